What follows belongs to an exercise in optimizing a design on an open flow for small area and a short achievable clock period; a production flow would make more cautious choices. RTL that was checked went through simulation tests only; none was proved equivalent to the original. Runs are listed by start time; runs that overlapped did not see each other's results, and the first one shown may already differ from the original design. The series may have gaps, and a smaller design here may also do less where the tests do not look. No functional check of the RTL was part of run 1. Power figures rest on the tool's default switching activity, not on a simulated workload.

==> design/flow/design.v <==
`timescale 1ns / 1ps
module MUX(
    input [1:0]i,
    input sel,
    output o
    );
    assign o = (sel & i[1]) | (~sel & i[0]);
endmodule
`timescale 1ns / 1ps
module MUXarray #(parameter SIZE=4)(
    input [SIZE-1:0] a,
    input [SIZE-1:0] b,
    input sel,
    output [SIZE-1:0] o
    );
    genvar i;
    generate 
        for(i=0; i<SIZE; i=i+1) begin
            MUX m(
                .i({a[i],b[i]}),
                .sel(sel),
                .o(o[i])
                );
        end
    endgenerate 
endmodule
`timescale 1ns / 1ps
module decoder3_8(
    input [2:0] d,
    input en,
    output reg [7:0] o
    );
always @(*) begin
    if (en) begin
        case (d)
            3'd7: o=8'd1;
            3'd6: o=8'd2;
            3'd5: o=8'd4;
            3'd4: o=8'd8;
            3'd3: o=8'd16;
            3'd2: o=8'd32;
            3'd1: o=8'd64;
            3'd0: o=8'd128;
        endcase
    end
    else
        o=8'd0;
end
endmodule
`timescale 1ns / 1ps
module decoder4_16(
    input [3:0]d,
    output [15:0]o
    );
    wire en1, en2;
    assign en1 = d[3];
    assign en2 = ~d[3];
    decoder3_8 low ( 
        .en(en1),
        .d(d),
        .o(o[7:0])
        );
    decoder3_8 high(
        .en(en2),
        .d(d),
        .o(o[15:8])
        );
endmodule
`timescale 1ns / 1ps
module NewSevenSegment(
    input [3:0] d,
    output [6:0] seg
    );
    wire [15:0] o;
    decoder4_16 D(.d(d), .o(o));
    assign seg [0] = ~| (16'hB7EB& o);
    assign seg [1] = ~| (16'hF9E4& o);
    assign seg [2] = ~| (16'hDFF4& o);
    assign seg [3] = ~| (16'hB6DE& o);
    assign seg [4] = ~| (16'hA2BF& o);
    assign seg [5] = ~| (16'h8EFB& o);
    assign seg [6] = ~| (16'h3EF7& o);
endmodule
`timescale 1ns / 1ns
module ClockDivider #(parameter PRESCALER = 25_000_000)(
    input clkin,
    input rst,
    output reg clkout
    );
    reg [24:0] count;
    always @(posedge clkin) begin
        if(rst) begin
            count <= 0;
            clkout <= 0;
        end
        else if(count == PRESCALER) begin
            count <=0;
            clkout <= ~clkout;
        end
        else begin
            count <= count + 1;
        end
    end
endmodule
`timescale 1ns / 1ps
module DoubleSevenSegment(
    input clk,
    input rst,
    input [3:0] a,
    input [3:0] b,
    input [3:0] c,
    input [3:0] d,
    output [6:0] out,
    output [0:3] an
    );
    wire sel, sel2;
    wire [3:0] d1, d2, d3;
    ClockDivider #(.PRESCALER(25000)) CDK(
                    .clkin(clk),
                    .rst(rst),
                    .clkout(sel)
                    );
    ClockDivider #(.PRESCALER (50001)) CDK1(
                     .clkin(clk),
                    .rst(rst),
                    .clkout(sel2)
    );
    MUXarray run1 (.a(a), .b(c), .sel(sel), .o(d1));
    MUXarray run2 (.a(b), .b(d), .sel(sel), .o(d2));
    MUXarray run3 (.a(d1), .b(d2), .sel(sel2), .o(d3));
    NewSevenSegment run4 (.d(d3), .seg(out));
   assign an[0] = ~sel & ~sel2;
   assign an[1] = sel & ~sel2;
   assign an[2] = ~sel & sel2;
   assign an[3] = sel & sel2;
endmodule
`timescale 1ns / 1ps
module FSM(
    input bu, br, bl, bd, reset,
    input [7:0]a,b,
    input clk,
    input rst,
    output reg [15:0]led
    );
    reg[3:0]state;
    always @(posedge clk) begin
        if (rst) begin
            state <= 0;
            led <= 0;
        end
        else
        case(state)
        4'b0000:begin
            if(bu ==1)begin
                state <=1;
                led <= a+b;
            end
            else if(br ==1)begin
                state <=2;
                led <= a-b;
            end
             else if(bd ==1)begin
                state <=3;
                led <=a*b;
            end
             else if(bl ==1 && b != 0)begin
                state <=4;
                led <=a/b;
            end
            else if(bl ==1 && b == 0)begin
                state <=4;
                led <=0;
            end
            else if(reset == 1)begin
                state <= 0;
                led <= 0;
            end
        end
        4'b0001:begin
            if (bl ==1) begin
                led <= led << 1;
                state <= 5;
            end
            else if(br ==1)begin
                led <= led >> 1;
                state <= 6;
            end
            else if(bd ==1)begin
                led <= a|b;
                state <= 7;
            end
            if(reset ==1)begin
                state <=0;
                led <=0;
                end
        end
        4'b0010:begin
            if(reset ==1)begin
                state <=0;
                led <=0;
            end
            if(reset ==1)begin
                state <=0;
                led <=0;
                end
        end
        4'b0011:begin
            if(bu ==1) begin
                led <=a&b;
                state <= 8;
            end
            if(reset ==1)begin
                state <=0;
                led <=0;
                end
        end
        4'b0100:begin
            if(reset ==1)begin
                state <=0;
                led <=0;
            end
        end
         4'b0101:begin
            if(reset ==1)begin
                state <=0;
                led <=0;
            end
        end
         4'b0110:begin
            if(reset ==1)begin
                state <=0;
                led <=0;
            end
        end
         4'b0111:begin
            if(reset ==1)begin
                state <=0;
                led <=0;
            end
        end
         4'b1000:begin
            if(reset ==1)begin
                state <=0;
                led <=0;
            end
        end
        default:begin
            state <= 0;
            led <=0;
        end
   endcase
   end     
endmodule
`timescale 1ns / 1ps
module top(
output[15:0]led,
    input [15:0]sw,
    output[6:0]seg,
    input btnC, btnU, btnL, btnR, btnD,
    output [3:0] an,
    input clk,
    input rst
    );
    wire [3:0] bicks;
    assign an = ~bicks;
    FSM tig (.bu(btnU),.br(btnR),.bl(btnL),.bd(btnD),
             .reset(btnC),.a(sw[15:8]),.b(sw[7:0]),.clk(clk),.rst(rst),.led(led));
    DoubleSevenSegment biddies (.clk(clk),.rst(rst),.a(led[15:12]),.b(led[11:8]),.c(led[7:4]),.d(led[3:0]), .an(bicks), .out(seg));
endmodule
==> design/flow/run.sh <==
#!/bin/bash
# synth_recipe.tcl (not shown) runs the flow's synth.tcl, then flattens the netlist and writes it again
# the make line also repeats each setting of config.mk as NAME=value (left out here)
make -C /OpenROAD-flow-scripts/flow DESIGN_CONFIG=/design/flow/config.mk WORK_HOME=/design/flow/orfs CLKGATE_MAP_FILE= SYNTH_SCRIPT=/design/flow/synth_recipe.tcl finish
==> design/flow/config.mk <==
export PLATFORM = sky130hd
export DESIGN_NAME = top
export DESIGN_NICKNAME = top
export VERILOG_FILES = /design/flow/design.v
export SDC_FILE = /design/flow/constraint.sdc
export NUM_CORES = 4
export LEC_CHECK = 0
export CAP_MARGIN = 20
export CORE_MARGIN = 2
export CORE_UTILIZATION = 40
export SLEW_MARGIN = 20
==> design/flow/constraint.sdc <==
create_clock -name core_clock -period 32.0 [get_ports {clk}]
set_input_delay 6.4000 -clock core_clock [delete_from_list [all_inputs] [get_ports {clk}]]
set_output_delay 6.4000 -clock core_clock [all_outputs]
set_load 0.01 [all_outputs]
==> notes.md, run 1 <==
The flow ran to the end and the layout has no timing, DRC or antenna violations. The I/O pin count is 50. For the worst-skew pair, the clock arrives at the later sink with an insertion delay of 340 ps.

For this run, the leading register cell type out of synthesis is dfxtp_1. Largest stage delay on the critical path: 480 ps. The logs give 0 for the post-route DRC violation count and 9 for the clock buffer count from CTS.

For the placer's final routability congestion estimate, the log shows 0.921. In the detailed route, the total length drawn on met3 is 1.82 mm. The hold violation count in the final report is 0. The data required time at the worst endpoint is 32210 ps, and the relative max-transition margin is 36.2%. For this design the ratio of total power to cell area is 91.2 nW/um2. After legalization and detailed placement, the total HPWL measured 26.1 mm. The run gives 31040 ps as the data arrival at the endpoint of the critical path. The starting density of the core is 40.5%, and the area overhead of the layout relative to synthesis is 16.1%. The via count of the first global-routing pass is 10.9k.

The repair_antennas step left the layout with diodes totalling 0. The ratio of routed vias to standard cells came out at 5.61. In this run the tool buffered the top-level ports with 49 buffer cells.

In this run the worst hold path is classified as reg -> reg. The logs give 11.7k for the via total after detailed routing and 10.5 ps for the clock tree skew after final layout. Among the stages of the critical path, the cell type that occurs most often is o21a_1. Of all flip-flops after synthesis, the portion carrying an async set or reset was 0%. The number of search-and-repair iterations in the first detailed-routing pass was 5; the net count of the finished layout was 1917.

The run gives 2 as the largest buffer count on any clock path. After filler insertion, the fill cell instance count of the layout stands at 2953. The initial antenna violation count was 1; the number of enable-type register cells in the synthesized netlist was 0. The post-route netlist has 13.0% of its cells at a drive strength greater than 1. For this run, the number of Yosys warnings is 6.

The final critical delay including setup and external delays was 30820 ps. In the post-route analysis, the smallest setup slack over all paths is 1180 ps. The clock tree synthesis step divided the H-tree into 3 levels.

The average instance in the mapped netlist occupies 7.49 um2. The die footprint is 31300 um2. The run gives 56.2 mm as the first-pass GRT wire length. The wire length reported by the detailed router was 34.7 mm; the maximum clock frequency was 32.4 MHz. Highest signal layer in the routed design: met4. The number of placed instances, taps included, is 2039.

The tree is rooted in a clkbuf_16. Height of the die: 177 um. Endpoint type of the worst setup path: a register.

Counting every sink on the clock net gives 72. Prior to clock tree synthesis, the placed netlist has a worst setup slack of -738 ps. In this run, the number of DRC markers left after iteration 0 of detailed routing was 780. Of all nets on the critical path, the largest fanout is 8. Total count of max-transition violations in the final report: 0.

The detailed-route wire length on metal 1 was 17.0 mm. Counting flops and latches in the post-synthesis netlist gives 72. Synthesis instantiated 93 different standard cells from the library. The nature of the critical path startpoint is an input port. The area of the placeable core was 29600 um2; the met2 wire length was 15.3 mm. The tools report the number of core rows as 63. The tools report the final global-route overflow total as 0. In this run the remaining antenna-violating nets after routing total 0.

Combined area of all synthesized cells: 12000 um2. The ratio of final minimum period to clock period was 96.3%; the number of standard cells in the final layout excluding fillers was 2085. Of the synthesized area, sequential elements account for 12.0%. At the pin with the least slew margin, the transition time is 949 ps. The logs give 1599 for the number of instances in the synthesized netlist and 52 for the maximum number of pins on one net before global-route repair. The tools report the peak supply drop as 0.105 mV.

TritonCTS built the clock tree. The die width is 177 um. The global-route usage over all layers is 21.9%.

The slowest stage of the critical path is the clkdlybuf4s50_1 cell. The run gives 6.08 nW as the reported leakage power. The mean routed wirelength per cell is 16.7 um.

Clock-pin slew was measured on the worst setup and hold paths at 70 ps. The class of the most critical setup path was in -> reg. The count of maximum capacitance violations was 0.

The count of final setup violators was 0.
where the power goes:
group	internal, W	total [W]	switching, W
clock	0.0000543	0.0000980	0.0000438
sequential	0.0000938	0.000102	0.00000865
combinational	0.000495	0.00107	0.000572
registers in the layout (all words and copies together), names as in the netlist:
name / count
biddies.CDK.clkout: 1
tig.led: 16
biddies.CDK1.count: 25
biddies.CDK.count: 25
tig.state: 4
biddies.CDK1.clkout: 1
layout make-up:
class / instances / area, um2 / area share, %
well taps: 390 / 488 / 3.51
inverters: 111 / 417 / 3.00
multi-input cells: 1368 / 10200 / 73.1
clock inverters: 7 / 63.8 / 0.459
flip-flops and latches: 72 / 1440 / 10.4
clock buffers: 9 / 225 / 1.62
repair buffers: 128 / 1100 / 7.90
layout by cell type (no fill, tap or decap), types with 23 or more instances in the layout:
cell and count:
inv_1 110, fa_1 38, nand2_1 129, dfxtp_1 72
a21o_1 23, buf_4 76, nor3_1 60, nor2_1 227
xor2_1 46, clkdlybuf4s50_1 48, ha_1 160, a21oi_1 90
nand3_1 45, o21ai_0 65, o21a_1 49, xnor2_1 56
per-layer routing:
| layer | global-route usage, % | vias up |
|---|---|---|
| met2 | 35.0 | 307 |
| met4 | 5.37 | 0 |
| met3 | 2.81 | 49 |
| met5 | 0 | - |
| met1 | 31.2 | 5468 |
| li1 | - | 5873 |
what timing repair did:
item	in CTS	in global routing
resized for setup	6	63
setup endpoints to repair	1	2
setup buffers	5	25
pin swaps	5	29
hold buffers	0	0
per-stage QoR:
stage / util (%) / hold WS [ps] / area, um2 / power, W / TNS, ps
global route: 47.0 / 483 / 13900 / 0.00139 / -162
CTS: 45.5 / 468 / 13400 / 0.00119 / 0
floorplan: - / 430 / 12000 / 0.000895 / 0
global placement: 44.3 / 444 / 13100 / 0.00107 / 0
detailed placement: 44.3 / 453 / 13100 / 0.00107 / -738
finish: 47.0 / 461 / 13900 / 0.00127 / 0
worst max-delay path: cells and delay by family:
| kind | cells | cell delay [ps] |
|---|---|---|
| AND/OR/NAND/NOR | 29 | 4290 |
| AO/OA/AOI/OAI | 71 | 12860 |
| buffers and inverters | 6 | 990 |
| multiplexers | 9 | 2450 |
| adder cells (fa/ha/maj) | 14 | 4050 |
synth_stat cells (7+ instances only):
cell type | n | share of area (%)
nor2_1 | 234 | 7.3
ha_1 | 166 | 17
nand2_1 | 130 | 4.1
inv_1 | 110 | 3.4
a21oi_1 | 97 | 4.1
o21ai_0 | 73 | 3.1
dfxtp_1 | 72 | 12
nor3_1 | 62 | 2.6
xnor2_1 | 56 | 4.1
o21a_1 | 50 | 3.1
xor2_1 | 46 | 3.4
nand3_1 | 45 | 1.9
clkbuf_1 | 44 | 1.4
fa_1 | 38 | 6.4
a21o_1 | 24 | 1.5
o31ai_1 | 23 | 1.4
a221oi_1 | 19 | 1.4
mux2_2 | 18 | 1.7
nor2b_1 | 18 | 0.94
nand4_1 | 17 | 0.89
a211oi_1 | 16 | 1.0
nand2b_1 | 16 | 0.84
and2_1 | 15 | 0.78
and3_1 | 13 | 0.68
o21bai_1 | 13 | 0.82
mux2i_1 | 11 | 0.92
or3_1 | 11 | 0.57
or2_2 | 10 | 0.52
nor4_1 | 9 | 0.47
a31oi_1 | 8 | 0.42
o21ai_2 | 7 | 0.51
logic make-up (layout without fill, tap and decap cells):
logic type,after synthesis,in the layout,share of synthesized area (%)
adders and majority gates,204,204,23.7
other,1,8,0.0313
buffers and inverters,166,255,5.59
AOI/OAI and AO/OA,402,402,22.9
muxes,39,39,4.06
DFF,72,72,12.0
xor gates and xnor gates,102,102,7.46
and+or+nand+nor,613,613,24.2
final timing paths:
path                            depth (start not counted)  slack [ps]                              end                            start
worst min-delay path                                    1         460  biddies.CDK.count[0]$_SDFF_PP0_  biddies.CDK.count[0]$_SDFF_PP0_
worst max register to register                         15       29220          tig.led[0]$_SDFFE_PP0P_        tig.state[3]$_SDFFE_PP0P_
worst max-delay path                                  129        1180          tig.led[0]$_SDFFE_PP0P_                            sw[0]
worst min register to register                          1         460  biddies.CDK.count[0]$_SDFF_PP0_  biddies.CDK.count[0]$_SDFF_PP0_
==> inputs of run 2 (changes only) <==
--- a/design/flow/design.v
+++ b/design/flow/design.v
@@ -254,16 +254,104 @@
 `timescale 1ns / 1ps
 module top(
-output[15:0]led,
-    input [15:0]sw,
-    output[6:0]seg,
-    input btnC, btnU, btnL, btnR, btnD,
-    output [3:0] an,
-    input clk,
-    input rst
+    output [15:0] led,
+    input  [15:0] sw,
+    output [6:0]  seg,
+    input  btnC, btnU, btnL, btnR, btnD,
+    output [3:0]  an,
+    input  clk,
+    input  rst
     );
-    wire [3:0] bicks;
-    assign an = ~bicks;
-    FSM tig (.bu(btnU),.br(btnR),.bl(btnL),.bd(btnD),
-             .reset(btnC),.a(sw[15:8]),.b(sw[7:0]),.clk(clk),.rst(rst),.led(led));
-    DoubleSevenSegment biddies (.clk(clk),.rst(rst),.a(led[15:12]),.b(led[11:8]),.c(led[7:4]),.d(led[3:0]), .an(bicks), .out(seg));
+    wire [7:0] a = sw[15:8];
+    wire [7:0] b = sw[7:0];
+    localparam IDLE = 2'd0, SUM = 2'd1, PROD = 2'd2, DONE = 2'd3;
+    reg [1:0]  state;
+    reg [15:0] led_r;
+    assign led = led_r;
+    wire [8:0] addr = {1'b0, a} + {1'b0, b};
+    wire [8:0] subr = {1'b0, a} - {1'b0, b};
+    wire [15:0] mulr = a * b;
+    reg [7:0] q;
+    reg [8:0] rem;
+    reg [8:0] p;
+    reg [8:0] dif;
+    integer j;
+    always @(*) begin
+        rem = 9'd0;
+        for (j = 7; j >= 0; j = j - 1) begin
+            p = {rem[7:0], a[j]};
+            dif = p - {1'b0, b};
+            q[j] = ~dif[8];
+            if (~dif[8]) rem = dif & ((9'd1 << (8 - j)) - 9'd1);
+            else rem = p & ((9'd1 << (8 - j)) - 9'd1);
+        end
+    end
+    wire bz = (b == 8'd0);
+    wire [7:0] divr = bz ? 8'd0 : q;
+    reg [15:0] led_n;
+    reg [1:0]  state_n;
+    always @(*) begin
+        led_n = led_r;
+        state_n = state;
+        case (state)
+            IDLE: begin
+                if (btnU)      begin led_n = {7'd0, addr};        state_n = SUM;  end
+                else if (btnR) begin led_n = {{7{subr[8]}}, subr}; state_n = DONE; end
+                else if (btnD) begin led_n = mulr;                state_n = PROD; end
+                else if (btnL) begin led_n = {8'd0, divr};        state_n = DONE; end
+                else if (btnC) begin led_n = 16'd0; end
+            end
+            SUM: begin
+                if (btnC)      begin led_n = 16'd0;              state_n = IDLE; end
+                else if (btnL) begin led_n = {led_r[14:0], 1'b0}; state_n = DONE; end
+                else if (btnR) begin led_n = {1'b0, led_r[15:1]}; state_n = DONE; end
+                else if (btnD) begin led_n = {8'd0, a | b};       state_n = DONE; end
+            end
+            PROD: begin
+                if (btnC)      begin led_n = 16'd0;              state_n = IDLE; end
+                else if (btnU) begin led_n = {8'd0, a & b};       state_n = DONE; end
+            end
+            default: begin
+                if (btnC)      begin led_n = 16'd0;              state_n = IDLE; end
+            end
+        endcase
+    end
+    always @(posedge clk) begin
+        if (rst) begin
+            state <= IDLE;
+            led_r <= 16'd0;
+        end else begin
+            state <= state_n;
+            led_r <= led_n;
+        end
+    end
+    reg [14:0] lfsr;
+    reg [1:0]  dsel;    
+    wire wrap = (lfsr == 15'h6F73);
+    always @(posedge clk) begin
+        if (rst | wrap) lfsr <= 15'd0;
+        else            lfsr <= {lfsr[13:0], ~(lfsr[14] ^ lfsr[13])};
+        if (rst)        dsel <= 2'd0;
+        else if (wrap)  dsel <= dsel + 2'd1;
+    end
+    reg [3:0] v;
+    reg [3:0] an_r;
+    always @(*) begin
+        case (dsel)
+            2'b00: begin v = led_r[3:0];   an_r = 4'b0111; end
+            2'b01: begin v = led_r[11:8];  an_r = 4'b1011; end
+            2'b10: begin v = led_r[7:4];   an_r = 4'b1101; end
+            default: begin v = led_r[15:12]; an_r = 4'b1110; end
+        endcase
+    end
+    assign an = an_r;
+    localparam [15:0] M0 = 16'hB7EB, M1 = 16'hF9E4, M2 = 16'hDFF4, M3 = 16'hB6DE,
+                      M4 = 16'hA2BF, M5 = 16'h8EFB, M6 = 16'h3EF7;
+    wire [3:0] vi = 4'd15 - v;
+    assign seg[0] = ~M0[vi];
+    assign seg[1] = ~M1[vi];
+    assign seg[2] = ~M2[vi];
+    assign seg[3] = ~M3[vi];
+    assign seg[4] = ~M4[vi];
+    assign seg[5] = ~M5[vi];
+    assign seg[6] = ~M6[vi];
 endmodule
==> run 2 against run 1 <==
Global-route usage up 1.5 points. Critical path depth decreased by 84. Utilization decreased by 1.4 points. Critical path type unchanged. Final area fell by 44%. Largest power group unchanged.
==> notes.md, run 2 <==
The worst hold margin is 457 ps (-4.43 ps). The largest registers in the layout are led_r x16, lfsr x15. The final total negative setup slack is 0 ps (unchanged).

The run gives 1113 (-42%) as the net count of the finished layout. The logs give 5 (-4) for the clock buffer count from CTS and 701 um2 (-51%) for the area occupied by registers. Area fraction of the dominant cell type after synthesis: 20.3% (+3.0 points).

The register with the most flip-flops in the layout has 16 of them. Quantity of hold-fixing buffers added after cts: 0 (unchanged). Final global-route overflow total: 0 (unchanged).

The family with the most delay on the worst path is compound AO/OA/AOI/OAI gates. Placed instance count: 1151 (-44%). The number of storage elements in the synthesis netlist was 35 (-51%). Post-CTS setup buffer count: 0 (-5). The maximum clock frequency is 53.7 MHz (+65%), and the ratio of final minimum period to clock period is 58.2% (-38 points). For the number of standard cells in the final layout excluding fillers, the log shows 1159 (-44%).

Endpoint type of the worst setup path: a register. In the post-synthesis netlist, the cell with the most instances is ha_1. Among all flip-flop cells after synthesis, the most frequent one is dfxtp_1. In this design, the critical path's most frequently occurring cell is ha_1. Ranked by total cell area, the synthesized netlist is headed by ha_1 (20%), fa_1 (13%), dfxtp_1 (10%).

Combined area of all synthesized cells: 6950 um2 (-42%). The detailed placement HPWL came out at 16.6 mm (-36%). The number of search-and-repair iterations in the first detailed-routing pass is 5 (unchanged), and the wire length reported by the detailed router is 21.1 mm (-39%).

The ratio of cells with drive above 1 in the final layout is 4.28% (-8.7 points). The tools report the first-pass GRT wire length as 34.2 mm (-39%). The die width is 136 um (-23%), and the initial antenna violation count is 0 (-1). The hold violation count in the final report is 0 (unchanged), and the count of input and output buffers is 49 (unchanged).

The number of core rows came out at 48 (-24%). From synthesis to final layout, the design area changed by 12.5%. The class of the most critical setup path is in -> reg. ha_1 takes more of the synthesized area than any other cell.

The post-synthesis cell type count was 70 (-25%); the power per standard cell area was 52.5 nW/um2 (-42%). More flip-flops sit in one register than any other, and that register is led_r. The min-delay analysis places its worst path in the category reg -> reg. The post-route antenna net violation count is 0 (unchanged), and the number of instances in the synthesized netlist is 899 (-44%).

By count the netlist is led by ha_1 (113), inv_1 (105), nand2_1 (80), nor2_1 (78), a21oi_1 (69). For the die footprint, the log shows 18400 um2 (-41%). The height of the die works out to 136 um (-23%). The post-cts gate resize count came out at 0 (-6). The peak fanout along the critical path came out at 10 (+2). The tools report the nature of the critical path startpoint as an input port.

The final critical delay including setup and external delays is 18640 ps (-12190 ps). TritonCTS built the clock tree. Area of the placeable core: 17100 um2 (-42%).

The library cell used most frequently in the layout, excluding fill and tap cells, is ha_1. The clock tree skew after final layout is 4.40 ps (-6.13 ps), and the clock sink count is 35 (-51%). Setup repair after global routing left no endpoint under its margin. Async set-or-reset flop fraction in the synthesized netlist: 0% (unchanged).

The peak supply drop is 0.0357 mV (-66%). The run finished with no timing, DRC or antenna violations. The via count of the first global-routing pass is 6418 (-41%).

The largest stage delay on the critical path works out to 680 ps (+200 ps). The data arrival at the endpoint of the critical path was 18810 ps (-12230 ps). The tree is rooted in a clkbuf_16. The tools report the maximum number of pins on one net before global-route repair as 39 (-25%). The core utilization of the finished layout is 45.7% (-1.4 points). The starting density of the core was 40.6% (+0.10 points).

The tools report the data required time at the worst endpoint as 32170 ps (-40 ps). The area taken by multi-input logic gates is 5720 um2 (-44%). The critical path buffer and inverter count was 3 (-3); the total count of max-transition violations in the final report was 0 (unchanged).

The tools report the I/O pin count as 50 (unchanged). The clock edge transition at the registers on the reported setup and hold paths is 60 ps (about the same), and the count of yosys warnings during synthesis is 1 (-5). The post-route DRC violation count was 0 (unchanged); the worst-skew pair later-pin latency was 280 ps (-60 ps). The library cells used most frequently in the layout, excluding fill and tap cells, are ha_1 (113), inv_1 (105), nand2_1 (80), nor2_1 (78), a21oi_1 (69).

The mean post-synth cell area was 7.73 um2 (+3.2%); the largest buffer count on any clock path was 2 (unchanged). Worst-path cell with the longest stage delay: o31ai_2. The number of enable-type register cells in the synthesized netlist came out at 0 (unchanged). The actual transition at the worst max-transition pin is 1180 ps (+235 ps), and the relative max-transition margin is 20.9% (-15 points). The tools report the count of maximum capacitance violations as 0 (unchanged).

The mean routed wirelength per cell was 18.2 um (+9.1%); the number of inserted diodes was 0 (unchanged). The ratio of routed vias to standard cells was 5.74 (+2.3%). For the final-layout fill cell count, the log shows 1766 (-40%).

The reported leakage power came out at 3.53 nW (-42%). The tools report the number of levels the H-tree was split into as 2 (-1). The count of final setup violators is 0 (unchanged), and the register area share after synthesis is 10.1% (-2.0 points). For the violation count after the first detailed-route iteration, the log shows 568 (-27%).

The via total after detailed routing came out at 6650 (-43%). Global-route usage over all layers: 23.4% (+1.5 points). The placer's final routability congestion estimate is 0.941 (+2.2%).
-- run 2: cell count changes after synthesis, moves of 15 or more --
| cell | delta |
|---|---|
| a21oi_1 | -28 |
| clkbuf_1 | -20 |
| dfxtp_1 | -37 |
| ha_1 | -53 |
| nand2_1 | -50 |
| nand3_1 | -29 |
| nor2_1 | -156 |
| nor3_1 | -50 |
| o21a_1 | -44 |
| o21ai_0 | -15 |
| o31ai_1 | -18 |
| xnor2_1 | -38 |
| xor2_1 | -36 |
-- run 2: report_power, final --
part | switching (W) | total [W] | internal, W | leakage, nW
sequential | 0.0000179 | 0.0000703 | 0.0000525 | 0.286
combinational | 0.000161 | 0.000285 | 0.000124 | 3.16
clock | 0.0000188 | 0.0000555 | 0.0000367 | 0.0838
total | 0.000197 | 0.000410 | 0.000213 | 3.53
-- run 2: metal layers --
layer	track usage [%]	wire length, um	share of wire (%)
met3	2.24	1460	6.9
met2	38.8	9520	45
met1	32.5	9570	45
met5	0	0	0
met4	6.37	497	2.4
-- run 2: path summary, 6_finish.rpt --
kind         slack [ps]                    end  cells after the start                   from
max reg2reg       29380  led_r[2]$_SDFFE_PP0P_                      9  state[0]$_SDFFE_PP0P_
min reg2reg         460    lfsr[11]$_SDFF_PP0_                      1    lfsr[10]$_SDFF_PP0_
max               13360  led_r[0]$_SDFFE_PP0P_                     45                 sw[15]
min                 460    lfsr[11]$_SDFF_PP0_                      1    lfsr[10]$_SDFF_PP0_
-- run 2: per-stage QoR --
step           instance area (um2)  power [W]  worst slack (ps)
2_1_floorplan                 6950   0.000255             15290
3_3_place_gp                  7650   0.000353             13600
3_5_place_dp                  7650   0.000352             13160
4_1_cts                       7820   0.000410             13440
5_1_grt                       7820   0.000449             12050
6_report                      7820   0.000410             13360
-- run 2: layout make-up --
type	count	share of cell area (%)
sequential	35	8.96
tap	225	3.60
clock buffer	5	1.60
timing repair buffer	56	6.95
multi-input combinational	727	73.1
inverter	108	5.19
clock inverter	3	0.560
-- run 2: logic make-up (layout without fill, tap and decap cells) --
family	Yosys count	in the layout	share of synthesized area [%]
AND/OR/NAND/NOR	269	269	18.7
AO/OA/AOI/OAI	252	252	23.7
adder cells (fa/ha/maj)	157	157	33.0
buffers and inverters	137	172	7.64
flip-flops	35	35	10.1
XOR/XNOR	28	28	3.53
multiplexers	21	21	3.35
==> inputs of run 3 (changes only) <==
--- a/design/flow/design.v
+++ b/design/flow/design.v
@@ -264,65 +264,95 @@
     wire [7:0] a = sw[15:8];
     wire [7:0] b = sw[7:0];
+    function [15:0] mul8(input [7:0] x, input [7:0] y);
+        reg [7:0] sm, cy, ns, nc, pp;
+        reg       t;
+        integer r, c;
+        begin
+            sm = x & {8{y[0]}};
+            cy = 8'd0;
+            mul8 = 16'd0;
+            mul8[0] = sm[0];
+            for (r = 1; r < 8; r = r + 1) begin
+                pp = x & {8{y[r]}};
+                for (c = 0; c < 8; c = c + 1) begin
+                    t = (c < 7) ? sm[(c + 1) % 8] : 1'b0;
+                    ns[c] = pp[c] ^ t ^ cy[c];
+                    nc[c] = (pp[c] & t) | (pp[c] & cy[c]) | (t & cy[c]);
+                end
+                sm = ns;
+                cy = nc;
+                mul8[r] = sm[0];
+            end
+            mul8[15:8] = {1'b0, sm[7:1]} + cy;
+        end
+    endfunction
+    function [12:0] divrows(input [7:0] r0, input [7:0] x, input [7:0] y,
+                            input integer hi, input integer lo);
+        reg [8:0] rem, p, dif;
+        integer j;
+        begin
+            rem = {1'b0, r0};
+            divrows = 13'd0;
+            for (j = hi; j >= lo; j = j - 1) begin
+                p = {rem[7:0], x[j]};
+                dif = p - {1'b0, y};
+                divrows[j] = ~dif[8];
+                if (~dif[8]) rem = dif & ((9'd1 << (8 - j)) - 9'd1);
+                else         rem = p   & ((9'd1 << (8 - j)) - 9'd1);
+            end
+            divrows[12:8] = rem[4:0];
+        end
+    endfunction
     localparam IDLE = 2'd0, SUM = 2'd1, PROD = 2'd2, DONE = 2'd3;
     reg [1:0]  state;
     reg [15:0] led_r;
-    assign led = led_r;
-    wire [8:0] addr = {1'b0, a} + {1'b0, b};
-    wire [8:0] subr = {1'b0, a} - {1'b0, b};
-    wire [15:0] mulr = a * b;
-    reg [7:0] q;
-    reg [8:0] rem;
-    reg [8:0] p;
-    reg [8:0] dif;
-    integer j;
-    always @(*) begin
-        rem = 9'd0;
-        for (j = 7; j >= 0; j = j - 1) begin
-            p = {rem[7:0], a[j]};
-            dif = p - {1'b0, b};
-            q[j] = ~dif[8];
-            if (~dif[8]) rem = dif & ((9'd1 << (8 - j)) - 9'd1);
-            else rem = p & ((9'd1 << (8 - j)) - 9'd1);
-        end
-    end
+    reg        divmode;    
+    reg [4:0]  rem_r;      
+    wire       sub  = ~btnU;
+    wire [8:0] asum = {1'b0, a} + {1'b0, b ^ {8{sub}}} + {8'd0, sub};
+    wire [15:0] addsub = sub ? {{8{~asum[8]}}, asum[7:0]} : {7'd0, asum};
+    wire [15:0] mulr = mul8(a, b);
+    wire [12:0] dh = divrows(8'd0, a, b, 7, 3);
     wire bz = (b == 8'd0);
-    wire [7:0] divr = bz ? 8'd0 : q;
-    reg [15:0] led_n;
-    reg [1:0]  state_n;
-    always @(*) begin
-        led_n = led_r;
-        state_n = state;
-        case (state)
-            IDLE: begin
-                if (btnU)      begin led_n = {7'd0, addr};        state_n = SUM;  end
-                else if (btnR) begin led_n = {{7{subr[8]}}, subr}; state_n = DONE; end
-                else if (btnD) begin led_n = mulr;                state_n = PROD; end
-                else if (btnL) begin led_n = {8'd0, divr};        state_n = DONE; end
-                else if (btnC) begin led_n = 16'd0; end
-            end
-            SUM: begin
-                if (btnC)      begin led_n = 16'd0;              state_n = IDLE; end
-                else if (btnL) begin led_n = {led_r[14:0], 1'b0}; state_n = DONE; end
-                else if (btnR) begin led_n = {1'b0, led_r[15:1]}; state_n = DONE; end
-                else if (btnD) begin led_n = {8'd0, a | b};       state_n = DONE; end
-            end
-            PROD: begin
-                if (btnC)      begin led_n = 16'd0;              state_n = IDLE; end
-                else if (btnU) begin led_n = {8'd0, a & b};       state_n = DONE; end
-            end
-            default: begin
-                if (btnC)      begin led_n = 16'd0;              state_n = IDLE; end
-            end
-        endcase
-    end
+    wire in_idle = (state == IDLE);
+    wire in_sum  = (state == SUM);
+    wire in_prod = (state == PROD);
+    wire op_as  = in_idle & (btnU | btnR);
+    wire op_mul = in_idle & ~btnU & ~btnR & btnD;
+    wire op_div = in_idle & ~btnU & ~btnR & ~btnD & btnL;
+    wire op_shl = in_sum & ~btnC & btnL;
+    wire op_shr = in_sum & ~btnC & ~btnL & btnR;
+    wire op_or  = in_sum & ~btnC & ~btnL & ~btnR & btnD;
+    wire op_and = in_prod & ~btnC & btnU;
+    wire op_clr = btnC & ~op_as & ~op_mul & ~op_div;
+    wire ld = op_as | op_mul | op_div | op_shl | op_shr | op_or | op_and | op_clr;
+    wire [15:0] led_n =
+        ({16{op_as}}  & addsub) |
+        ({16{op_mul}} & mulr) |
+        ({16{op_div & ~bz}} & {b, dh[7:3], a[2:0]}) |
+        ({16{op_shl}} & {led_r[14:0], 1'b0}) |
+        ({16{op_shr}} & {1'b0, led_r[15:1]}) |
+        ({16{op_or}}  & {8'd0, a | b}) |
+        ({16{op_and}} & {8'd0, a & b});
+    wire [1:0] state_n =
+        op_clr ? IDLE :
+        op_as  ? (btnU ? SUM : DONE) :
+        op_mul ? PROD :
+        (op_div | op_shl | op_shr | op_or | op_and) ? DONE : state;
     always @(posedge clk) begin
         if (rst) begin
             state <= IDLE;
             led_r <= 16'd0;
+            divmode <= 1'b0;
         end else begin
             state <= state_n;
-            led_r <= led_n;
+            if (ld) led_r <= led_n;
+            if (ld) divmode <= op_div & ~bz;
         end
+        if (op_div) rem_r <= dh[12:8];
     end
+    wire [12:0] dl = divrows({3'd0, rem_r}, led_r[7:0], led_r[15:8], 2, 0);
+    wire [15:0] ledv = divmode ? {8'd0, led_r[7:3], dl[2:0]} : led_r;
+    assign led = ledv;
     reg [14:0] lfsr;
     reg [1:0]  dsel;    
@@ -334,24 +364,13 @@
         else if (wrap)  dsel <= dsel + 2'd1;
     end
-    reg [3:0] v;
-    reg [3:0] an_r;
-    always @(*) begin
-        case (dsel)
-            2'b00: begin v = led_r[3:0];   an_r = 4'b0111; end
-            2'b01: begin v = led_r[11:8];  an_r = 4'b1011; end
-            2'b10: begin v = led_r[7:4];   an_r = 4'b1101; end
-            default: begin v = led_r[15:12]; an_r = 4'b1110; end
-        endcase
-    end
-    assign an = an_r;
+    wire [3:0] v = (dsel == 2'b00) ? ledv[3:0] :
+                   (dsel == 2'b01) ? ledv[11:8] :
+                   (dsel == 2'b10) ? ledv[7:4] : ledv[15:12];
+    assign an = (dsel == 2'b00) ? 4'b0111 :
+                (dsel == 2'b01) ? 4'b1011 :
+                (dsel == 2'b10) ? 4'b1101 : 4'b1110;
     localparam [15:0] M0 = 16'hB7EB, M1 = 16'hF9E4, M2 = 16'hDFF4, M3 = 16'hB6DE,
                       M4 = 16'hA2BF, M5 = 16'h8EFB, M6 = 16'h3EF7;
     wire [3:0] vi = 4'd15 - v;
-    assign seg[0] = ~M0[vi];
-    assign seg[1] = ~M1[vi];
-    assign seg[2] = ~M2[vi];
-    assign seg[3] = ~M3[vi];
-    assign seg[4] = ~M4[vi];
-    assign seg[5] = ~M5[vi];
-    assign seg[6] = ~M6[vi];
+    assign seg = ~{M6[vi], M5[vi], M4[vi], M3[vi], M2[vi], M1[vi], M0[vi]};
 endmodule
==> run 3 against run 2 <==
Still clean on timing, DRC and antenna. First-iteration DRC count shrank 12%. Final area shrank 13%. Fmax grew 31%. Final cell count shrank 19%. Global-route usage shrank 2.3 points. Sequential power shrank 2%. Sequential share of layout area grew 3.8 points. Utilization grew 0.81 points. Critical path depth shrank 21. Largest power group unchanged. Highest routed layer unchanged.
==> notes.md, run 3 <==
The final total negative setup slack is 0 ps (unchanged). The tools report the clock tree skew after final layout as 6.22 ps (+1.81 ps). The ratio of final minimum period to clock period is 44.5% (-14 points), and the post-route antenna net violation count is 0 (unchanged). The slowest stage of the critical path belongs to the cell nor3_1.

Largest stage delay on the critical path: 760 ps (+80 ps). Top cell type by total area after synthesis: fa_1. The number of enable-type register cells in the synthesized netlist is 5 (+5), and the largest buffer count on any clock path is 2 (unchanged). For the peak supply drop, the log shows 0.0351 mV (-1.8%). The worst hold path belongs to the class reg -> reg. The data arrival at the endpoint of the critical path is 7850 ps (-10960 ps). Maximum number of pins on one net before global-route repair: 25 (-36%). Area fraction of the dominant cell type after synthesis: 16.6% (-3.8 points). The run gives 6030 um2 (-13%) as the combined area of all synthesized cells.

The number of search-and-repair iterations in the first detailed-routing pass was 5 (unchanged); the number of core rows was 44 (-8.3%). The starting density of the core came out at 41.2% (+0.62 points). The top register by number of flip-flops is led_r. Number of standard cells in the final layout excluding fillers: 936 (-19%). The signal on the critical path passes through ha_1, inv_1, fa_1, a211oi_1, nor2_1, o31ai_1, a21oi_1, fa_1, nor2b_1, o31a_1, nor4_1, nor3_1, mux2_2, ha_1, a211oi_1, o21ai_0, o22ai_1, a221oi_1, inv_1, ha_1, nand2_1, o21ai_0, o21ai_0, clkdlybuf4s50_1.

The final global-route overflow total is 0 (unchanged), and the post-synthesis cell type count is 69 (-1.4%). The tools report the reported leakage power as 2.87 nW (-19%). The setup path with the least slack is of type reg -> out.

The run gives 13.2 mm (-21%) as the detailed placement HPWL. The count of maximum capacitance violations is 0 (unchanged), and the data required time at the worst endpoint is 25600 ps (-6570 ps). The hold violation count in the final report was 0 (unchanged). The run gives 725 (-19%) as the number of instances in the synthesized netlist.

The first-pass GRT wire length was 27.7 mm (-19%). In the layout the commonest cells are inv_1 (76), ha_1 (74), nor2_1 (59), nand2_1 (53), fa_1 (50). The relative max-transition margin was 34.0% (+13 points). The peak fanout along the critical path was 8 (-2); the via count of the first global-routing pass was 5474 (-15%). The clock edge transition at the registers on the reported setup and hold paths is 60 ps (about the same). Flip-flop count of the largest register, all copies and words added: 16 (unchanged). The post-route DRC violation count is 0 (unchanged), and the maximum clock frequency is 70.2 MHz (+31%). The number of inserted diodes is 0 (unchanged), and the mean post-synth cell area is 8.32 um2 (+7.7%). The actual transition at the worst max-transition pin is 986 ps (-198 ps). The height of the die came out at 127 um (-6.6%). In the final layout, the registers with the most flip-flops are led_r x16, lfsr x15, rem_r x5. The run gives 0 (unchanged) as the post-cts gate resize count. The clock buffer count from CTS is 5 (unchanged). TritonCTS built the clock tree. The most common library cell in the layout ignoring fill and taps was inv_1. For the violation count after the first detailed-route iteration, the log shows 499 (-12%).

The async set-or-reset flop fraction in the synthesized netlist is 0% (unchanged). The count of input and output buffers came out at 49 (unchanged). The global-route usage over all layers was 21.0% (-2.3 points). The power per standard cell area was 55.2 nW/um2 (+5.1%); the placer's final routability congestion estimate was 0.920 (-2.3%). Setup repair after global routing left no endpoint under its margin. I/O pin count: 50 (unchanged).

The tools report the cell at the root of the clock tree as clkbuf_16. The logs give 0 (unchanged) for the quantity of hold-fixing buffers added after cts and 14.4% (+4.3 points) for the register area share after synthesis. STA classifies the critical path endpoint as an output pin.

The placed instance count is 928 (-19%), and the initial antenna violation count is 0 (unchanged). Via total after detailed routing: 5440 (-18%). For the total count of max-transition violations in the final report, the log shows 0 (unchanged). The mean routed wirelength per cell works out to 17.8 um (-1.8%). The die width came out at 127 um (-6.6%). The most common cell in the synthesized netlist is inv_1. The tools report the area of the placeable core as 14600 um2 (-14%). Counting instances in the post-synthesis netlist gives the leading cell types as inv_1 (76), ha_1 (74), nor2_1 (59), nand2_1 (53), fa_1 (50). For the count of final setup violators, the log shows 0 (unchanged). For the number of levels the H-tree was split into, the log shows 2 (unchanged).

Sorting the synthesized cells by area gives the leading types as fa_1 (17%), ha_1 (15%), dfxtp_1 (12%). The power after layout was 0.000375 W (-8.5%). The final critical delay including setup and external delays was 14250 ps (-4390 ps).

Post-CTS setup buffer count: 0 (unchanged). The wire length reported by the detailed router is 16.7 mm (-21%), and the area overhead of the layout relative to synthesis is 12.8%. The clock sink count came out at 41 (+17%). The run finished with no timing, DRC or antenna violations. The tools report the final-layout fill cell count as 1436 (-19%). STA classifies the critical path startpoint as a register.

The ratio of cells with drive above 1 in the final layout was 4.26% (-0.027 points). Ratio of routed vias to standard cells: 5.81 (+1.3%). The logs give 280 ps (about the same) for the worst-skew pair later-pin latency and 898 (-19%) for the net count of the finished layout.

The number of storage elements in the synthesis netlist is 41 (+17%), and the die footprint is 16100 um2 (-13%). The count of yosys warnings during synthesis was 1 (unchanged). Among all flip-flop cells after synthesis, the most frequent one is dfxtp_1.
-- run 3: cell types whose count changed after synthesis, sizes merged, moves of 7 or more --
cell / previous run / this run
a21oi: 69 / 36
and2: 19 / 41
ha: 113 / 74
inv: 105 / 76
nand2: 80 / 53
nand3: 16 / 9
nor2: 78 / 59
o211ai: 10 / 3
o21ai: 58 / 39
-- run 3: area by class of cell --
type                            count  area [um2]  share of cell area (%)
Clock buffer                        6         139                    2.04
Clock inverter                      2        13.8                   0.202
Inverter                           77         289                    4.25
Multi-Input combinational cell    574        4750                    69.8
Sequential cell                    41         871                    12.8
Tap cell                          184         230                    3.38
Timing Repair Buffer               52         513                    7.54
-- run 3: path summary, 6_finish.rpt --
kind	end	cells past startpoint	slack, ps	startpoint
max	seg[3]	24	17750	led_r[8]$_SDFFE_PP0P_
min	lfsr[12]$_SDFF_PP0_	1	460	lfsr[11]$_SDFF_PP0_
max reg2reg	led_r[15]$_SDFFE_PP0P_	5	29320	state[1]$_SDFFE_PP0P_
min reg2reg	lfsr[12]$_SDFF_PP0_	1	460	lfsr[11]$_SDFF_PP0_
-- run 3: layer usage --
layer / global-route usage, % / vias up / part of all wire, %
li1: - / 2591 / -
met1: 28.2 / 2626 / 44
met2: 36.6 / 196 / 48
met3: 1.31 / 27 / 5.5
met4: 6.33 / 0 / 2.5
met5: 0 / - / 0
-- run 3: worst max-delay path, delay by kind of cell (launching register included) --
family	cells	cell delay, ps
mux	1	440
flops	1	570
simple gates	5	1200
fa+ha+maj	5	1820
buf+inv	3	830
compound gates	10	2670
-- run 3: kinds of logic (layout without fill, tap and decap cells) --
| group | count (synthesis) | in the layout | share of synthesized area (%) |
|---|---|---|---|
| and+or+nand+nor | 227 | 227 | 19.3 |
| AOI/OAI and AO/OA | 175 | 175 | 19.3 |
| adders and majority gates | 124 | 124 | 31.9 |
| buffers and inverters | 110 | 137 | 7.19 |
| DFF | 41 | 41 | 14.4 |
| xor gates and xnor gates | 25 | 25 | 3.63 |
| muxes | 23 | 23 | 4.19 |
-- run 3: power by group --
group / leakage, nW / switching (W) / internal [W]
clock network: 0.0768 / 0.0000187 / 0.0000310
logic: 2.45 / 0.000141 / 0.000115
registers: 0.339 / 0.0000113 / 0.0000578
total: 2.87 / 0.000171 / 0.000204
-- run 3: through the flow --
stage / setup slack (ps) / cell area [um2] / hold WS (ps) / utilization [%]
detailed placement: 17540 / 6650 / 443 / 45.4
global route: 17140 / 6810 / 473 / 46.5
finish: 17750 / 6810 / 459 / 46.5
global placement: 17890 / 6650 / 435 / 45.4
CTS: 17820 / 6800 / 460 / 46.4
floorplan: 18960 / 6030 / 420 / -
==> inputs of run 4 (changes only) <==
--- a/design/flow/design.v
+++ b/design/flow/design.v
@@ -264,4 +264,16 @@
     wire [7:0] a = sw[15:8];
     wire [7:0] b = sw[7:0];
+    function [8:0] ripple(input [7:0] x, input [7:0] y, input ci);
+        reg c;
+        integer i;
+        begin
+            c = ci;
+            for (i = 0; i < 8; i = i + 1) begin
+                ripple[i] = x[i] ^ y[i] ^ c;
+                c = (x[i] & y[i]) | (x[i] & c) | (y[i] & c);
+            end
+            ripple[8] = c;
+        end
+    endfunction
     function [15:0] mul8(input [7:0] x, input [7:0] y);
         reg [7:0] sm, cy, ns, nc, pp;
@@ -310,5 +322,5 @@
     reg [4:0]  rem_r;      
     wire       sub  = ~btnU;
-    wire [8:0] asum = {1'b0, a} + {1'b0, b ^ {8{sub}}} + {8'd0, sub};
+    wire [8:0] asum = ripple(a, b ^ {8{sub}}, sub);
     wire [15:0] addsub = sub ? {{8{~asum[8]}}, asum[7:0]} : {7'd0, asum};
     wire [15:0] mulr = mul8(a, b);
--- a/design/flow/config.mk
+++ b/design/flow/config.mk
@@ -8,4 +8,5 @@
 export CAP_MARGIN = 20
 export CORE_MARGIN = 2
-export CORE_UTILIZATION = 40
+export CORE_UTILIZATION = 70
+export PLACE_DENSITY = 0.8
 export SLEW_MARGIN = 20
==> run 4 against run 3 <==
Largest cell class unchanged. Register-to-register slack better by 260 ps. Global-route usage rose by 15 points. Highest routed layer unchanged. Critical path type is now in -> reg. Combinational power decreased by 21%. Largest power group unchanged.
==> notes.md, run 4 <==
Ratio of routed vias to standard cells: 6.55 (+13%). The actual transition at the worst max-transition pin is 1120 ps (+136 ps). Worst hold path class: reg -> reg.

The main combinational cell family by area after synthesis was adder cells. The count of input and output buffers is 49 (unchanged), and the via count of the first global-routing pass is 5287 (-3.4%). The register area share after synthesis came out at 15.0% (+0.61 points).

The tools report the initial antenna violation count as 0 (unchanged). The mean routed wirelength per cell came out at 19.0 um (+6.8%). The run gives 50 (unchanged) as the I/O pin count. The tools report the die footprint as 9010 um2 (-44%).

The peak supply drop is 0.0264 mV (-25%), and the peak fanout along the critical path is 17 (+9). The violation count after the first detailed-route iteration was 491 (-1.6%). The run gives 65.6% (-2.8 points) as the combinational cell fraction of total power.

The clock edge transition at the registers on the reported setup and hold paths is 90 ps (+30 ps), and the final total negative setup slack is 0 ps (unchanged). The xor and xnor fraction of the mapped netlist area came out at 3.33% (-0.30 points). The ratio of cells with drive above 1 in the final layout is 3.98% (-0.28 points). The library cell used most frequently in the layout, excluding fill and tap cells, is inv_1.

Mean post-synth cell area: 8.52 um2 (+2.4%). The count of final setup violators was 0 (unchanged). The multiplexer share of the synthesized area works out to 3.89% (-0.30 points). The logs give 64 (-7.2%) for the post-synthesis cell type count and 300 ps (+20 ps) for the worst-skew pair later-pin latency. Die width: 94.9 um (-25%). Maximum clock frequency: 73.4 MHz (+4.5%). The area of the placeable core came out at 8130 um2 (-44%). The worst setup path is of the in -> reg kind. The tools report the hold violation count in the final report as 0 (unchanged).

The wire length reported by the detailed router is 15.4 mm (-7.7%). The fraction of the mapped netlist area in adder cells was 33.9% (+1.9 points); the number of instances on the worst hold path was 1 (unchanged). For the relative max-transition margin, the log shows 25.0% (-9.0 points). Setup repair after global routing left no endpoint under its margin. The logs give 14.0% (+0.8 points) for the fraction of power consumed by the clock network and 2 (unchanged) for the largest buffer count on any clock path. The fraction of the mapped netlist area in compound gates came out at 19.0% (-0.30 points). Post-route antenna net violation count: 0 (unchanged). The starting density of the core was 71.2% (+30 points). The cell at the root of the clock tree was clkbuf_8. Reported leakage power: 2.73 nW (-4.7%). Summed over all instances, the cell type with the most area after synthesis is fa_1. Post-cts gate resize count: 0 (unchanged).

The logs give 2 (unchanged) for the number of levels the H-tree was split into and 13690 ps (+5840 ps) for the data arrival at the endpoint of the critical path. For the worst slack at placement, the log shows 18270 ps (+729 ps). The logs give 0 (unchanged) for the post-CTS setup buffer count and 0 (unchanged) for the total count of max-transition violations in the final report.

The final global-route overflow total is 0 (unchanged). For the net count of the finished layout, the log shows 849 (-5.5%). Portion of total power attributed to sequential cells: 20.3% (+1.9 points).

By area the synthesized netlist is led by fa_1 (19%), ha_1 (14%), dfxtp_1 (12%). The flow ran to the end and the layout has no timing, DRC or antenna violations. Flip-flop count of the largest register, all copies and words added: 16 (unchanged). The number of storage elements in the synthesis netlist was 41 (unchanged); the number of inserted diodes was 0 (unchanged).

For the combined area of all synthesized cells, the log shows 5790 um2 (-4.1%). The clock tree skew after final layout was 5.07 ps (-1.15 ps); the share of synthesized cell area in and, or, nand and nor gates was 17.3% (-2.1 points). The height of the die is 94.9 um (-25%), and the number of search-and-repair iterations in the first detailed-routing pass is 7 (+2).

The number of enable-type register cells in the synthesized netlist was 5 (unchanged). The clock sink count was 41 (unchanged); the detailed placement HPWL was 12.0 mm (-8.7%). The run gives 18370 ps (+617 ps) as the slack of the critical path. The number of core rows is 33 (-25%). The run gives 0 (unchanged) as the count of maximum capacitance violations. The ratio of final minimum period to clock period was 42.6% (-1.9 points).

The library cells used most frequently in the layout, excluding fill and tap cells, are inv_1 (76), ha_1 (67), nor2_1 (60), fa_1 (56), clkdlybuf4s50_1 (49). The quantity of hold-fixing buffers added after cts was 0 (unchanged). The global-route usage over all layers is 36.4% (+15 points).

The maximum number of pins on one net before global-route repair is 26 (+4.0%), and the switching power share of the total is 44.2% (-1.5 points). The tools report the placer's final routability congestion estimate as 0.897 (-2.5%). The async set-or-reset flop fraction in the synthesized netlist was 0% (unchanged). STA classifies the critical path startpoint as an input port. The count of yosys warnings during synthesis was 1 (unchanged). The internal power contribution was 0.000172 W (-16%). Among all cell types in the netlist, the one instantiated most often is inv_1. The commonest cells after synthesis are inv_1 (76), ha_1 (67), nor2_1 (60), fa_1 (56), nand2_1 (41).

Number of instances in the synthesized netlist: 679 (-6.3%). The cell count of the worst reg-to-reg path works out to 6 (+1). The tools report the endpoint type of the worst setup path as a register. First-pass GRT wire length: 25.4 mm (-8.6%). For the switching component of the power, the log shows 0.000136 W (-20%). The area overhead of the layout relative to synthesis was 10.4%; the clock buffer count from CTS was 5 (unchanged). In the final layout, the registers with the most flip-flops are led_r x16, lfsr x15, rem_r x5. The power per standard cell area came out at 48.3 nW/um2 (-12%). The final critical delay including setup and external delays is 13630 ps (-617 ps), and the via total after detailed routing is 5299 (-2.6%). The area fraction of the dominant cell type after synthesis was 19.4% (+2.8 points).

The top register by number of flip-flops was led_r. The logs give 32060 ps (+6460 ps) for the data required time at the worst endpoint and 0 (unchanged) for the post-route DRC violation count. Most common flop cell mapped by yosys: dfxtp_1. TritonCTS built the clock tree.
[run 4: cell types whose count changed after synthesis, sizes merged, moves of 4 or more]
| cell | previous run | this run |
|---|---|---|
| a31oi | 12 | 8 |
| ha | 74 | 67 |
| o22ai | 5 | 1 |
| a221oi | 14 | 8 |
| o21ai | 39 | 29 |
| o21a | 5 | 10 |
| nor3 | 11 | 17 |
| nand3 | 9 | 4 |
| fa | 50 | 56 |
| a222oi | 2 | 11 |
| nand2 | 53 | 41 |
[run 4: worst paths after layout]
| check | startpoint | to | slack (ps) |
|---|---|---|---|
| hold / removal | lfsr[4]$_SDFF_PP0_ | lfsr[5]$_SDFF_PP0_ | 460 |
| setup / recovery | sw[0] | rem_r[3]$_DFFE_PP_ | 18370 |
| setup reg to reg | state[1]$_SDFFE_PP0P_ | led_r[14]$_SDFFE_PP0P_ | 29580 |
| hold reg to reg | lfsr[4]$_SDFF_PP0_ | lfsr[5]$_SDFF_PP0_ | 460 |
[run 4: layout make-up]
cell class | count | area [um2]
multi-input combinational | 525 | 4470
fill | 599 | 1740
sequential | 41 | 871
timing repair buffer | 51 | 505
inverter | 79 | 297
tap | 105 | 131
clock buffer | 5 | 68.8
clock inverter | 3 | 45.0
[run 4: stage by stage]
step	hold WS [ps]	total power [W]	utilization, %	std cells	cell area [um2]
3_3_place_gp	437	0.000252	77.1	800	6270
3_5_place_dp	442	0.000262	77.1	800	6270
5_1_grt	490	0.000337	78.6	809	6390
2_1_floorplan	420	0.000207	-	679	5790
6_report	460	0.000309	78.6	809	6390
4_1_cts	457	0.000306	78.5	808	6380
[run 4: worst max-delay path, stage by stage]
cell	delay [ps]
clkdlybuf4s50_1	870
ha_1	490
nor4_1	280
a21o_1	190
nand2_1	80
fa_1	380
or3_1	350
or2_1	270
a31o_1	250
ha_1	310
a21oi_1	70
nor3_1	480
mux2i_1	450
fa_1	290
a21o_1	130
a21oi_1	60
nor2_1	330
mux2_2	410
ha_1	320
a21oi_1	190
nor2b_1	80
o21a_1	190
o21ai_1	440
mux2_2	400
[run 4: metal layers]
metal	global-route usage, %	vias to the layer above	part of all wire [%]
met3	5.35	76	8.5
met4	17.5	0	4.8
met2	62.9	353	48
met5	0	-	0
met1	44.5	2464	38
li1	-	2406	-
[run 4: cells by family (layout without fill, tap and decap cells)]
group / Yosys count / after routing
simple gates: 200 / 200
compound gates: 159 / 159
buf+inv: 113 / 138
fa+ha+maj: 123 / 123
xor+xnor: 22 / 22
flops: 41 / 41
mux: 21 / 21
[run 4: power groups by stage]
stage	logic (W)	registers (W)	clock network [W]
after global placement	0.000188	0.0000633	0
after global routing	0.000228	0.0000632	0.0000453
final	0.000203	0.0000628	0.0000433
after detailed placement	0.000199	0.0000634	0
after floorplan	0.000147	0.0000607	0
after CTS	0.000200	0.0000622	0.0000433
==> inputs of run 5 (changes only) <==
--- a/design/flow/config.mk
+++ b/design/flow/config.mk
@@ -8,5 +8,4 @@
 export CAP_MARGIN = 20
 export CORE_MARGIN = 2
-export CORE_UTILIZATION = 70
-export PLACE_DENSITY = 0.8
+export CORE_UTILIZATION = 40
 export SLEW_MARGIN = 20
==> run 5 against run 4 <==
Hold slack worse by 3.7 ps. Worst setup slack gained 33 ps. Utilization shrank 32 points. Clock-buffer cell count unchanged. Register-to-register slack gained 40 ps. Highest routed layer unchanged. Final cell count increased by 9.1%. Global-route usage shrank 16 points. Critical path depth is 1 lower.
==> notes.md, run 5 <==
The flow ran to the end and the layout has no timing, DRC or antenna violations. The tools report the slack of the critical path as 18400 ps (+33.2 ps). The endpoint identified for the worst register-to-register timing path is led_r[14]$_SDFFE_PP0P_. Cell at the root of the clock tree: clkbuf_16. Clock buffer count from CTS: 5 (unchanged). The combined area of all synthesized cells is 5790 um2 (unchanged). The area fraction of the dominant cell type after synthesis came out at 19.4% (unchanged). The most used flip-flop cell after synthesis is dfxtp_1. The top register by number of flip-flops was led_r. The logs give 25600 ps (-6460 ps) for the data required time at the worst endpoint and 0 (unchanged) for the post-CTS setup buffer count. In this run the critical register-to-register path is launched from state[1]$_SDFFE_PP0P_. The largest buffer count on any clock path was 2 (unchanged); the area of the placeable core was 14000 um2 (+72%). The peak fanout along the critical path was 12 (-5); the wire length reported by the detailed router was 15.9 mm (+3.0%).

The final total negative setup slack is 0 ps (unchanged), and the actual transition at the worst max-transition pin is 1050 ps (-72.5 ps). For the placed instance count, the log shows 875 (+9.4%). The mean routed wirelength per cell is 18.0 um (-5.6%). TritonCTS built the clock tree. The logs give 0.0278 mV (+5.1%) for the peak supply drop and 12.6 mm (+4.7%) for the detailed placement HPWL. The run gives 8 (+1) as the number of search-and-repair iterations in the first detailed-routing pass. The destination of the worst hold path was lfsr[12]$_SDFF_PP0_. The largest registers in the layout are led_r x16, lfsr x15, rem_r x5. The number of instances in the synthesized netlist is 679 (unchanged).

After synthesis, the cell types taking the most area are fa_1 (19%), ha_1 (14%), dfxtp_1 (12%). The net count of the finished layout is 848 (-0.12%). The power per standard cell area was 49.7 nW/um2 (+2.9%); the quantity of hold-fixing buffers added after cts was 0 (unchanged).

The initial antenna violation count is 0 (unchanged). The maximum number of pins on one net before global-route repair is 26 (unchanged). The run gives 18350 ps (+88.0 ps) as the worst slack at placement.

In the layout the commonest cells are inv_1 (76), ha_1 (67), nor2_1 (59), fa_1 (56), clkdlybuf4s50_1 (49). The clock edge transition at the registers on the reported setup and hold paths is 60 ps (-30 ps). The total count of max-transition violations in the final report was 0 (unchanged). The number of standard cells in the final layout excluding fillers is 883 (+9.1%), and the die width is 124 um (+31%). The tools report the post-route antenna net violation count as 0 (unchanged). The number of enable-type register cells in the synthesized netlist came out at 5 (unchanged). Setup repair after global routing left no endpoint under its margin.

The tools report the post-cts gate resize count as 0 (unchanged). The logs give 5228 (-1.1%) for the via count of the first global-routing pass and 0 (unchanged) for the count of maximum capacitance violations. The run gives 73.6 MHz (+0.24%) as the maximum clock frequency. The register area share after synthesis was 15.0% (unchanged); the cell count of the worst reg-to-reg path was 6 (unchanged). The library cell used most frequently in the layout, excluding fill and tap cells, is inv_1. Post-synthesis cell type count: 64 (unchanged). The tools report the core utilization of the finished layout as 46.7% (-32 points). The ratio of final minimum period to clock period came out at 42.5% (-0.10 points). The class of the most critical setup path was reg -> out.

The mean post-synth cell area was 8.52 um2 (unchanged); the data arrival at the endpoint of the critical path was 7200 ps (-6490 ps). The final critical delay including setup and external delays was 13600 ps (-33.2 ps); the global-route usage over all layers was 20.3% (-16 points). STA classifies the critical path endpoint as an output pin. Via total after detailed routing: 5123 (-3.3%). The clock sink count came out at 41 (unchanged).

Yosys instantiated no cell more often than inv_1. The number of instances on the worst hold path was 1 (unchanged). The flip-flop count of the largest register, all copies and words added came out at 16 (unchanged). The starting density of the core is 41.4% (-30 points). The final global-route overflow total is 0 (unchanged), and the ratio of cells with drive above 1 in the final layout is 3.98% (+0.0057 points). The run gives 0 (unchanged) as the count of final setup violators.

The ratio of routed vias to standard cells was 5.80 (-11%); the number of levels the H-tree was split into was 2 (unchanged). The tools report the relative max-transition margin as 29.9% (+4.8 points). Ranked by instance count, the synthesized netlist is headed by inv_1 (76), ha_1 (67), nor2_1 (60), fa_1 (56), nand2_1 (41). The number of storage elements in the synthesis netlist works out to 41 (unchanged). The run gives 485 (-1.2%) as the violation count after the first detailed-route iteration. The tools report the worst-skew pair later-pin latency as 280 ps (-20 ps).

The logs give 0.869 (-3.1%) for the placer's final routability congestion estimate and 43 (+30%) for the number of core rows. The first-pass GRT wire length was 26.0 mm (+2.6%). The nature of the critical path startpoint is a register. The tools report the die footprint as 15400 um2 (+71%). The count of input and output buffers came out at 49 (unchanged).

The async set-or-reset flop fraction in the synthesized netlist came out at 0% (unchanged). From synthesis to final layout, the design area changed by 12.9%. The run gives 4.02 ps (-1.05 ps) as the clock tree skew after final layout. The run gives 1 (unchanged) as the count of yosys warnings during synthesis.

The tools report the worst reg-to-reg setup slack as 29620 ps (+40 ps). For the post-route DRC violation count, the log shows 0 (unchanged). The number of inserted diodes is 0 (unchanged). The worst hold path begins at lfsr[11]$_SDFF_PP0_. The height of the die was 124 um (+31%); the I/O pin count was 50 (unchanged). For the reported leakage power, the log shows 2.75 nW (+0.74%).

The min-delay analysis places its worst path in the category reg -> reg. The worst hold margin was 457 ps (-3.66 ps); the hold violation count in the final report was 0 (unchanged). The biggest area contributor in the post-synthesis netlist is fa_1.
[run 5: cell counts after synthesis]
No cell type changed its count.
[run 5: final cells by class]
type / instances / area [um2]
sequential: 41 / 871
multi-input combinational: 525 / 4480
tap: 180 / 225
clock inverter: 3 / 45.0
timing repair buffer: 50 / 498
clock buffer: 5 / 125
fill: 1398 / 7450
inverter: 79 / 297
[run 5: worst max-delay path by stage]
stage	start	endpoint	depth (start not counted)	slack, ps
final	led_r[8]$_SDFFE_PP0P_	seg[0]	23	18400
after CTS	led_r[8]$_SDFFE_PP0P_	seg[0]	23	18520
after floorplan	sw[15]	rem_r[1]$_DFFE_PP_	25	19710
after global routing	led_r[8]$_SDFFE_PP0P_	seg[0]	23	17920
after global placement	sw[0]	rem_r[2]$_DFFE_PP_	24	18660
after detailed placement	sw[0]	rem_r[2]$_DFFE_PP_	24	18350
[run 5: cell families (layout without fill, tap and decap cells)]
group,after synthesis,in the layout,synth area share [%]
fa+ha+maj,123,123,33.9
xor+xnor,22,22,3.33
buf+inv,113,137,7.65
simple gates,200,200,17.3
flops,41,41,15.0
mux,21,21,3.89
compound gates,159,159,19.0
[run 5: layer usage]
metal / GRT usage (%) / part of all wire (%)
met4: 7.87 / 3.1
met3: 1.98 / 5.1
met5: 0 / 0
met2: 35.3 / 49
met1: 26.0 / 43
[run 5: metrics by stage]
stage / total power, W / cell area [um2]
floorplan: 0.000207 / 5790
global placement: 0.000257 / 6360
detailed placement: 0.000265 / 6360
CTS: 0.000325 / 6540
global route: 0.000353 / 6540
finish: 0.000325 / 6540
[run 5: worst max-delay path, stage by stage, from the launching register on]
cell and delay (ps):
dfxtp_1 540, ha_1 260, inv_1 60, fa_1 400
a211oi_1 410, o21ai_0 160, o211ai_1 390, mux2_2 430
ha_1 360, nor2b_1 190, o31ai_1 120, a21oi_1 690
a21bo_2 300, o21a_1 100, ha_1 290, a211oi_1 250
o21ai_0 140, o22ai_1 230, a21o_1 280, inv_1 90
ha_1 240, or3_1 370, o221a_2 130, clkdlybuf4s50_1 470
[run 5: report_power, final]
group | switching (W) | internal [W] | total, W
sequential | 0.00000699 | 0.0000561 | 0.0000631
combinational | 0.000110 | 0.0000929 | 0.000203
clock | 0.0000217 | 0.0000370 | 0.0000586
total | 0.000139 | 0.000186 | 0.000325
==> inputs of run 6 (changes only) <==
==> design/flow/flow/run.sh (new file) <==
#!/bin/bash
set -euo pipefail
bash standard.sh SETUP_SLACK_MARGIN=19 finish > standard_flow.log 2>&1
==> design/flow/standard.sh (new file) <==
#!/bin/bash
# synth_recipe.tcl (not shown) runs the flow's synth.tcl, then flattens the netlist and writes it again
# the make line also repeats each setting of config.mk as NAME=value (left out here)
make -C /OpenROAD-flow-scripts/flow DESIGN_CONFIG=/design/flow/config.mk WORK_HOME=/design/flow/orfs CLKGATE_MAP_FILE= SYNTH_SCRIPT=/design/flow/synth_recipe.tcl "${@:-finish}"
removed: design/flow/run.sh
==> run 6 against run 5 <==
Still clean on timing, DRC and antenna. Synthesized cell count unchanged. First-iteration DRC count decreased by 19%. Register-to-register slack barely moved. Critical path type unchanged.
==> notes.md, run 6 <==
The flow ran to the end and the layout has no timing, DRC or antenna violations. The nature of the critical path startpoint was a register. Worst reg-to-reg setup slack: 29620 ps (about the same).

Largest stage delay on the critical path: 470 ps (-220 ps). The cell count of the worst reg-to-reg path was 6 (unchanged); the I/O pin count was 50 (unchanged). Die footprint: 15400 um2 (unchanged).

The count of yosys warnings during synthesis is 1 (unchanged). The met3 usage is 2.19% (+0.21 points). By area the synthesized netlist is led by fa_1 (19%), ha_1 (14%), dfxtp_1 (12%). Area of the placeable core: 14000 um2 (unchanged). Counting flops per register, the top entry is led_r. The slowest stage of the critical path is the clkdlybuf4s50_1 cell.

The clock sink count was 41 (unchanged); the area overhead of the layout relative to synthesis was 15.3%. Counting stages on the worst path, the most repeated cell is ha_1. Critical path buffer and inverter count: 4 (+1).

The data required time at the worst endpoint came out at 25600 ps (about the same). Setup repair after global routing could not meet its margin everywhere. The worst hold path class is reg -> reg. The worst setup path is of the reg -> out kind. The power per standard cell area is 50.3 nW/um2 (+1.2%), and the peak fanout along the critical path is 6 (-6). The ratio of cells with drive above 1 in the final layout was 6.89% (+2.9 points). The number of cells on the critical path was 25 (+8.7%); the number of instances on the worst hold path was 1 (unchanged).

The run gives 5790 um2 (unchanged) as the combined area of all synthesized cells. The largest registers in the layout are led_r x16, lfsr x15, rem_r x5. Grouping stages by cell kind, the critical path spends the most delay in compound AO/OA/AOI/OAI gates.

The placer's final routability congestion estimate came out at 0.869 (unchanged). The clock tree skew after final layout came out at 5.55 ps (+1.53 ps). The tools report the global-route usage over all layers as 20.6% (+0.29 points). The post-route DRC violation count came out at 0 (unchanged).

The run gives 78.2 MHz (+6.4%) as the maximum clock frequency. Die width: 124 um (unchanged). In the synthesized netlist, the cells that appear most often are inv_1 (76), ha_1 (67), nor2_1 (60), fa_1 (56), nand2_1 (41). The final global-route overflow total was 0 (unchanged); the mean post-synth cell area was 8.52 um2 (unchanged). The final-layout fill cell count is 1388 (-0.72%), and the data arrival at the endpoint of the critical path is 6380 ps (-820 ps).

The worst-skew pair later-pin latency was 290 ps (about the same); the starting density of the core was 41.4% (unchanged). CTS placed an instance of clkbuf_16 at the clock tree root. The initial antenna violation count is 0 (unchanged), and the count of final setup violators is 0 (unchanged). The first-pass GRT wire length came out at 26.4 mm (+1.4%). The number of enable-type register cells in the synthesized netlist was 5 (unchanged); the flip-flop count of the largest register, all copies and words added was 16 (unchanged).

The top cell types in the final layout, fill and taps aside, are inv_1 (76), ha_1 (67), nor2_1 (59), fa_1 (56). The clock edge transition at the registers on the reported setup and hold paths was 60 ps (about the same); the clock buffer count from CTS was 5 (unchanged). For the largest buffer count on any clock path, the log shows 2 (unchanged). In the post-synthesis netlist, the cell with the most instances is inv_1. The number of storage elements in the synthesis netlist was 41 (unchanged). The number of search-and-repair iterations in the first detailed-routing pass came out at 8 (unchanged).

The endpoint of the worst register-to-register path was led_r[14]$_SDFFE_PP0P_. The run gives 856 (+0.94%) as the net count of the finished layout. The startpoint identified for the worst hold timing path is lfsr[0]$_SDFF_PP0_.

The register area share after synthesis came out at 15.0% (unchanged). The area fraction of the dominant cell type after synthesis is 19.4% (unchanged), and the final total negative setup slack is 0 ps (unchanged). TritonCTS built the clock tree. The post-synthesis cell type count is 64 (unchanged). Most common flop cell mapped by yosys: dfxtp_1. The tools report the number of levels the H-tree was split into as 2 (unchanged). Top cell type by total area after synthesis: fa_1. The async set-or-reset flop fraction in the synthesized netlist came out at 0% (unchanged).

For the via total after detailed routing, the log shows 5200 (+1.5%). The library cell used most frequently in the layout, excluding fill and tap cells, is inv_1. The detailed placement HPWL was 12.6 mm (unchanged).

The count of input and output buffers was 49 (unchanged). The relative max-transition margin was 30.4% (+0.57 points). The peak supply drop is 0.0278 mV (about the same), and the height of the die is 124 um (unchanged). The hold violation count in the final report is 0 (unchanged), and the wire length reported by the detailed router is 16.2 mm (+2.0%). For the power after layout, the log shows 0.000336 W (+3.3%). The maximum number of pins on one net before global-route repair came out at 26 (unchanged).

The tools report the number of core rows as 43 (unchanged). The number of instances in the synthesized netlist was 679 (unchanged); the total count of max-transition violations in the final report was 0 (unchanged). The number of inserted diodes was 0 (unchanged); the actual transition at the worst max-transition pin was 1040 ps (-8.49 ps). The ratio of final minimum period to clock period is 39.9% (-2.5 points). The via count of the first global-routing pass came out at 5297 (+1.3%). The count of maximum capacitance violations was 0 (unchanged); the final critical delay including setup and external delays was 12780 ps (-815 ps).

For the met2 routing resource usage after global routing, the log shows 35.8% (+0.51 points). The layer flagged by global routing as most heavily used is met2. The mean routed wirelength per cell came out at 18.2 um (+1.1%). The violation count after the first detailed-route iteration was 395 (-19%); the reported leakage power was 2.87 nW (+4.2%). The ratio of routed vias to standard cells was 5.84 (+0.59%). The tools report the post-route antenna net violation count as 0 (unchanged). The tools report the destination of the worst hold path as lfsr[1]$_SDFF_PP0_.

The startpoint of the lowest-slack register-to-register path is state[1]$_SDFFE_PP0P_. The met1 demand-to-capacity share in global routing came out at 26.2% (+0.19 points). STA classifies the critical path endpoint as an output pin.

The launch point of the critical path is led_r[2]$_SDFFE_PP0P_.
## run 6: final cells by class
type,instances,area (um2),area share [%]
multi-input cells,526,4550,68.2
repair buffers,57,559,8.38
clock buffers,5,125,1.88
well taps,180,225,3.38
flip-flops and latches,41,873,13.1
inverters,79,297,4.44
clock inverters,3,45.0,0.675
## run 6: worst max-delay path by stage
stage | to | slack [ps]
floorplan | rem_r[1]$_DFFE_PP_ | 19710
detailed placement | rem_r[2]$_DFFE_PP_ | 18350
CTS | seg[0] | 19110
finish | seg[0] | 19220
global route | seg[0] | 18910
global placement | rem_r[2]$_DFFE_PP_ | 18660
## run 6: kinds of logic (layout without fill, tap and decap cells)
group           Yosys count  after routing  synth area share [%]
xor+xnor                 22             22                  3.33
mux                      21             21                  3.89
fa+ha+maj               123            123                  33.9
buf+inv                 113            144                  7.65
compound gates          159            160                  19.0
simple gates            200            200                  17.3
flops                    41             41                  15.0
## run 6: per-stage QoR
step	instance area (um2)	worst slack [ps]	std cells	util [%]	hold WS, ps
after floorplan	5790	19710	679	-	420
after global placement	6360	18660	875	45.5	434
after detailed placement	6360	18350	875	45.5	440
after CTS	6590	19110	888	47.1	461
after global routing	6670	18910	891	47.7	478
final	6670	19220	891	47.7	457
## run 6: layer usage
layer  wire [um]  part of all wire, %  vias up
li1            -                    -     2421
met1        6910                   43     2569
met2        8020                   50      173
met3         820                  5.1       37
met4         438                  2.7        0
met5           0                    0        -
## run 6: power by group
| group | switching (W) | total [W] | internal, W |
|---|---|---|---|
| logic | 0.000116 | 0.000214 | 0.0000977 |
| registers | 0.00000710 | 0.0000633 | 0.0000562 |
| clock network | 0.0000220 | 0.0000590 | 0.0000370 |
| total | 0.000145 | 0.000336 | 0.000191 |
## run 6: repair_timing
action,in CTS,in global routing
setup buffers,4,3
setup endpoints to repair,13,13
cloned,1,0
pin swaps,1,3
gates resized for setup,7,19
hold buffers,0,0
==> inputs of run 7 (changes only) <==
==> design/flow/flow/run.sh (replaced) <==
#!/bin/bash
# The standard layout (standard synthesis included), with two changes to
# how it is made; the clock period and constraints are the design's own:
#  - the port buffers are sky130_fd_sc_hd__buf_1 instead of the delay buffer
#    buffer_ports picks by default (every port still gets its own buffer);
#  - the timing repair is asked to leave extra setup slack, so it sizes and
#    buffers the critical paths instead of stopping at the 32 ns target.
set -euo pipefail
bash standard.sh "BUFFER_PORTS_ARGS=-buffer_cell sky130_fd_sc_hd__buf_1" \
    SETUP_SLACK_MARGIN=19 finish > standard_flow.log 2>&1
==> run 7 against run 6 <==
Still clean on timing, DRC and antenna. Synthesized cell count is the same. Clock-buffer cell count is 1 higher. Combinational power decreased by 8%. Flip-flop and latch count unchanged. Critical path depth shrank 2. Clock power shrank 15%. Hold slack improved by 9.3 ps. Final cell count shrank 0.79%. Largest power group unchanged.
==> notes.md, run 7 <==
The worst setup path is captured at an output pin. TritonCTS built the clock tree. Clock edge transition at the registers on the reported setup and hold paths: 60 ps (about the same).

For the die footprint, the log shows 15400 um2 (unchanged). The first-pass GRT wire length was 26.3 mm (-0.10%). The number of levels the H-tree was split into is 2 (unchanged). The power per standard cell area was 49.4 nW/um2 (-1.8%). The run gives 1 (unchanged) as the count of yosys warnings during synthesis.

The ratio of routed vias to standard cells is 5.77 (-1.1%). The worst hold path belongs to the class reg -> reg. Clock tree skew after final layout: 8.45 ps (+2.91 ps).

The total length of routed met3 wires is 841 um (+2.6%), and the number of core rows is 43 (unchanged). The I/O pin count came out at 50 (unchanged). In the post-synthesis netlist, the cell with the most instances is inv_1. The peak supply drop is 0.0314 mV (+13%). The area of the placeable core was 14000 um2 (unchanged).

Setup repair after global routing left no endpoint under its margin. The worst-skew pair later-pin latency was 280 ps (about the same); the total count of max-transition violations in the final report was 0 (unchanged). The detailed placement HPWL was 12.3 mm (-2.3%).

The flip-flop count of the largest register, all copies and words added was 16 (unchanged). After synthesis, the cell types taking the most area are fa_1 (19%), ha_1 (14%), dfxtp_1 (12%). The nature of the critical path startpoint is a register.

The area fraction of the dominant cell type after synthesis was 19.4% (unchanged); the final-layout fill cell count was 1402 (+1.0%). The starting density of the core was 41.4% (unchanged). The post-synthesis cell type count came out at 64 (unchanged).

The library cell used most frequently in the layout, excluding fill and tap cells, is inv_1. Via total after detailed routing: 5104 (-1.8%). Final total negative setup slack: 0 ps (unchanged).

The highest signal layer in the routed design is met4. The run gives 8 (unchanged) as the number of search-and-repair iterations in the first detailed-routing pass. The most common flop cell mapped by yosys was dfxtp_1. The final critical delay including setup and external delays is 12580 ps (-204 ps).

The worst hold margin is 467 ps (+9.30 ps), and the placer's final routability congestion estimate is 0.854 (-1.8%). The run gives 44.7% (-3.0 points) as the core utilization of the finished layout. The logs give 0 (unchanged) for the post-route antenna net violation count and 7.56 mm (-5.8%) for the met2 wire length. The mean post-synth cell area was 8.52 um2 (unchanged); the count of final setup violators was 0 (unchanged). For the area taken by multi-input logic gates, the log shows 4510 um2 (-0.77%).

The number of inserted diodes came out at 0 (unchanged). The net count of the finished layout came out at 850 (-0.70%). The number of enable-type register cells in the synthesized netlist came out at 5 (unchanged).

The tools report the largest buffer count on any clock path as 2 (unchanged). The ratio of cells with drive above 1 in the final layout was 5.26% (-1.6 points). The number of instances in the synthesized netlist is 679 (unchanged), and the area occupied by registers is 871 um2 (-0.29%).

Register area share after synthesis: 15.0% (unchanged). The die width was 124 um (unchanged). The relative max-transition margin was 43.9% (+14 points); the worst reg-to-reg setup slack was 29650 ps (+30 ps). The count of input and output buffers is 49 (unchanged). The hold violation count in the final report was 0 (unchanged); the area overhead of the layout relative to synthesis was 8.13%. The data arrival at the endpoint of the critical path was 6180 ps (-200 ps).

The quantity of hold-fixing buffers added after cts came out at 0 (unchanged). The top cell types in the final layout, fill and taps aside, are inv_1 (76), ha_1 (67), nor2_1 (59), fa_1 (56), buf_1 (47). The global-route usage over all layers is 20.5% (-0.11 points), and the height of the die is 124 um (unchanged). For the data required time at the worst endpoint, the log shows 25600 ps (about the same). The largest registers in the layout are led_r x16, lfsr x15, rem_r x5.

The detailed-route wire length on metal 1 came out at 7.06 mm (+2.2%). For the maximum clock frequency, the log shows 79.5 MHz (+1.6%). The wire length reported by the detailed router is 15.7 mm (-3.0%), and the reported leakage power is 2.64 nW (-8.1%). The mean routed wirelength per cell works out to 17.8 um (-2.2%). The number of storage elements in the synthesis netlist works out to 41 (unchanged). Clock buffer count from CTS: 5 (unchanged).

For the clock sink count, the log shows 41 (unchanged). By count the netlist is led by inv_1 (76), ha_1 (67), nor2_1 (60), fa_1 (56), nand2_1 (41). The peak fanout along the critical path is 11 (+5), and the maximum number of pins on one net before global-route repair is 26 (unchanged). The combined area of all synthesized cells was 5790 um2 (unchanged). The worst setup path is of the reg -> out kind.

The run finished with no timing, DRC or antenna violations. The tools report the via count of the first global-routing pass as 5199 (-1.9%). Actual transition at the worst max-transition pin: 841 ps (-200 ps). The count of maximum capacitance violations is 0 (unchanged), and the post-route DRC violation count is 0 (unchanged).

The run gives 0 (unchanged) as the final global-route overflow total. The ratio of final minimum period to clock period was 39.3% (-0.64 points); the initial antenna violation count was 0 (unchanged). The synthesized design spends more area on one cell type than any other, namely fa_1. The cell at the root of the clock tree is clkbuf_16. The run gives 451 (+14%) as the violation count after the first detailed-route iteration. Top register by number of flip-flops: led_r. The async set-or-reset flop fraction in the synthesized netlist came out at 0% (unchanged).
==> run 7: cell counts after synthesis <==
No cell type changed its count.
==> run 7: kinds of logic (layout without fill, tap and decap cells) <==
kind of cell | Yosys count | after routing | share of synthesized area, %
xor gates and xnor gates | 22 | 22 | 3.33
DFF | 41 | 41 | 15.0
AOI/OAI and AO/OA | 159 | 159 | 19.0
adders and majority gates | 123 | 123 | 33.9
buffers and inverters | 113 | 138 | 7.65
and+or+nand+nor | 200 | 200 | 17.3
muxes | 21 | 21 | 3.89
==> run 7: path summary, 6_finish.rpt <==
check                        start                      to  cells after the start
max          led_r[8]$_SDFFE_PP0P_                  seg[0]                     23
min             lfsr[3]$_SDFF_PP0_      lfsr[4]$_SDFF_PP0_                      1
max reg2reg  state[1]$_SDFFE_PP0P_  led_r[14]$_SDFFE_PP0P_                      6
min reg2reg     lfsr[3]$_SDFF_PP0_      lfsr[4]$_SDFF_PP0_                      1
==> run 7: what timing repair did <==
| item | CTS | global route |
|---|---|---|
| pin swaps | 0 | 1 |
| resized for setup | 1 | 8 |
| setup endpoints to repair | 3 | 13 |
| buffers inserted | 0 | 1 |
==> run 7: final cells by class <==
type	count	share of cell area, %
well taps	180	3.60
repair buffers	52	3.34
inverters	79	4.74
multi-input cells	525	72.1
flip-flops and latches	41	13.9
clock inverters	1	0.100
clock buffers	6	2.22
==> run 7: report_power, final <==
part / leakage [nW] / internal, W / switching (W)
Sequential: 0.339 / 0.0000561 / 0.00000706
Clock: 0.0733 / 0.0000306 / 0.0000197
Combinational: 2.23 / 0.0000852 / 0.000111
==> run 7: metal layers <==
| layer | track usage, % | vias to the layer above |
|---|---|---|
| li1 | - | 2403 |
| met1 | 27.9 | 2484 |
| met2 | 34.9 | 198 |
| met3 | 1.72 | 19 |
| met4 | 5.62 | 0 |
| met5 | 0 | - |
==> run 7: worst max-delay path, stage by stage, from the launching register on <==
cell	delay [ps]
dfxtp_1	530
ha_1	250
inv_1	60
fa_1	420
a211oi_2	300
o21ai_0	130
o211ai_1	300
mux2_2	420
ha_1	340
nor2b_1	210
o31ai_2	120
a21oi_4	320
a21bo_2	260
o21a_1	100
ha_1	290
a211oi_1	260
o21ai_0	130
o22ai_1	240
a21o_1	280
inv_1	90
ha_1	240
or3_1	370
o221a_2	120
buf_1	120
==> run 7: metrics by stage <==
step	power [W]	std cells	instance area, um2	setup WS (ps)
3_3_place_gp	0.000249	876	6070	19060
2_1_floorplan	0.000207	679	5790	19710
4_1_cts	0.000306	883	6210	19010
6_report	0.000309	884	6260	19420
5_1_grt	0.000338	884	6260	19060
3_5_place_dp	0.000255	876	6070	18780
==> inputs of run 8 (changes only) <==
--- a/design/flow/design.v
+++ b/design/flow/design.v
@@ -326,8 +326,8 @@
     wire [15:0] mulr = mul8(a, b);
     wire [12:0] dh = divrows(8'd0, a, b, 7, 3);
-    wire bz = (b == 8'd0);
-    wire in_idle = (state == IDLE);
-    wire in_sum  = (state == SUM);
-    wire in_prod = (state == PROD);
+    wire bz = ~|b;
+    wire in_idle = ~state[1] & ~state[0];
+    wire in_sum  = ~state[1] &  state[0];
+    wire in_prod =  state[1] & ~state[0];
     wire op_as  = in_idle & (btnU | btnR);
     wire op_mul = in_idle & ~btnU & ~btnR & btnD;
@@ -368,21 +368,29 @@
     assign led = ledv;
     reg [14:0] lfsr;
-    reg [1:0]  dsel;    
-    wire wrap = (lfsr == 15'h6F73);
+    reg [1:0]  dsel;
+    wire wrap = &(lfsr ^ ~15'h6F73);
     always @(posedge clk) begin
         if (rst | wrap) lfsr <= 15'd0;
         else            lfsr <= {lfsr[13:0], ~(lfsr[14] ^ lfsr[13])};
         if (rst)        dsel <= 2'd0;
-        else if (wrap)  dsel <= dsel + 2'd1;
+        else if (wrap)  dsel <= {dsel[0], ~dsel[1]};
     end
-    wire [3:0] v = (dsel == 2'b00) ? ledv[3:0] :
-                   (dsel == 2'b01) ? ledv[11:8] :
-                   (dsel == 2'b10) ? ledv[7:4] : ledv[15:12];
-    assign an = (dsel == 2'b00) ? 4'b0111 :
-                (dsel == 2'b01) ? 4'b1011 :
-                (dsel == 2'b10) ? 4'b1101 : 4'b1110;
+    wire s00 = ~dsel[1] & ~dsel[0];
+    wire s01 = ~dsel[1] &  dsel[0];
+    wire s10 =  dsel[1] &  dsel[0];
+    wire s11 =  dsel[1] & ~dsel[0];
+    wire [3:0] v = ({4{s00}} & ledv[3:0]) | ({4{s01}} & ledv[11:8]) |
+                   ({4{s10}} & ledv[7:4]) | ({4{s11}} & ledv[15:12]);
+    assign an = ~{s00, s01, s10, s11};
     localparam [15:0] M0 = 16'hB7EB, M1 = 16'hF9E4, M2 = 16'hDFF4, M3 = 16'hB6DE,
                       M4 = 16'hA2BF, M5 = 16'h8EFB, M6 = 16'h3EF7;
-    wire [3:0] vi = 4'd15 - v;
-    assign seg = ~{M6[vi], M5[vi], M4[vi], M3[vi], M2[vi], M1[vi], M0[vi]};
+    wire [3:0] nv = ~v;
+    wire [15:0] o;
+    genvar k;
+    generate for (k = 0; k < 16; k = k + 1) begin : dec
+        assign o[k] = (k[3] ? nv[3] : v[3]) & (k[2] ? nv[2] : v[2]) &
+                      (k[1] ? nv[1] : v[1]) & (k[0] ? nv[0] : v[0]);
+    end endgenerate
+    assign seg = ~{|(M6 & o), |(M5 & o), |(M4 & o), |(M3 & o),
+                   |(M2 & o), |(M1 & o), |(M0 & o)};
 endmodule
==> run 8 against run 7 <==
Hold slack worse by 14 ps. Worst setup slack better by 38 ps. Clock-buffer cell count unchanged. Area after synthesis up 0.17%. Utilization grew 0.24 points. Still clean.
==> notes.md, run 8 <==
The number of core rows is 43 (unchanged). The die width is 124 um (about the same), and the data arrival at the endpoint of the critical path is 12570 ps (+6390 ps). The run gives 0.888 (+4.0%) as the placer's final routability congestion estimate. The ratio of cells with drive above 1 in the final layout works out to 6.72% (+1.5 points). The initial antenna violation count was 0 (unchanged). The count of yosys warnings during synthesis was 1 (unchanged). The nature of the critical path startpoint is an input port. The maximum clock frequency was 79.8 MHz (+0.30%); the count of input and output buffers was 49 (unchanged). Setup repair after global routing left no endpoint under its margin. The ratio of routed vias to standard cells was 5.88 (+1.8%). For the relative max-transition margin, the log shows 25.5% (-18 points).

The power per standard cell area works out to 57.7 nW/um2 (+17%). The logs give 50 (unchanged) for the I/O pin count and 687 (+1.2%) for the number of instances in the synthesized netlist. The final-layout fill cell count was 1395 (-0.50%); the power after layout was 0.000364 W (+18%).

The ratio of final minimum period to clock period came out at 39.2% (-0.12 points). The clock edge transition at the registers on the reported setup and hold paths is 60 ps (about the same). For the cell area after placement, the log shows 6080 um2 (+0.23%).

The mean post-synth cell area was 8.44 um2 (-0.99%); the actual transition at the worst max-transition pin was 1120 ps (+274 ps). Height of the die: 124 um (about the same). The tree is rooted in a clkbuf_16. The final critical delay including setup and external delays is 12540 ps (-37.9 ps).

The tools report the worst hold margin as 453 ps (-13.6 ps). Endpoint type of the worst setup path: a register. Area fraction of the dominant cell type after synthesis: 19.3% (-0.033 points). The flip-flop count of the largest register, all copies and words added works out to 16 (unchanged). Starting density of the core: 41.3% (-0.087 points). The logs give 6320 um2 (+0.92%) for the final non-filler cell area and 21.4% (+0.89 points) for the global-route usage over all layers. Counting flops per register, the top entry is led_r. The clock tree skew after final layout was 3.84 ps (-4.62 ps). The async set-or-reset flop fraction in the synthesized netlist is 0% (unchanged).

Number of inserted diodes: 0 (unchanged). Final total negative setup slack: 0 ps (unchanged). The clock sink count is 41 (unchanged), and the violation count after the first detailed-route iteration is 491 (+8.9%). TritonCTS built the clock tree.

The clock buffer count from CTS was 5 (unchanged). The via count of the first global-routing pass came out at 5399 (+3.8%). The tools report the number of standard cells in the final layout excluding fillers as 894 (+1.1%). Peak supply drop: 0.0276 mV (-12%). The logs give 0 (unchanged) for the final global-route overflow total and 0 (unchanged) for the quantity of hold-fixing buffers added after cts. The tools report the wire length reported by the detailed router as 16.5 mm (+4.8%).

The number of enable-type register cells in the synthesized netlist works out to 5 (unchanged). Post-synthesis cell type count: 71 (+11%). For the data required time at the worst endpoint, the log shows 32030 ps (+6430 ps). The total count of max-transition violations in the final report is 0 (unchanged). Worst-skew pair later-pin latency: 280 ps (about the same). Leaving out fill and tap cells, the most frequent cells in the layout are inv_1 (69), nor2_1 (62), nand2_1 (56), fa_1 (56), ha_1 (55). The logs give 882 (+0.68%) for the placed instance count and 0 (unchanged) for the post-route antenna net violation count. Die footprint: 15500 um2 (+0.17%).

The flow ran to the end and the layout has no timing, DRC or antenna violations. The via total after detailed routing came out at 5253 (+2.9%). For the reported leakage power, the log shows 2.67 nW (+1.2%).

The library cell used most frequently in the layout, excluding fill and tap cells, is inv_1. The run gives 14000 um2 (+0.38%) as the area of the placeable core. The first-pass GRT wire length is 27.3 mm (+3.5%). The class of the most critical setup path is in -> reg. The tools report the register area share after synthesis as 15.0% (-0.026 points). The logs give 847 (-0.35%) for the net count of the finished layout and 2 (unchanged) for the largest buffer count on any clock path. Yosys instantiated no cell more often than inv_1.

Sorting the synthesized cells by area gives the leading types as fa_1 (19%), dfxtp_1 (12%), ha_1 (12%). The peak fanout along the critical path works out to 14 (+3). Ranked by instance count, the synthesized netlist is headed by inv_1 (69), nor2_1 (63), fa_1 (56), nand2_1 (56), ha_1 (55). The logs give 0 (unchanged) for the count of final setup violators and 0 (unchanged) for the count of maximum capacitance violations. From synthesis to final layout, the design area changed by 8.93%. The path class of the tightest hold or removal check is reg -> reg.

The hold violation count in the final report is 0 (unchanged), and the number of search-and-repair iterations in the first detailed-routing pass is 8 (unchanged). The tools report the number of levels the H-tree was split into as 2 (unchanged). The detailed placement HPWL is 12.7 mm (+3.6%), and the mean routed wirelength per cell is 18.4 um (+3.6%).

The biggest area contributor in the post-synthesis netlist is fa_1. The largest registers in the layout are led_r x16, lfsr x15, rem_r x5. The maximum number of pins on one net before global-route repair was 25 (-3.8%).

Among all flip-flop cells after synthesis, the most frequent one is dfxtp_1. The combined area of all synthesized cells was 5800 um2 (+0.17%). The post-route DRC violation count was 0 (unchanged).

The number of storage elements in the synthesis netlist was 41 (unchanged).
run 8: cell types whose count changed after synthesis, moves of 5 or more:
| cell | previous run | this run |
|---|---|---|
| nand2_1 | 41 | 56 |
| ha_1 | 67 | 55 |
| nand3_1 | 4 | 14 |
| a21oi_1 | 34 | 25 |
| o21ai_0 | 28 | 20 |
| inv_1 | 76 | 69 |
| a21o_1 | 8 | 13 |
| nor2b_1 | 9 | 14 |
| nor3_1 | 17 | 12 |
| o211ai_1 | 3 | 8 |
run 8: where the power goes:
group          internal, W   total, W  switching (W)  leakage (nW)
logic             0.000103   0.000235       0.000132          2.24
registers        0.0000570  0.0000661     0.00000902         0.339
clock network    0.0000418  0.0000629      0.0000211        0.0926
total             0.000202   0.000364       0.000162          2.67
run 8: per-stage QoR:
step	setup slack, ps	utilization, %
6_report	19460	45.0
5_1_grt	19060	45.0
4_1_cts	19100	44.7
3_5_place_dp	18830	43.3
3_3_place_gp	18960	43.3
2_1_floorplan	19840	-
run 8: layout make-up:
cell class / instances / area (um2) / share of cell area, %
clock buffers: 6 / 150 / 2.38
repair buffers: 57 / 250 / 3.96
multi-input cells: 537 / 4510 / 71.5
flip-flops and latches: 41 / 871 / 13.8
inverters: 71 / 267 / 4.22
clock inverters: 2 / 38.8 / 0.614
well taps: 180 / 225 / 3.57
run 8: kinds of logic after synthesis:
family / Yosys count / share of synthesized area (%)
compound gates: 147 / 18.2
xor+xnor: 25 / 3.78
mux: 21 / 4.23
flops: 41 / 15.0
simple gates: 233 / 20.1
buf+inv: 109 / 7.42
fa+ha+maj: 111 / 31.2
run 8: final timing paths:
path,endpoint,start,depth (start not counted),slack (ps)
max,rem_r[3]$_DFFE_PP_,sw[7],25,19460
min,lfsr[12]$_SDFF_PP0_,lfsr[11]$_SDFF_PP0_,1,450
max reg2reg,led_r[15]$_SDFFE_PP0P_,state[0]$_SDFFE_PP0P_,5,29190
min reg2reg,lfsr[12]$_SDFF_PP0_,lfsr[11]$_SDFF_PP0_,1,450
run 8: routing by layer:
layer / up-vias / track usage [%] / part of all wire [%]
met2: 234 / 36.6 / 48
li1: 2439 / - / -
met4: 0 / 5.75 / 1.9
met5: - / 0 / 0
met3: 35 / 2.79 / 6.6
met1: 2545 / 28.4 / 43
run 8: critical path, stage by stage:
cell,delay (ps)
clkbuf_2,220
or4_4,620
nor2_1,200
nand2_1,100
nor2_1,100
a21oi_1,70
fa_1,470
or3_1,440
mux2_4,350
fa_1,430
nor2b_1,130
o211ai_1,120
buf_4,200
mux2i_4,190
ha_1,330
a21o_1,130
a21oi_1,60
nor2_2,240
mux2_2,390
ha_1,330
a21o_1,190
a21oi_1,200
nor2b_1,80
o21a_1,270
mux2_2,320
run 8: timing repair:
item / in CTS / in global routing
setup endpoints to repair: 6 / 13
pin swaps: 0 / 2
setup buffers: 0 / 4
endpoints found under the hold margin: 0 / 0
gates resized for setup: 1 / 6
==> inputs of run 9 (changes only) <==
--- a/design/flow/flow/run.sh
+++ b/design/flow/flow/run.sh
@@ -8,3 +8,3 @@
 set -euo pipefail
 bash standard.sh "BUFFER_PORTS_ARGS=-buffer_cell sky130_fd_sc_hd__buf_1" \
-    SETUP_SLACK_MARGIN=19 finish > standard_flow.log 2>&1
+    SETUP_SLACK_MARGIN=20 finish > standard_flow.log 2>&1
--- a/design/flow/config.mk
+++ b/design/flow/config.mk
@@ -6,4 +6,5 @@
 export NUM_CORES = 4
 export LEC_CHECK = 0
+export ABC_AREA = 1
 export CAP_MARGIN = 20
 export CORE_MARGIN = 2
==> run 9 against run 8 <==
Still clean on timing, DRC and antenna. Clock power fell by 22%. Clock skew hardly changed. Flip-flop and latch count unchanged. Utilization down 0.61 points. Combinational power is 7% higher. Synthesized cell count rose by 28%. Final cell count rose by 23%. Final area increased by 2.5%. Critical path type unchanged. Largest cell class unchanged.
==> notes.md, run 9 <==
The tools report the clock buffer count from CTS as 5 (unchanged). The mean post-synth cell area came out at 6.80 um2 (-19%). The violation count after the first detailed-route iteration was 439 (-11%).

The I/O pin count is 50 (unchanged). The clock tree skew after final layout was 3.94 ps (+0.0963 ps). The maximum number of pins on one net before global-route repair was 16 (-36%); the mean routed wirelength per cell was 14.8 um (-20%). The power per standard cell area is 56.5 nW/um2 (-2.0%). The flow ran to the end and the layout has no timing, DRC or antenna violations.

The async set-or-reset flop fraction in the synthesized netlist is 0% (unchanged), and the reported leakage power is 3.34 nW (+25%). The most common library cell in the layout ignoring fill and taps was nand2_1. Worst hold margin: 425 ps (-28.2 ps). The via count of the first global-routing pass came out at 5409 (+0.19%). The tools report the worst reg-to-reg setup slack as 29860 ps (+670 ps). TritonCTS built the clock tree. The slack of the critical path is 20480 ps (+1020 ps), and the actual transition at the worst max-transition pin is 861 ps (-255 ps). Post-CTS setup buffer count: 0 (unchanged). Number of levels the H-tree was split into: 2 (unchanged). The number of core rows was 44 (+2.3%); the final total negative setup slack was 0 ps (unchanged). For the die footprint, the log shows 16000 um2 (+3.4%). The ratio of cells with drive above 1 in the final layout is 5.69% (-1.0 points), and the internal power contribution is 0.000183 W (-9.1%).

The wire length reported by the detailed router was 16.2 mm (-1.4%). The logs give 0 (unchanged) for the quantity of hold-fixing buffers added after cts and 42.6% (+17 points) for the relative max-transition margin. The peak supply drop is 0.0244 mV (-12%), and the clock edge transition at the registers on the reported setup and hold paths is 60 ps (about the same). STA classifies the critical path startpoint as an input port. The number of storage elements in the synthesis netlist is 41 (unchanged). The height of the die was 126 um (+1.7%).

The die width is 126 um (+1.7%). The run gives 5 (-3) as the number of search-and-repair iterations in the first detailed-routing pass. The register area share after synthesis was 14.5% (-0.51 points). For the via total after detailed routing, the log shows 5508 (+4.9%). The count of input and output buffers is 49 (unchanged). The count of maximum capacitance violations is 0 (unchanged), and the area overhead of the layout relative to synthesis is 7.86%. The largest buffer count on any clock path was 2 (unchanged); the post-synthesis cell type count was 46 (-35%). The run gives 17.6% (-0.5 points) as the portion of total power attributed to sequential cells. The number of enable-type register cells in the synthesized netlist was 5 (unchanged); the global-route usage over all layers was 21.1% (-0.27 points).

The area fraction of the dominant cell type after synthesis came out at 18.7% (-0.66 points). The flip-flop count of the largest register, all copies and words added is 16 (unchanged). The class of the most critical setup path is in -> reg. The logs give 0.000366 W (+0.44%) for the power after layout and 0 (unchanged) for the final global-route overflow total.

The data required time at the worst endpoint is 32180 ps (+150 ps), and the ratio of routed vias to standard cells is 5.02 (-15%). Number of instances in the synthesized netlist: 882 (+28%). The tools report the total count of max-transition violations in the final report as 0 (unchanged). The fraction of power consumed by the clock network was 13.5% (-3.8 points). The area of the placeable core was 14600 um2 (+3.9%). The run gives 0 (unchanged) as the number of inserted diodes. The logs give 68.9% (+4.3 points) for the combinational cell fraction of total power and 12.9 mm (+1.5%) for the detailed placement HPWL.

Data arrival at the endpoint of the critical path: 11700 ps (-870 ps). The worst-skew pair later-pin latency was 290 ps (about the same). Setup repair after global routing could not meet its margin everywhere.

The clock sink count came out at 41 (unchanged). The first-pass GRT wire length is 27.5 mm (+0.94%), and the placer's final routability congestion estimate is 0.872 (-1.7%). The worst slack at placement was 19690 ps (+862 ps); the final critical delay including setup and external delays was 11520 ps (-1020 ps). The logs give 0 (unchanged) for the hold violation count in the final report and 1 (unchanged) for the count of yosys warnings during synthesis.

Of all cell types, the one taking the most synthesized area is fa_1. The post-route antenna net violation count was 0 (unchanged). The count of final setup violators was 0 (unchanged). For the post-route DRC violation count, the log shows 0 (unchanged). The library cells used most frequently in the layout, excluding fill and tap cells, are nand2_1 (216), inv_1 (177), nor2_1 (76), fa_1 (56), ha_1 (55). The worst hold path belongs to the class reg -> reg. Top register by number of flip-flops: led_r. Starting density of the core: 41.1% (-0.15 points).

The tools report the combined area of all synthesized cells as 6000 um2 (+3.5%). Ratio of final minimum period to clock period: 36.0% (-3.2 points). For the initial antenna violation count, the log shows 0 (unchanged). The maximum clock frequency is 86.8 MHz (+8.8%), and the net count of the finished layout is 1047 (+24%). The most used flip-flop cell after synthesis is dfxtp_1. The peak fanout along the critical path is 12 (-2). The switching component of the power was 0.000182 W (+12%). Ranked by total cell area, the synthesized netlist is headed by fa_1 (19%), nand2_1 (14%), dfxtp_1 (12%). Ranked by instance count, the synthesized netlist is headed by nand2_1 (218), inv_1 (178), nor2_1 (77), fa_1 (56), ha_1 (55).

Endpoint type of the worst setup path: a register. In this run the clock root is driven by a clkbuf_16. nand2_1 is the most common cell in the netlist. Switching power share of the total: 49.8% (+5.3 points). In the final layout, the registers with the most flip-flops are led_r x16, lfsr x15, rem_r x5.
run 9: final timing paths:
| path | from | endpoint | depth (start not counted) |
|---|---|---|---|
| max | sw[14] | led_r[14]$_SDFFE_PP0P_ | 25 |
| min | lfsr[11]$_SDFF_PP0_ | lfsr[12]$_SDFF_PP0_ | 2 |
| max reg2reg | state[1]$_SDFFE_PP0P_ | led_r[3]$_SDFFE_PP0P_ | 9 |
| min reg2reg | lfsr[11]$_SDFF_PP0_ | lfsr[12]$_SDFF_PP0_ | 2 |
run 9: timing repair:
action / 4_1_cts / 5_1_grt
endpoints found under the setup margin: 4 / 13
pin swaps: 0 / 1
gates cloned: 0 / 0
resized for setup: 3 / 15
run 9: cells by family (layout without fill, tap and decap cells):
logic type	count (synthesis)	in the layout	share of synthesized area, %
buf+inv	213	245	14.0
fa+ha+maj	111	111	30.1
flops	41	41	14.5
compound gates	125	125	12.0
simple gates	372	372	26.5
xor+xnor	20	20	2.92
run 9: final cells by class:
cell class	instances	area, um2
Clock buffer	5	125
Clock inverter	3	17.5
Multi-Input combinational cell	628	4310
Tap cell	184	230
Sequential cell	41	871
Fill cell	1516	8120
Inverter	184	693
Timing Repair Buffer	53	226
run 9: stage by stage:
stage	area (um2)	utilization, %	std cells
detailed placement	6300	43.2	1090
global placement	6300	43.2	1090
finish	6470	44.4	1098
floorplan	6000	-	882
global route	6470	44.4	1098
CTS	6450	44.2	1098
run 9: critical path: stages:
cell     delay (ps)
buf_1           490
ha_1            270
ha_1            150
inv_1            50
fa_1            470
inv_1            50
fa_1            400
fa_1            520
fa_1            440
fa_1            550
fa_1            430
ha_1            220
fa_1            380
nand2_1         100
nand2_1          50
nand2_1          70
nand2_1          60
nand2_1          70
nand2_1          50
a21oi_1         160
nand2_1          70
nand2_1          50
o21ai_0          70
nor2_1          100
nor2_1           40
run 9: power by group through the flow:
stage / clock network, W / registers (W) / logic [W]
CTS: 0.0000502 / 0.0000644 / 0.000251
floorplan: 0 / 0.0000629 / 0.000196
finish: 0.0000493 / 0.0000645 / 0.000252
global route: 0.0000528 / 0.0000653 / 0.000296
detailed placement: 0 / 0.0000655 / 0.000250
global placement: 0 / 0.0000656 / 0.000246
run 9: routing by layer:
metal / track usage (%) / vias to the layer above / wire [um] / part of all wire, %
li1: - / 2802 / - / -
met5: 0 / - / 0 / 0
met1: 31.3 / 2541 / 8000 / 49
met2: 34.0 / 155 / 7080 / 44
met4: 4.01 / 0 / 149 / 0.92
met3: 1.64 / 10 / 988 / 6.1
==> inputs of run 10 (changes only) <==
--- a/design/flow/config.mk
+++ b/design/flow/config.mk
@@ -10,3 +10,4 @@
 export CORE_MARGIN = 2
 export CORE_UTILIZATION = 40
+export CTS_BUF_LIST = sky130_fd_sc_hd__clkbuf_8
 export SLEW_MARGIN = 20
==> run 10 against run 9 <==
Worst setup slack gained 28 ps. Register-to-register slack is essentially flat. First-iteration DRC count shrank 7.5%. Sequential share of layout area grew 0.10 points. Non-clock buffer count is the same. Fmax grew 0.25%. Clock skew grew 3.2 ps. Clock-buffer cell count is the same. Flip-flop and latch count is the same. Area after synthesis is the same. Final cell count is essentially flat.
==> notes.md, run 10 <==
Hold violation count in the final report: 0 (unchanged). The area fraction of the dominant cell type after synthesis came out at 18.7% (unchanged). The relative max-transition margin came out at 40.8% (-1.8 points).

The most used flip-flop cell after synthesis is dfxtp_1. The run gives 9.7% (-3.8 points) as the fraction of power consumed by the clock network. The number of enable-type register cells in the synthesized netlist is 5 (unchanged).

Placer's final routability congestion estimate: 0.872 (unchanged). The count of maximum capacitance violations was 0 (unchanged); the ratio of final minimum period to clock period was 35.9% (-0.088 points). By instance count, the cell type seen most on the critical path is nand2_1. The run gives 1099 (+0.091%) as the number of standard cells in the final layout excluding fillers. The library cell used most frequently in the layout, excluding fill and tap cells, is nand2_1.

The ratio of routed vias to standard cells is 5.05 (+0.73%). The tools report the final global-route overflow total as 0 (unchanged). The most critical setup path has its startpoint at sw[14].

For the total count of max-transition violations in the final report, the log shows 0 (unchanged). The largest stage delay on the critical path is 550 ps (about the same), and the async set-or-reset flop fraction in the synthesized netlist is 0% (unchanged). The clock edge transition at the registers on the reported setup and hold paths is 90 ps (+30 ps), and the maximum number of pins on one net before global-route repair is 16 (unchanged). The combined area of all synthesized cells came out at 6000 um2 (unchanged). The initial antenna violation count is 0 (unchanged), and the count of input and output buffers is 49 (unchanged). The combinational cell fraction of total power is 72.2% (+3.3 points), and the register area share after synthesis is 14.5% (unchanged). The number of inserted diodes is 0 (unchanged). The cell at the root of the clock tree was clkbuf_8. The final non-filler cell area came out at 6420 um2 (-0.75%). The run gives 1048 (+0.096%) as the net count of the finished layout. The worst register-to-register path ends at led_r[14]$_SDFFE_PP0P_. The clock sink count was 41 (unchanged); the worst-skew pair later-pin latency was 310 ps (+20 ps). The largest registers in the layout are led_r x16, lfsr x15, rem_r x5.

The met2 wire length was 7.16 mm (+1.2%). The top cell types in the final layout, fill and taps aside, are nand2_1 (215), inv_1 (175), nor2_1 (76), fa_1 (56), ha_1 (55). For the die footprint, the log shows 16000 um2 (unchanged).

nand2_1 is the most common cell in the netlist. The clock tree skew after final layout is 7.14 ps (+3.21 ps). The first-pass GRT wire length was 27.5 mm (about the same); the number of cells on the critical path was 25 (unchanged).

The peak fanout along the critical path was 12 (unchanged). The number of storage elements in the synthesis netlist was 41 (unchanged); the flip-flop count of the largest register, all copies and words added was 16 (unchanged). The placed instance count was 1090 (unchanged). For the number of core rows, the log shows 44 (unchanged).

The logs give 2 (unchanged) for the number of levels the H-tree was split into and 41.1% (unchanged) for the starting density of the core. The detailed router used layers up to and including met4. The cell area after placement is 6300 um2 (unchanged), and the number of instances in the synthesized netlist is 882 (unchanged). The tools report the endpoint type of the worst setup path as a register.

The run gives 0 (unchanged) as the post-route DRC violation count. The detailed-route wire length on metal 1 is 8.10 mm (+1.3%). The critical path ends at led_r[14]$_SDFFE_PP0P_.

The worst hold path begins at lfsr[11]$_SDFF_PP0_. fa_1 takes more of the synthesized area than any other cell. By area the synthesized netlist is led by fa_1 (19%), nand2_1 (14%), dfxtp_1 (12%). Counting flops per register, the top entry is led_r. The run gives 1 (unchanged) as the count of yosys warnings during synthesis. The logs give 19690 ps (unchanged) for the worst slack at placement and 0.000185 W (+1.4%) for the switching component of the power. The run gives 44.0% (-0.33 points) as the core utilization of the finished layout. The worst reg-to-reg setup slack is 29870 ps (about the same), and the via total after detailed routing is 5553 (+0.82%). The path class of the tightest hold or removal check is reg -> reg. For the violation count after the first detailed-route iteration, the log shows 406 (-7.5%). The ratio of cells with drive above 1 in the final layout was 6.12% (+0.43 points); the maximum clock frequency was 87.0 MHz (+0.25%). The slowest stage of the critical path is the fa_1 cell. Mean post-synth cell area: 6.80 um2 (unchanged). For the number of search-and-repair iterations in the first detailed-routing pass, the log shows 5 (unchanged). The data required time at the worst endpoint was 32210 ps (+30 ps). The peak supply drop was 0.0213 mV (-12%); the detailed placement HPWL was 12.9 mm (unchanged). The post-route antenna net violation count was 0 (unchanged); the critical path buffer and inverter count was 3 (unchanged). The run gives 21.1% (about the same) as the global-route usage over all layers.

Count of final setup violators: 0 (unchanged). The height of the die works out to 126 um (unchanged). The run finished with no timing, DRC or antenna violations. The I/O pin count was 50 (unchanged); the actual transition at the worst max-transition pin was 887 ps (+26.9 ps).

The tools report the area of the placeable core as 14600 um2 (unchanged). The run gives 5 (unchanged) as the clock buffer count from CTS. The power per standard cell area works out to 55.4 nW/um2 (-1.9%). The area growth from synthesis to layout is 7.05%. Cell count of the worst reg-to-reg path: 10 (+1).

The tools report the data arrival at the endpoint of the critical path as 11700 ps (about the same). The largest buffer count on any clock path is 2 (unchanged). The family with the most delay on the worst path was adder cells. The worst setup path is launched from an input port.

Post-synthesis cell type count: 46 (unchanged). The total length of routed met3 wires was 894 um (-9.5%). For the wire length reported by the detailed router, the log shows 16.3 mm (+0.57%).

Ranked by instance count, the synthesized netlist is headed by nand2_1 (218), inv_1 (178), nor2_1 (77), fa_1 (56), ha_1 (55). The logs give 3.30 nW (-0.97%) for the reported leakage power and 18.1% (+0.5 points) for the portion of total power attributed to sequential cells. The die width was 126 um (unchanged).

Final total negative setup slack: 0 ps (unchanged). The switching power share of the total works out to 51.9% (+2.0 points). Quantity of hold-fixing buffers added after cts: 0 (unchanged). The worst register-to-register path begins at state[1]$_SDFFE_PP0P_. The mean routed wirelength per cell works out to 14.8 um (+0.48%).

TritonCTS built the clock tree. The via count of the first global-routing pass is 5426 (+0.31%). Class of the most critical setup path: in -> reg. The final critical delay including setup and external delays is 11490 ps (-28.2 ps), and the internal power contribution is 0.000171 W (-6.6%). Setup repair after global routing left no endpoint under its margin.

The final-layout fill cell count was 1527 (+0.73%); the slack of the critical path was 20510 ps (+28.2 ps).
[run 10: cell types whose count changed in the layout (fill, tap and decap cells not counted)]
cell             before  now
clkbuf_16             5    0
nand2_1             216  215
clkinvlp_4            1    3
inv_2                 5    6
clkbuf_8              0    5
o21ai_1               2    3
clkbuf_2              3    4
clkdlybuf4s15_2       1    0
o21ai_0              44   43
inv_1               177  175
nand2_2               5    6
[run 10: metrics by stage]
stage                     total power [W]  hold WS [ps]
final                            0.000356           425
after floorplan                  0.000258           408
after detailed placement         0.000315           419
after global placement           0.000312           420
after CTS                        0.000351           429
after global routing             0.000404           448
[run 10: kinds of logic after synthesis]
| logic type | synth area share (%) |
|---|---|
| AOI/OAI and AO/OA | 12.0 |
| xor gates and xnor gates | 2.92 |
| adders and majority gates | 30.1 |
| buffers and inverters | 14.0 |
| DFF | 14.5 |
| and+or+nand+nor | 26.5 |
[run 10: cell type report]
class | count | area, um2 | share of cell area (%)
Clock buffer | 5 | 68.8 | 1.07
Clock inverter | 3 | 17.5 | 0.273
Inverter | 184 | 697 | 10.8
Multi-Input combinational cell | 628 | 4310 | 67.1
Sequential cell | 41 | 871 | 13.6
Tap cell | 184 | 230 | 3.58
Timing Repair Buffer | 53 | 220 | 3.43
Timing Repair inverter | 1 | 7.51 | 0.117
[run 10: how the worst min path moves through the flow]
| stage | end | slack [ps] | depth (start not counted) |
|---|---|---|---|
| final | lfsr[12]$_SDFF_PP0_ | 420 | 2 |
| after global routing | lfsr[12]$_SDFF_PP0_ | 450 | 2 |
| after CTS | lfsr[12]$_SDFF_PP0_ | 430 | 2 |
| after detailed placement | lfsr[12]$_SDFF_PP0_ | 420 | 2 |
| after global placement | lfsr[12]$_SDFF_PP0_ | 420 | 2 |
| after floorplan | lfsr[1]$_SDFF_PP0_ | 410 | 2 |
[run 10: worst register-to-register path, cell delays in order (launching register included)]
cell and delay (ps):
dfxtp_1 360, nor2_2 170, nand2_2 80, nor3_4 500, inv_2 160, nand3_1 140
nor3_2 70, nand2_1 270, nand3_1 120, nor2_1 120, nor2_1 40
[run 10: power by group through the flow]
| stage | Clock [W] | Combinational (W) | Sequential [W] |
|---|---|---|---|
| final | 0.0000345 | 0.000257 | 0.0000644 |
| after detailed placement | 0 | 0.000250 | 0.0000655 |
| after global placement | 0 | 0.000246 | 0.0000656 |
| after floorplan | 0 | 0.000196 | 0.0000629 |
| after global routing | 0.0000375 | 0.000301 | 0.0000652 |
| after CTS | 0.0000353 | 0.000251 | 0.0000643 |
[run 10: per-layer routing]
metal,vias to the layer above,track usage (%)
met2,171,33.9
met3,12,1.81
met5,-,0
li1,2803,-
met1,2567,31.2
met4,0,4.01
[run 10: what timing repair did]
action	4_1_cts	5_1_grt
gates cloned	0	1
resized for setup	1	22
hold endpoints to repair	0	0
endpoints found under the setup margin	3	14
buffers inserted	0	0
pin swaps	0	2
==> inputs of run 11 (changes only) <==
==> design/flow/run.sh (new file) <==
#!/bin/bash
# synth_recipe.tcl (not shown) runs the flow's synth.tcl, then flattens the netlist and writes it again
# the make line also repeats each setting of config.mk as NAME=value (left out here)
make -C /OpenROAD-flow-scripts/flow DESIGN_CONFIG=/design/flow/config.mk WORK_HOME=/design/flow/orfs CLKGATE_MAP_FILE= SYNTH_SCRIPT=/design/flow/synth_recipe.tcl finish
removed: design/flow/flow/run.sh
removed: design/flow/standard.sh
==> run 11 against run 10 <==
Clock skew is 6.7 ps higher. Largest power group unchanged. Sequential power hardly changed. Fmax is 7.3% lower. Clock-buffer cell count stayed put. Clock power is 31% higher. Flip-flop and latch count stayed put. Worst setup slack worse by 910 ps.
==> notes.md, run 11 <==
The startpoint of the lowest-slack register-to-register path was state[1]$_SDFFE_PP0P_. Final non-filler cell area: 6700 um2 (+4.3%). The largest stage delay on the critical path was 790 ps (+240 ps); the first-pass GRT wire length was 27.2 mm (-1.2%). The cell count of the worst reg-to-reg path works out to 10 (unchanged). For the register area share after synthesis, the log shows 14.5% (unchanged). Clock edge transition at the registers on the reported setup and hold paths: 100 ps (about the same). The cell area after placement was 6590 um2 (+4.6%).

The count of yosys warnings during synthesis came out at 1 (unchanged). The async set-or-reset flop fraction in the synthesized netlist was 0% (unchanged). By area the synthesized netlist is led by fa_1 (19%), nand2_1 (14%), dfxtp_1 (12%). The tools report the cell at the root of the clock tree as clkbuf_8. The ratio of cells with drive above 1 in the final layout came out at 4.17% (-2.0 points). The run gives 42.8% (+2.0 points) as the relative max-transition margin.

The placer's final routability congestion estimate is 0.865 (-0.81%), and the area fraction of the dominant cell type after synthesis is 18.7% (unchanged). Worst hold path class: reg -> reg. The met3 usage was 1.94% (+0.13 points). For the count of final setup violators, the log shows 0 (unchanged). The flow ran to the end and the layout has no timing, DRC or antenna violations. The clock sink count is 41 (unchanged), and the via count of the first global-routing pass is 5321 (-1.9%). Among the stages of the critical path, the cell type that occurs most often is nand2_1. The met2 routing resource usage after global routing was 33.8% (-0.19 points); the post-cts gate resize count was 0 (-1). The run gives 0 (unchanged) as the number of inserted diodes. The most common cell in the synthesized netlist was nand2_1. The largest buffer count on any clock path was 2 (unchanged); the violation count after the first detailed-route iteration was 365 (-10%).

The tools report the number of search-and-repair iterations in the first detailed-routing pass as 5 (unchanged). Sorting the synthesized cells by how often they occur yields nand2_1 (218), inv_1 (178), nor2_1 (77), fa_1 (56), ha_1 (55). The run gives 50 (unchanged) as the I/O pin count. The tools report the quantity of hold-fixing buffers added after cts as 0 (unchanged). The switching power share of the total is 48.9% (-3.0 points), and the number of levels the H-tree was split into is 2 (unchanged). The endpoint type of the worst setup path is a register.

Count of input and output buffers: 49 (unchanged). The final global-route overflow total is 0 (unchanged). The library cell used most frequently in the layout, excluding fill and tap cells, is nand2_1. The data arrival at the endpoint of the critical path is 12470 ps (+770 ps). The die footprint is 16000 um2 (unchanged).

The actual transition at the worst max-transition pin works out to 855 ps (-32.4 ps). TritonCTS built the clock tree. The power per standard cell area was 55.1 nW/um2 (-0.68%). The fraction of power consumed by the clock network is 12.2% (+2.5 points), and the met1 demand-to-capacity share in global routing is 30.9% (-0.36 points). The number of storage elements in the synthesis netlist is 41 (unchanged), and the die width is 126 um (unchanged).

Number of instances on the worst hold path: 2 (unchanged). For the total count of max-transition violations in the final report, the log shows 0 (unchanged). The worst setup path is launched from an input port. The number of enable-type register cells in the synthesized netlist was 5 (unchanged). The number of core rows is 44 (unchanged). Peak fanout along the critical path: 12 (unchanged). The final critical delay including setup and external delays came out at 12400 ps (+906 ps).

The top cell types in the final layout, fill and taps aside, are nand2_1 (218), inv_1 (178), nor2_1 (77), fa_1 (56), ha_1 (55). The data required time at the worst endpoint is 32070 ps (-140 ps), and the worst hold margin is 430 ps (+5.06 ps). The logs give 882 (unchanged) for the number of instances in the synthesized netlist and 5 (unchanged) for the clock buffer count from CTS. The class of the most critical setup path was in -> reg.

The detailed placement HPWL is 12.7 mm (-1.4%). The tools report the count of maximum capacitance violations as 0 (unchanged). The most common flop cell mapped by yosys is dfxtp_1. Setup repair after global routing left no endpoint under its margin. The ratio of routed vias to standard cells came out at 4.97 (-1.6%). The height of the die was 126 um (unchanged); the reported leakage power was 3.42 nW (+3.7%). The worst-path cell with the longest stage delay is clkdlybuf4s50_1. The tools report the post-synthesis cell type count as 46 (unchanged). The flip-flop count of the largest register, all copies and words added works out to 16 (unchanged). Combinational cell fraction of total power: 70.4% (-1.8 points). The maximum clock frequency was 80.7 MHz (-7.3%). In this run the critical register-to-register path is captured at led_r[14]$_SDFFE_PP0P_. Wire length reported by the detailed router: 16.0 mm (-1.9%). The post-CTS setup buffer count was 0 (unchanged); the mean routed wirelength per cell was 14.6 um (-1.7%). The run gives 13.9 ps (+6.75 ps) as the clock tree skew after final layout.

The register with the most flip-flops in the final layout is led_r. The post-route DRC violation count came out at 0 (unchanged). The tools report the final total negative setup slack as 0 ps (unchanged). The run gives 0 (unchanged) as the initial antenna violation count. Compared with the post-synthesis result, the final layout area differs by 11.7%. The busiest layer in global routing is met2. For the area of the placeable core, the log shows 14600 um2 (unchanged).

The top cell type by total area after synthesis is fa_1. Starting density of the core: 41.1% (unchanged). The ratio of final minimum period to clock period works out to 38.7% (+2.8 points).

The logs give 0.000189 W (+10%) for the internal power contribution and 16 (unchanged) for the maximum number of pins on one net before global-route repair. For the hold violation count in the final report, the log shows 0 (unchanged). The largest registers in the layout are led_r x16, lfsr x15, rem_r x5.

The via total after detailed routing was 5448 (-1.9%); the worst-skew pair later-pin latency was 320 ps (about the same). Global-route usage over all layers: 20.9% (-0.19 points). The logs give 0.000180 W (-2.4%) for the switching component of the power and 29860 ps (about the same) for the worst reg-to-reg setup slack. The mean post-synth cell area was 6.80 um2 (unchanged).

The post-route antenna net violation count is 0 (unchanged). The startpoint identified for the worst hold timing path is lfsr[6]$_SDFF_PP0_. Peak supply drop: 0.0233 mV (+9.1%).

The worst hold path terminates at lfsr[7]$_SDFF_PP0_. Net count of the finished layout: 1045 (-0.29%). The portion of total power attributed to sequential cells is 17.4% (-0.7 points).

The tools report the combined area of all synthesized cells as 6000 um2 (unchanged).
run 11: cell counts after synthesis:
Identical to the previous run, type by type.
run 11: area by class of cell:
cell class / count / area (um2)
Inverter: 184 / 693
Clock buffer: 5 / 68.8
Timing Repair Buffer: 51 / 505
Multi-Input combinational cell: 628 / 4290
Tap cell: 184 / 230
Clock inverter: 3 / 43.8
Sequential cell: 41 / 871
Fill cell: 1509 / 7890
run 11: critical path, delay by kind of cell:
family                   cells  cell delay (ps)
adder cells (fa/ha/maj)      5             1820
AND/OR/NAND/NOR             15             1580
buffers and inverters        6             1350
AO/OA/AOI/OAI                8             1300
run 11: kinds of logic after synthesis:
group	synth area share, %
AOI/OAI and AO/OA	12.0
adders and majority gates	30.1
xor gates and xnor gates	2.92
buffers and inverters	14.0
and+or+nand+nor	26.5
DFF	14.5
run 11: worst max-delay path by stage:
stage / cells after the start / slack, ps / startpoint / end
detailed placement: 34 / 19310 / sw[15] / rem_r[4]$_DFFE_PP_
global placement: 31 / 19500 / sw[15] / rem_r[4]$_DFFE_PP_
floorplan: 34 / 20540 / sw[15] / rem_r[4]$_DFFE_PP_
finish: 34 / 19600 / sw[15] / rem_r[4]$_DFFE_PP_
CTS: 34 / 19630 / sw[15] / rem_r[4]$_DFFE_PP_
global route: 31 / 18730 / sw[15] / rem_r[4]$_DFFE_PP_
run 11: routing by layer:
metal	routed length (um)	up-vias
met5	0	-
met4	150	0
met3	802	10
met1	7930	2515
li1	-	2795
met2	7120	128
run 11: power groups by stage:
stage / logic (W) / clock network, W / registers, W
after detailed placement: 0.000260 / 0 / 0.0000653
after global placement: 0.000258 / 0 / 0.0000654
final: 0.000260 / 0.0000452 / 0.0000641
after global routing: 0.000306 / 0.0000475 / 0.0000651
after floorplan: 0.000196 / 0 / 0.0000629
after CTS: 0.000262 / 0.0000457 / 0.0000641
run 11: metrics by stage:
step	setup WS, ps	total power [W]	utilization, %	instances
after floorplan	20540	0.000258	-	882
after global placement	19500	0.000323	45.2	1088
after detailed placement	19310	0.000325	45.2	1088
after CTS	19630	0.000371	46.0	1096
after global routing	18730	0.000418	46.0	1096
final	19600	0.000369	46.0	1096

==> what the ideal ports hide <==
The flow's constraints put no driver on any port. The routed layouts listed below were extracted and timed again, unchanged, in two steps.
Step 1 assumes that a clkbuf_16 drives the clock port and a buf_2 every other input.
Step 2 times the ports against the registers' clock, not the clock port: input delays grow and output delays shrink by t, the midpoint of the rising clock arrivals with the driver on.
Three values: ideal, step 1, step 2; two values: the first two.
run | t, ns | slack for setup (ns) | hold WS [ns]
run 1 | 0.372 | 1.175 / 1.194 / 0.821 | 0.461 / 0.461 / 0.461
run 2 | 0.313 | 13.363 / 13.375 / 13.062 | 0.457 / 0.457 / 0.457
run 3 | 0.307 | 17.755 / 17.722 / 17.524 | 0.459 / 0.459 / 0.459
run 4 | 0.331 | 18.372 / 18.352 / 18.052 | 0.460 / 0.460 / 0.460
run 5 | 0.314 | 18.405 / 18.374 / 18.298 | 0.457 / 0.457 / 0.457
run 6 | 0.314 | 19.220 / 19.189 / 19.062 | 0.457 / 0.457 / 0.457
run 7 | 0.307 | 19.424 / 19.393 / 19.136 | 0.467 / 0.467 / 0.467
run 8 | 0.313 | 19.462 / 19.465 / 19.152 | 0.453 / 0.453 / 0.453
run 9 | 0.320 | 20.480 / 20.493 / 20.173 | 0.425 / 0.425 / 0.425
run 10 | 0.334 | 20.508 / 20.488 / 20.183 | 0.425 / 0.425 / 0.425
run 11 | 0.343 | 19.602 / 19.605 / 19.262 | 0.430 / 0.430 / 0.430
After both steps setup and hold are still met in every run listed. For run 1, which loses most, drivers alone change the setup slack by +0.019 ns; drivers and shift together by -0.354 ns.
